This is an optimization exercise on Yosys and OpenROAD, whose aim is small area, a short achievable clock period and few clock cycles, not a production implementation.
Where RTL was checked, it was by simulation tests only, not by an equivalence proof against the original.
The runs stand in the order in which they began. Some may have run side by side, so a run need not build on the results above it, and the first need not be the original design.
Not every run is shown, and edits may drop behaviour that the tests do not exercise.
Function not checked in runs 2 to 4: the RTL went through the layout flow alone.
Power and IR drop assume default switching activity.

$ cat flow/run.sh
#!/bin/bash
# synth_recipe.tcl (not shown) runs the flow's synth.tcl, then flattens the netlist and writes it again
# the make line also repeats each setting of config.mk as NAME=value (left out here)
make -C /OpenROAD-flow-scripts/flow DESIGN_CONFIG=/design/flow/config.mk WORK_HOME=/design/flow/orfs CLKGATE_MAP_FILE= SYNTH_SCRIPT=/design/flow/synth_recipe.tcl finish
$ cat flow/constraint.sdc
create_clock -name core_clock -period 11.0 [get_ports {clk}]
set_input_delay 2.2000 -clock core_clock [delete_from_list [all_inputs] [get_ports {clk}]]
set_output_delay 2.2000 -clock core_clock [all_outputs]
set_load 0.01 [all_outputs]
$ cat flow/config.mk
export PLATFORM = sky130hd
export DESIGN_NAME = Processor_Top
export DESIGN_NICKNAME = Processor_Top
export VERILOG_FILES = /design/flow/design.v
export SDC_FILE = /design/flow/constraint.sdc
export NUM_CORES = 4
export LEC_CHECK = 0
export CAP_MARGIN = 20
export CORE_MARGIN = 2
export CORE_UTILIZATION = 40
export SLEW_MARGIN = 20
$ cat flow/design.v
module Program_Counter
( 
    clk, 
    rst_n, 
    in_address, 
    out_address
);
input clk, rst_n;
input [31:0] in_address;
output reg [31:0] out_address;
always @ (posedge clk or negedge rst_n)
begin
  if(!rst_n)
  out_address <= 32'd0;
  else
  out_address <= in_address;
end
endmodule
module Sign_Extension
( 
    bits16_in, 
    bits32_out 
);
input [15:0] bits16_in;
output wire [31:0] bits32_out;
assign bits32_out = {{16{bits16_in[15]}} , bits16_in[15:0]};
endmodule
module Shifter
(
    indata, 
    shift_amt, 
    shift_left,
    outdata
);
input [31:0] indata;
input [1:0] shift_amt;
input shift_left;
output wire [31:0] outdata;
assign outdata = shift_left ? indata<<shift_amt : indata>>shift_amt;
endmodule
module Adder
( 
    in1, 
    in2, 
    out
);
input [31:0] in1;
input [31:0] in2;
output wire [31:0] out;
assign out = in1 + in2;
endmodule
module Alu_Control
(
	opcode,
	func_field,
	alu_control
);
input [5:0] opcode;
input [5:0] func_field;
output reg [2:0] alu_control;
reg [2:0] func_code;
always @ (*)
begin
	case (func_field)
	6'h20: func_code = 3'h0;
	6'h22: func_code = 3'h1;
	6'h24: func_code = 3'h2;
	6'h25: func_code = 3'h3;
	6'h27: func_code = 3'h4;
	6'h2A: func_code = 3'h5;
	default: func_code = 3'h0;
	endcase
	case (opcode)
	6'h00: alu_control = func_code;
	6'h04: alu_control = 3'h1;
	6'h23: alu_control = 3'h0;
	6'h2B: alu_control = 3'h0;
	default: alu_control = 3'h0;
	endcase
end
endmodule
module Alu_Core
(
	A,
	B,
	alu_control,
	result,
	zero
);
input [31:0] A;
input [31:0] B;
input [2:0] alu_control;
output reg [31:0] result;
output wire zero;
assign zero = !(|result);
always @ (*)
begin
	case(alu_control)
	3'h0: result = A + B;
	3'h1: result = A - B;
	3'h2: result = A & B;
	3'h3: result = A | B;
	3'h4: result = ~(A | B);
	3'h5: result = (A < B);
	default: result = A + B;
	endcase
end
endmodule
module Alu_Top
( 
    opcode, 
    func_field, 
    A, 
    B, 
    result, 
    zero
);
input  [5:0] opcode;
input  [5:0] func_field;
input  [31:0] A;
input  [31:0] B;
output [31:0] result;
output zero;
wire   [2:0] alu_control;
Alu_Control alu_ctrlr_inst 
(
    .opcode (opcode),
    .func_field (func_field),
    .alu_control (alu_control)
);
Alu_Core alu_core_inst 
(
    .A (A),
    .B (B),
    .alu_control (alu_control),
    .result (result),
    .zero (zero)
);
endmodule
module Register_File
(
    clk, 
    rst_n, 
    read_addr1, 
    read_addr2, 
    write_en, 
    write_addr, 
    write_data, 
    read_data1, 
    read_data2 
);
input clk;
input rst_n;
input [4:0] read_addr1;
input [4:0] read_addr2;
input write_en;
input [4:0] write_addr;
input [31:0] write_data;
output wire [31:0] read_data1;
output wire [31:0] read_data2;
reg [31:0] reg_mem [0:31];
assign read_data1 = reg_mem[read_addr1];
assign read_data2 = reg_mem[read_addr2];
always @ (posedge clk)
begin
  if (write_en)
    reg_mem[write_addr] <= write_data;
end
endmodule
module Control_Logic
(
    instrn,
	instrn_opcode,
	address_plus_4,
	branch_address,
	ctrl_in_address,
	alu_result,
	zero_out,
	ctrl_write_en,
	ctrl_write_addr,
	read_data2,
	sign_ext_out,
	ctrl_aluin2,
	ctrl_datamem_write_en,
	datamem_read_data,
	ctrl_regwrite_data
);
input [31:0] instrn;	 
input [5:0] instrn_opcode;
input [31:0] address_plus_4;
input [31:0] branch_address;
input [31:0] datamem_read_data;
input [31:0] alu_result;
input zero_out;
input [31:0] read_data2;
input [31:0] sign_ext_out;
output wire [31:0] ctrl_in_address;
output wire ctrl_write_en;
output wire [4:0] ctrl_write_addr;
output wire [31:0] ctrl_aluin2;
output wire ctrl_datamem_write_en;
output wire [31:0] ctrl_regwrite_data;
assign ctrl_in_address = (instrn_opcode==6'h04 && zero_out) ? branch_address : address_plus_4;
assign ctrl_write_en = (instrn_opcode==6'h00) || (instrn_opcode==6'h23);
assign ctrl_write_addr = (instrn_opcode==6'h00) ? instrn[15:11] : instrn[20:16];
assign ctrl_regwrite_data = (instrn_opcode==6'h23) ? datamem_read_data : alu_result;
assign ctrl_aluin2 = (instrn_opcode==6'h23 || instrn_opcode==6'h2B) ? sign_ext_out : read_data2;
assign ctrl_datamem_write_en = (instrn_opcode==6'h2B); 
endmodule
module Processor_Top
( 
    clk, rst_n,
    imem_addr, imem_rdata,
    dmem_addr, dmem_wdata, dmem_we, dmem_rdata
);
input clk;
input rst_n;
output [31:0] imem_addr;
input [31:0] imem_rdata;
output [31:0] dmem_addr;
output [31:0] dmem_wdata;
output dmem_we;
input [31:0] dmem_rdata;
wire [31:0] ctrl_in_address;
wire [31:0] out_address;
wire [31:0] addr_incr;
wire [31:0] address_plus_4;
wire [31:0] branch_addr_offset;
wire [31:0] branch_address;
wire [31:0] instrn;
wire ctrl_write_en;
wire final_write_en;
wire [4:0] ctrl_write_addr;
wire [31:0] ctrl_regwrite_data;
wire [31:0] read_data1;
wire [31:0] read_data2;
wire [31:0] sign_ext_out;
wire [31:0] ctrl_aluin2;
wire [31:0] alu_result;
wire zero_out;
wire [31:0] datamem_read_data;
wire ctrl_datamem_write_en;
assign addr_incr = (!rst_n) ? 32'd0 : 32'd4;
assign final_write_en = (!rst_n) ? 1'b0 : ctrl_write_en;
Program_Counter prg_cntr 
(
    .clk (clk),
    .rst_n (rst_n),
    .in_address (ctrl_in_address),
    .out_address (out_address)	
);
Adder adder_next_addr 
(
    .in1 (out_address),
    .in2 (addr_incr),
    .out (address_plus_4)
);
Adder adder_branch_addr 
(
    .in1 (address_plus_4),
    .in2 (branch_addr_offset),
    .out (branch_address)
);
assign imem_addr = out_address;
assign instrn = imem_rdata;
Register_File regfile 
(
    .clk (clk),
    .rst_n (rst_n),
    .read_addr1 (instrn[25:21]),
    .read_addr2 (instrn[20:16]), 
    .write_en   (final_write_en),
    .write_addr (ctrl_write_addr),
    .write_data (ctrl_regwrite_data),
    .read_data1 (read_data1),
    .read_data2 (read_data2)
);
Sign_Extension sign_ext 
(
    .bits16_in (instrn[15:0]),
    .bits32_out (sign_ext_out)
);
Shifter shifter 
(
    .indata (sign_ext_out),
    .shift_amt (2'd2),
    .shift_left (1'b1),
    .outdata (branch_addr_offset)
);
Alu_Top alu 
(
    .opcode (instrn[31:26]),
    .func_field (instrn[5:0]),
    .A (read_data1),
    .B (ctrl_aluin2),
    .result (alu_result),
    .zero (zero_out)
);
assign dmem_addr = alu_result;
assign dmem_wdata = read_data2;
assign dmem_we = ctrl_datamem_write_en;
assign datamem_read_data = dmem_rdata;
Control_Logic ctrl_logic 
(
    .instrn	(instrn),
    .instrn_opcode (instrn[31:26]),
    .address_plus_4 (address_plus_4),
    .branch_address (branch_address),
    .ctrl_in_address (ctrl_in_address),
    .alu_result (alu_result),
    .zero_out (zero_out),
    .ctrl_write_en (ctrl_write_en),
    .ctrl_write_addr (ctrl_write_addr),
    .read_data2 (read_data2),
    .sign_ext_out (sign_ext_out),
    .ctrl_aluin2 (ctrl_aluin2),
    .ctrl_datamem_write_en (ctrl_datamem_write_en),
    .datamem_read_data (datamem_read_data),
    .ctrl_regwrite_data (ctrl_regwrite_data)
);
endmodule
==> run notes, run 1 <==
- Run status: complete, no violations
- Reg-to-reg slack, setup: 4.15 ns
- Grt ovf: 0
- Synth warn: 4
- Post-synth top cells: edfxtp_1 (1024), mux4_2 (548), nor2_1 (197)
- CP Launch Type: primary input
- Nets: 4055
- Vias per inst: 6.415
- Max-cap violations: 0
- Hold path depth: 2
- Setup-failing EPs final: 0
- Per-cell routed wire length: approximately 33 um
- Hold_buf cts: 0
- Power Total: 11650 uW
- Rel. slew slack: a little over a fifth
- HP Class: reg2reg
- Initial antenna violation count: 6
- Reg clk slew, reported paths: 0.06 ns
- Max VDD drop: 0.1455 mV
- Global router's overall resource usage: 25.92%
- Seq/Total Area, Yosys: 54.98%
- Syn Area/Cell: 15.88 sq um
- DP Area: between 0.06 and 0.07 sq mm
- DR vias: around 37k
- 1st-pass router iterations: 5
- Drt drc: 0
- Row count: 138
- Reg2reg path depth: 18
- Tightest Pin Transition: 1.172 ns
- Largest area contributor in the netlist: edfxtp_1
- Pwr Density: approximately 180 mW/mm^2
- Unique masters post-synth: 99
- Fmax: 93.73 MHz
- Unrepaired setup endpoints after global routing: false
- CTS max path bufs: 3
- Vias in the first global route: between 30k and 40k
- Syn-to-layout area delta: 15.42%
- Final hold vios: 0
- DIE WIDTH: 382.5 um
- Starting Density: between 40% and 50%
- Critical path class: in2out
- RR Endpoint: prg_cntr.out_address[11]
- CP Capture Type: primary output
- Post-Syn Area: approximately 0.057 sq mm
- Full die area: 0.1463 sq mm
- Most frequent cell after synthesis: edfxtp_1
- Share of layout cells above drive strength 1: 27.62%
- Clk sinks: 1054
- Finished layout cell area: between 0.06 and 0.07 sq mm
- Final worst path period share: between 90% and 100%
- Post-CTS Setup Inserts: 0
- Hold path endpoint: prg_cntr.out_address[31]
- H-tree levels: 3
- CTS root buffer: clkbuf_16
- TritonCTS Buffers: 107
- Port-buffer cells: 160
- Critical Path AT: 8.47 ns
- Mapped Cells: 3608
- Min-delay src: prg_cntr.out_address[31]
- WL final: 191400 um
- First-pass GRT wire length: 270700 um
- Critical-path maximum fanout: between 40 and 50
- Die height: 382.5 um
- Pin count of the biggest net entering global routing: a little under 80
- Top_reg_cell synth: edfxtp_1
- Clock Latency Late Sink: 0.76 ns
- TNS Setup: 0 ns
- Final slew viol count: 0
- Area contributors post-synth: edfxtp_1 (54%), mux4_2 (22%), mux2i_1 (3.3%)
- Io pins: roughly 160
- Final Critical Period: 10.67 ns
- Core area: between 0.1 and 0.15 sq mm
- Final WS setup: about 0.33 ns
- TritonCTS clock tree: done
- Worst slack, placed: approximately 0.33 ns
- Filler Cell Count: 12.20k
- Number of synthesized flops with an enable pin: 1024
- Antenna-violating nets left: 0
- DR iter-0 viols: roughly 4.9k
- GP Congestion: 0.9661
- Critical path required time: 8.80 ns
- Post-synth top area share: 53.67%
- Async set-reset flop share out of synthesis: 2.846%
- Clock skew: 0.04658 ns
- Leakage: 0.02251 uW
- FF-to-FF Start: regfile.reg_mem[15][6]
- #FFs+latches synth: between 1k and 1.5k
- Dpl hpwl: ~120000 um
==> report_power, final <==
part | switching, uW | internal (uW)
combinational | 1770 | 975
clock | 1640 | 2270
sequential | 16.6 | 4970
total | 3430 | 8210
==> layout make-up <==
type                       count  area, sq um  share of cell area, %
sequential                  1054        31500                  47.63
multi-input combinational   2211        24670                  37.31
timing repair buffer         360         3395                  5.133
clock buffer                 125         2745                  4.151
tap                         1890         2365                  3.576
clock inverter                76         1008                  1.525
inverter                     117        440.4                 0.6660
antenna                        3        7.507                0.01135
==> how the worst max path moves through the flow <==
stage / from / end / slack [ns]
5_1_grt: imem_rdata[16] / dmem_addr[31] / 0.05
3_5_place_dp: imem_rdata[16] / dmem_addr[31] / 0.33
3_3_place_gp: imem_rdata[16] / dmem_addr[31] / 0.42
2_1_floorplan: imem_rdata[16] / dmem_addr[31] / 0.34
4_1_cts: imem_rdata[16] / dmem_addr[31] / 0.35
6_report: imem_rdata[16] / dmem_addr[31] / 0.33
==> cells by family after synthesis <==
family                     Yosys count  synth area share (%)
and+or+nand+nor                    636                 5.540
xor gates and xnor gates            73                 1.116
buffers and inverters              344                 2.586
adders and majority gates          138                 3.027
other                                1              0.006545
muxes                              804                 26.30
DFF                               1054                 54.98
AOI/OAI and AO/OA                  558                 6.451
==> through the flow <==
step	cells	hold slack [ns]	util, %
CTS	5832	0.6029	46.56
global route	5833	0.6220	46.59
detailed placement	5631	0.5891	43.92
finish	5836	0.5990	46.59
floorplan	3609	0.6307	-
global placement	5630	0.5885	43.89
==> critical path: stages <==
cell and delay [ns]:
buf_8 0.43, buf_12 0.33, buf_4 0.28, mux2i_1 0.11
a22oi_1 0.19, a21oi_1 0.10, nor4_2 0.56, buf_4 0.24
mux2i_1 0.12, ha_1 0.49, nand3_1 0.13, a21oi_1 0.16
a311oi_1 0.08, buf_4 0.18, a21o_1 0.20, and3_1 0.20
nor3_1 0.19, buf_4 0.15, o211ai_1 0.12, a31o_1 0.22
a221oi_1 0.35, nor4_1 0.13, nor3_1 0.41, or2_2 0.27
clkdlybuf4s50_1 0.56
==> layer usage <==
metal	vias to the layer above	GRT usage, %	wire (um)
met5	-	0	13
met4	2	9.347	7171
met3	381	4.220	17080
met2	2064	41.24	90100
met1	19709	36.06	77010
li1	15283	-	-
==> flip-flops by register name (all words and copies together), names as in the netlist <==
name                  count
prg_cntr.out_address     30
regfile.reg_mem        1024
==> layout by cell type (no fill, tap or decap), types with 51 or more instances in the layout <==
cell / synthesis / final
inv_1: 116 / 116
a22oi_1: 77 / 77
clkbuf_16: 0 / 107
edfxtp_1: 1024 / 1024
mux2_2: 54 / 54
nand3_1: 59 / 59
nor2_1: 197 / 152
clkdlybuf4s50_1: 0 / 149
mux4_2: 548 / 548
ha_1: 137 / 137
xnor2_1: 51 / 51
nand2_1: 139 / 137
buf_4: 9 / 181
mux2i_1: 188 / 188
a21oi_1: 148 / 144
o21ai_0: 103 / 99
==> timing repair <==
action | 4_1_cts | 5_1_grt
endpoints found under the hold margin | 0 | 0
endpoints found under the setup margin | 0 | 3
gates resized for setup | 0 | 1
Testbench counts, summed over its fixed seeds: cycles 28,212.
==> run 2: changes to the inputs <==
==> flow/design.v (replaced) <==
module Program_Counter
( 
    clk, 
    rst_n, 
    in_address, 
    out_address
);
input clk, rst_n;
input [31:0] in_address;
output reg [31:0] out_address;
always @ (posedge clk or negedge rst_n)
begin
  if(!rst_n)
  out_address <= 32'd0;
  else
  out_address <= in_address;
end
endmodule
module Sign_Extension
( 
    bits16_in, 
    bits32_out 
);
input [15:0] bits16_in;
output wire [31:0] bits32_out;
assign bits32_out = {{16{bits16_in[15]}} , bits16_in[15:0]};
endmodule
module Shifter
(
    indata, 
    shift_amt, 
    shift_left,
    outdata
);
input [31:0] indata;
input [1:0] shift_amt;
input shift_left;
output wire [31:0] outdata;
assign outdata = shift_left ? indata<<shift_amt : indata>>shift_amt;
endmodule
module Adder
( 
    in1, 
    in2, 
    out
);
input [31:0] in1;
input [31:0] in2;
output wire [31:0] out;
assign out = in1 + in2;
endmodule
module Alu_Control
(
	opcode,
	func_field,
	alu_control
);
input [5:0] opcode;
input [5:0] func_field;
output reg [2:0] alu_control;
reg [2:0] func_code;
always @ (*)
begin
	case (func_field)
	6'h20: func_code = 3'h0;
	6'h22: func_code = 3'h1;
	6'h24: func_code = 3'h2;
	6'h25: func_code = 3'h3;
	6'h27: func_code = 3'h4;
	6'h2A: func_code = 3'h5;
	default: func_code = 3'h0;
	endcase
	case (opcode)
	6'h00: alu_control = func_code;
	6'h04: alu_control = 3'h1;
	6'h23: alu_control = 3'h0;
	6'h2B: alu_control = 3'h0;
	default: alu_control = 3'h0;
	endcase
end
endmodule
module Alu_Core
(
	A,
	B,
	sub,
	op_and,
	op_or,
	op_nor,
	op_slt,
	result
);
input [31:0] A;
input [31:0] B;
input sub;
input op_and;
input op_or;
input op_nor;
input op_slt;
output reg [31:0] result;
wire [32:0] sum = {1'b0, A} + {1'b0, B ^ {32{sub}}} + {32'd0, sub};
wire ltu = ~sum[32];
always @ (*)
begin
	if (op_and)      result = A & B;
	else if (op_or)  result = A | B;
	else if (op_nor) result = ~(A | B);
	else if (op_slt) result = {31'd0, ltu};
	else             result = sum[31:0];
end
endmodule
module Alu_Top
(
    A,
    B,
    sub,
    op_and,
    op_or,
    op_nor,
    op_slt,
    result
);
input  [31:0] A;
input  [31:0] B;
input  sub;
input  op_and;
input  op_or;
input  op_nor;
input  op_slt;
output [31:0] result;
Alu_Core alu_core_inst
(
    .A (A),
    .B (B),
    .sub (sub),
    .op_and (op_and),
    .op_or (op_or),
    .op_nor (op_nor),
    .op_slt (op_slt),
    .result (result)
);
endmodule
module Register_File
(
    clk,
    read_addr1,
    read_addr2,
    write_en,
    write_addr,
    write_data,
    read_data1,
    read_data2
);
input clk;
input [4:0] read_addr1;
input [4:0] read_addr2;
input write_en;
input [4:0] write_addr;
input [31:0] write_data;
output wire [31:0] read_data1;
output wire [31:0] read_data2;
reg [31:0] reg_mem [0:31];
assign read_data1 = reg_mem[read_addr1];
assign read_data2 = reg_mem[read_addr2];
always @ (posedge clk)
begin
  if (write_en)
    reg_mem[write_addr] <= write_data;
end
endmodule
module Control_Logic
(
    instrn,
	instrn_opcode,
	address_plus_4,
	branch_address,
	ctrl_in_address,
	alu_result,
	zero_out,
	ctrl_write_en,
	ctrl_write_addr,
	read_data2,
	sign_ext_out,
	ctrl_aluin2,
	ctrl_datamem_write_en,
	datamem_read_data,
	ctrl_regwrite_data
);
input [31:0] instrn;	 
input [5:0] instrn_opcode;
input [31:0] address_plus_4;
input [31:0] branch_address;
input [31:0] datamem_read_data;
input [31:0] alu_result;
input zero_out;
input [31:0] read_data2;
input [31:0] sign_ext_out;
output wire [31:0] ctrl_in_address;
output wire ctrl_write_en;
output wire [4:0] ctrl_write_addr;
output wire [31:0] ctrl_aluin2;
output wire ctrl_datamem_write_en;
output wire [31:0] ctrl_regwrite_data;
assign ctrl_in_address = (instrn_opcode==6'h04 && zero_out) ? branch_address : address_plus_4;
assign ctrl_write_en = (instrn_opcode==6'h00) || (instrn_opcode==6'h23);
assign ctrl_write_addr = (instrn_opcode==6'h00) ? instrn[15:11] : instrn[20:16];
assign ctrl_regwrite_data = (instrn_opcode==6'h23) ? datamem_read_data : alu_result;
assign ctrl_aluin2 = (instrn_opcode==6'h23 || instrn_opcode==6'h2B) ? sign_ext_out : read_data2;
assign ctrl_datamem_write_en = (instrn_opcode==6'h2B); 
endmodule
module Processor_Top
(
    clk, rst_n,
    imem_addr, imem_rdata,
    dmem_addr, dmem_wdata, dmem_we, dmem_rdata
);
input clk;
input rst_n;
output [31:0] imem_addr;
input [31:0] imem_rdata;
output [31:0] dmem_addr;
output [31:0] dmem_wdata;
output dmem_we;
input [31:0] dmem_rdata;
reg  [9:0] pc;           
reg        id_valid;
reg [31:0] id_ir;
reg  [9:0] id_pc1;       
wire [5:0] id_op = id_ir[31:26];
wire [4:0] id_rs = id_ir[25:21];
wire [4:0] id_rt = id_ir[20:16];
wire [4:0] id_rdf = id_ir[15:11];
wire [5:0] id_fn = id_ir[5:0];
wire id_is_r  = (id_op == 6'h00);
wire id_is_lw = (id_op == 6'h23);
wire id_is_sw = (id_op == 6'h2B);
wire id_is_beq = (id_op == 6'h04);
wire id_same = (id_rs == id_rt);
wire id_uncond = id_is_beq & id_same;
wire id_cond = id_is_beq & ~id_same;
wire id_writes = id_is_r | id_is_lw;
wire [4:0] id_dest = id_is_r ? id_rdf : id_rt;
wire id_use_rs = id_is_r | id_is_lw | id_is_sw | id_cond;
wire id_use_rt = id_is_r | id_is_sw | id_cond;
wire id_f_sub = id_is_r & ((id_fn == 6'h22) | (id_fn == 6'h2A));
wire id_f_and = id_is_r & (id_fn == 6'h24);
wire id_f_or  = id_is_r & (id_fn == 6'h25);
wire id_f_nor = id_is_r & (id_fn == 6'h27);
wire id_f_slt = id_is_r & (id_fn == 6'h2A);
wire [9:0] id_target = id_pc1 + id_ir[9:0];
reg        ex_valid;
reg [31:0] ex_a, ex_b;
reg [15:0] ex_imm;
reg  [4:0] ex_dest;
reg        ex_writes, ex_lw, ex_sw, ex_cond, ex_useimm;
reg        ex_sub, ex_and, ex_or, ex_nor, ex_slt;
reg        ex_fa_mem, ex_fa_wb, ex_fb_mem, ex_fb_wb;
reg  [9:0] ex_target;
reg [31:0] mem_res;
reg [31:0] mem_sd;
reg        mem_sw, mem_lw, mem_writes;
reg  [4:0] mem_dest;
reg [31:0] wb_data;
reg        wb_we;
reg  [4:0] wb_dest;
wire [31:0] rf_a, rf_b;
Register_File regfile
(
    .clk (clk),
    .read_addr1 (id_rs),
    .read_addr2 (id_rt),
    .write_en (wb_we),
    .write_addr (wb_dest),
    .write_data (wb_data),
    .read_data1 (rf_a),
    .read_data2 (rf_b)
);
wire [31:0] id_a = (wb_we && wb_dest == id_rs) ? wb_data : rf_a;
wire [31:0] id_b = (wb_we && wb_dest == id_rt) ? wb_data : rf_b;
wire ex_live_w = ex_valid & ex_writes;
wire id_stall = id_valid & ex_valid & ex_lw &
                ((id_use_rs & (ex_dest == id_rs)) | (id_use_rt & (ex_dest == id_rt)));
wire [31:0] x_a = ex_fa_mem ? mem_res : ex_fa_wb ? wb_data : ex_a;
wire [31:0] x_b = ex_fb_mem ? mem_res : ex_fb_wb ? wb_data : ex_b;
wire [31:0] x_op2 = ex_useimm ? {{16{ex_imm[15]}}, ex_imm} : x_b;
wire [31:0] x_res;
Alu_Top alu
(
    .A (x_a),
    .B (x_op2),
    .sub (ex_sub),
    .op_and (ex_and),
    .op_or (ex_or),
    .op_nor (ex_nor),
    .op_slt (ex_slt),
    .result (x_res)
);
wire ex_taken = ex_valid & ex_cond & (x_a == x_b);
wire id_taken = id_valid & id_uncond & ~ex_taken;
always @ (posedge clk or negedge rst_n)
begin
  if (!rst_n) begin
    pc <= 10'd0;
    id_valid <= 1'b0;
    ex_valid <= 1'b0;
    mem_sw <= 1'b0;
    mem_writes <= 1'b0;
    wb_we <= 1'b0;
  end else begin
    if (ex_taken) begin
      pc <= ex_target;
      id_valid <= 1'b0;
    end else if (id_taken) begin
      pc <= id_target;
      id_valid <= 1'b0;
    end else if (!id_stall) begin
      pc <= pc + 10'd1;
      id_valid <= 1'b1;
    end
    ex_valid <= id_valid & ~id_stall & ~ex_taken & ~id_uncond;
    mem_sw <= ex_valid & ex_sw;
    mem_writes <= ex_valid & ex_writes;
    wb_we <= mem_writes;
  end
end
always @ (posedge clk)
begin
  if (!id_stall) begin
    id_ir <= imem_rdata;
    id_pc1 <= pc + 10'd1;
  end
  ex_a <= id_a;
  ex_b <= id_b;
  ex_imm <= id_ir[15:0];
  ex_dest <= id_dest;
  ex_writes <= id_writes;
  ex_lw <= id_is_lw;
  ex_sw <= id_is_sw;
  ex_cond <= id_cond;
  ex_useimm <= id_is_lw | id_is_sw;
  ex_sub <= id_f_sub | id_cond;
  ex_and <= id_f_and;
  ex_or <= id_f_or;
  ex_nor <= id_f_nor;
  ex_slt <= id_f_slt;
  ex_fa_mem <= ex_live_w & (ex_dest == id_rs);
  ex_fa_wb <= mem_writes & (mem_dest == id_rs);
  ex_fb_mem <= ex_live_w & (ex_dest == id_rt);
  ex_fb_wb <= mem_writes & (mem_dest == id_rt);
  ex_target <= id_target;
  mem_res <= x_res;
  mem_sd <= x_b;
  mem_lw <= ex_lw;
  mem_dest <= ex_dest;
  wb_data <= mem_lw ? dmem_rdata : mem_res;
  wb_dest <= mem_dest;
end
assign imem_addr = {20'd0, pc, 2'b00};
assign dmem_addr = mem_res;
assign dmem_wdata = mem_sd;
assign dmem_we = mem_sw;
endmodule
==> run 2 against run 1 <==
Via count increased by 3.3%; largest cell class unchanged; highest routed layer unchanged; sequential power up 28%; wire length is 13% higher; maximum frequency increased by 48%; register-to-register slack worse by 0.35 ns; critical endpoint is now mem_res[30]; global-route usage is 2.1 points higher; design area up 2.1%; still clean; non-clock buffer count is 80 lower.
==> run notes, run 2 <==
- Run status: complete, no violations (unchanged)
- Critical path required time: 11.65 ns (was 8.80 ns)
- Setup-failing EPs final: 0 (unchanged)
- Global router's overall resource usage: 28.05% (was 25.92%)
- Worst slack, placed: 3.943 ns (was 0.3349 ns)
- Number of synthesized flops with an enable pin: 1066 (was 1024)
- Most frequent cell after synthesis: edfxtp_1 (unchanged)
- Io pins: 163 (unchanged)
- Share of power burned in the clock network: 34.1% (was 33.6%)
- Die height: 389.8 um (was 382.5 um)
- Share of layout cells above drive strength 1: 24.03% (was 27.62%)
- Largest family of logic cells by synthesized area: multiplexers (unchanged)
- Tightest Pin Transition: 1.320 ns (was 1.172 ns)
- Synth Area in Compound Gates: 6.868% (was 6.451%)
- Final slew viol count: 0 (unchanged)
- Async set-reset flop share out of synthesis: 1.207% (was 2.846%)
- Sequential cell fraction of total power: 49.5% (was 42.8%)
- Switching share of power: 28.88% (was 29.47%)
- #FFs+latches synth: 1243 (was 1054)
- Final hold vios: 0 (unchanged)
- Pin count of the biggest net entering global routing: 123 (was 77)
- Syn-to-layout area delta: 13.45% (was 15.42%)
- Hold_buf cts: 0 (unchanged)
- CP Launch Type: flop (was primary input)
- WL final: 215400 um (was 191400 um)
- Grt ovf: 0 (unchanged)
- CTS max path bufs: 3 (unchanged)
- DR iter-0 viols: 5635 (was 4942)
- Leakage: 0.02250 uW (was 0.02251 uW)
- Post-synth top area share: 53.77% (was 53.67%)
- Met1 usage: 37.70% (was 36.06%)
- Critical Path AT: 7.85 ns (was 8.47 ns)
- CP Capture Type: flop (was primary output)
- Vias per inst: 6.575 (was 6.415)
- CTS root buffer: clkbuf_16 (unchanged)
- Switch Pwr: 3723 uW (was 3432 uW)
- Clk sinks: 1243 (was 1054)
- Post-synthesis simple-gate area fraction: 4.802% (was 5.540%)
- Max-cap violations: 0 (unchanged)
- Per-cell routed wire length: 36.62 um (was 32.79 um)
- H-tree levels: 4 (was 3)
- Antenna-violating nets left: 0 (unchanged)
- GP Congestion: 1.005 (was 0.9661)
- Combinational share of power: 16.4% (was 23.6%)
- Nets: 3959 (was 4055)
- Xor and xnor area share after synthesis: 2.060% (was 1.116%)
- Area contributors post-synth: edfxtp_1 (54%), mux4_2 (18%), dfxtp_1 (5.4%) (was edfxtp_1 (54%), mux4_2 (22%), mux2i_1 (3.3%))
- Pwr Density: 190.9 mW/mm^2 (was 176.1 mW/mm^2)
- Final WS setup: 3.801 ns (was 0.3311 ns)
- Core area: 0.1478 sq mm (was 0.1419 sq mm)
- Unrepaired setup endpoints after global routing: false (unchanged)
- TNS Setup: 0 ns (unchanged)
- Full die area: 0.1519 sq mm (was 0.1463 sq mm)
- TritonCTS clock tree: done (unchanged)
- FF/Latch Area: 0.03567 sq mm (was 0.03150 sq mm)
- CTS resizes: 0 (unchanged)
- Seq/Total Area, Yosys: 59.85% (was 54.98%)
- Fmax: 138.9 MHz (was 93.73 MHz)
- Synth warn: 3 (was 4)
- Grt peak-use layer: met2 (unchanged)
- DP Cell Count: 5637 (was 5631)
- Max VDD drop: 0.1644 mV (was 0.1455 mV)
- Most frequent cells in the layout: edfxtp_1 (1066), mux4_2 (476), mux2i_1 (200), nand2_1 (159), dfxtp_1 (142) (was edfxtp_1 (1024), mux4_2 (548), mux2i_1 (188), buf_4 (181), nor2_1 (152))
- Critical path class: reg2reg (was in2out)
- Critical-path maximum fanout: 47 (was 48)
- Multi-input logic area: 0.02256 sq mm (was 0.02467 sq mm)
- Drt drc: 0 (unchanged)
- Unique masters post-synth: 88 (was 99)
- Clock skew: 0.03242 ns (was 0.04658 ns)
- DIE WIDTH: 389.8 um (was 382.5 um)
- DR vias: 38.68k (was 37.44k)
- Met3 Use GR: 8.203% (was 4.220%)
- Top_reg_cell synth: edfxtp_1 (unchanged)
- Post-Syn Area: 0.05953 sq mm (was 0.05730 sq mm)
- P_int: 9170 uW (was 8215 uW)
- Adder-Cell Fraction of Synth Area: 1.097% (was 3.027%)
- Reg clk slew, reported paths: 0.06 ns (about the same)
- Initial antenna violation count: 12 (was 6)
- Mapped Cells: 3658 (was 3608)
- Row count: 141 (was 138)
- Starting Density: 40.27% (was 40.37%)
- 1st-pass router iterations: 6 (was 5)
- Post-CTS Setup Inserts: 0 (unchanged)
- Most common cell after layout, fill and taps aside: edfxtp_1 (unchanged)
- Filler Cell Count: 12.86k (was 12.20k)
- HP Class: reg2reg (unchanged)
- Largest area contributor in the netlist: edfxtp_1 (unchanged)
- Max FFs per register: 1024 (unchanged)
- Reg with most FFs: regfile.reg_mem (unchanged)
- Post-synthesis mux area share: 22.49% (was 26.30%)
- Syn Area/Cell: 16.28 sq um (was 15.88 sq um)
- Final worst path period share: 65.44% (was 96.99%)
- Clock Latency Late Sink: 0.79 ns (was 0.76 ns)
- First-pass GRT wire length: 296500 um (was 270700 um)
- Post-synth top cells: edfxtp_1 (1066), mux4_2 (476), mux2i_1 (200) (was edfxtp_1 (1024), mux4_2 (548), nor2_1 (197))
- Port-buffer cells: 140 (was 160)
- Final Critical Period: 7.199 ns (was 10.67 ns)
- Grt met2 use: 42.24% (was 41.24%)
- Vias in the first global route: 37.58k (was 36.67k)
- TritonCTS Buffers: 133 (was 107)
- Dpl hpwl: 139000 um (was 118300 um)
- Rel. slew slack: 12.01% (was 21.67%)
- Non-Filler Instances: 5882 (was 5836)
-- run 2: cell count changes after synthesis, sizes merged, moves of 25 or more --
| cell | before | now |
|---|---|---|
| clkbuf | 150 | 97 |
| o21ai | 116 | 80 |
| a221oi | 2 | 27 |
| buf | 77 | 155 |
| dfxtp | 0 | 162 |
| xnor2 | 51 | 94 |
| mux4 | 550 | 476 |
| nand2b | 39 | 14 |
| edfxtp | 1024 | 1066 |
| o22ai | 16 | 57 |
| nor2 | 200 | 152 |
| inv | 116 | 59 |
| ha | 137 | 49 |
-- run 2: per-stage QoR --
stage,hold WS (ns),utilization (%),total power [uW],instance area [sq um]
floorplan,0.3233,-,7420,59610
global placement,0.3305,42.85,8518,63350
detailed placement,0.3345,42.86,8531,63360
CTS,0.3484,45.68,12870,67530
global route,0.3538,45.68,13250,67540
finish,0.3493,45.69,12890,67540
-- run 2: final cells by class --
class	count	area share [%]
tap	1930	3.575
inverter	59	0.3279
timing repair buffer	280	3.705
clock inverter	67	0.8299
clock buffer	176	5.350
sequential	1243	52.81
multi-input combinational	2125	33.40
antenna	2	0.007410
-- run 2: path summary, 6_finish.rpt --
path	from	to	slack (ns)	cells after the start
setup / recovery	flop	mem_res[30]	3.80	20
hold / removal	id_ir[10]	ex_imm[10]	0.35	0
setup reg to reg	flop	mem_res[30]	3.80	20
hold reg to reg	id_ir[10]	ex_imm[10]	0.35	0
max in group asynchronous	rst_n	pc[0]	8.61	1
min in group asynchronous	rst_n	pc[5]	1.88	1
-- run 2: cells by family after synthesis --
kind of cell,after synthesis
adders and majority gates,51
DFF,1243
other,1
xor gates and xnor gates,140
buffers and inverters,311
and+or+nand+nor,589
AOI/OAI and AO/OA,589
muxes,734
-- run 2: layer usage --
metal  up-vias  routed length (um)
met1     20278               83160
li1      15323                   -
met4        11               10910
met5         -                  77
met3       564               24920
met2      2501               96320
-- run 2: power by group through the flow --
| stage | registers [uW] | logic (uW) | clock network, uW |
|---|---|---|---|
| after floorplan | 6390 | 1030 | 0 |
| after global placement | 6460 | 2060 | 0 |
| after detailed placement | 6460 | 2070 | 0 |
| after CTS | 6370 | 2080 | 4430 |
| after global routing | 6390 | 2240 | 4620 |
| final | 6380 | 2110 | 4390 |
-- run 2: critical path: stages, from the launching register on --
cell      delay, ns
dfxtp_4        0.83
buf_4          0.47
buf_4          0.59
nand2b_1       0.37
a21oi_1        0.07
nand3_1        0.12
and4_1         0.40
a21oi_1        0.21
mux2_2         0.34
xnor2_1        0.35
fa_1           0.31
nand3_1        0.12
a21oi_1        0.22
o211ai_1       0.17
a311oi_1       0.60
a21oi_1        0.34
o41a_1         0.52
o21a_1         0.25
o21ai_0        0.33
xnor2_1        0.16
o221ai_1       0.12
==> run 3: changes to the inputs <==
--- a/flow/design.v
+++ b/flow/design.v
@@ -157,11 +157,21 @@
 input write_en;
 input [4:0] write_addr;
 input [31:0] write_data;
-output wire [31:0] read_data1;
-output wire [31:0] read_data2;
+output reg [31:0] read_data1;
+output reg [31:0] read_data2;
 reg [31:0] reg_mem [0:31];
-assign read_data1 = reg_mem[read_addr1];
-assign read_data2 = reg_mem[read_addr2];
+wire [31:0] sel1 = 32'd1 << read_addr1;
+wire [31:0] sel2 = 32'd1 << read_addr2;
+integer i;
+always @ (*)
+begin
+  read_data1 = 32'd0;
+  read_data2 = 32'd0;
+  for (i = 0; i < 32; i = i + 1) begin
+    read_data1 = read_data1 | (reg_mem[i] & {32{sel1[i]}});
+    read_data2 = read_data2 | (reg_mem[i] & {32{sel2[i]}});
+  end
+end
 always @ (posedge clk)
 begin
   if (write_en)
@@ -254,34 +264,32 @@
 reg  [4:0] ex_dest;
 reg        ex_writes, ex_lw, ex_sw, ex_cond, ex_useimm;
 reg        ex_sub, ex_and, ex_or, ex_nor, ex_slt;
-reg        ex_fa_mem, ex_fa_wb, ex_fb_mem, ex_fb_wb;
+reg        ex_fa_mem, ex_fb_mem;
 reg  [9:0] ex_target;
 reg [31:0] mem_res;
 reg [31:0] mem_sd;
 reg        mem_sw, mem_lw, mem_writes;
 reg  [4:0] mem_dest;
-reg [31:0] wb_data;
-reg        wb_we;
-reg  [4:0] wb_dest;
+wire [31:0] wb_data = mem_lw ? dmem_rdata : mem_res;
 wire [31:0] rf_a, rf_b;
 Register_File regfile
 (
     .clk (clk),
     .read_addr1 (id_rs),
     .read_addr2 (id_rt),
-    .write_en (wb_we),
-    .write_addr (wb_dest),
+    .write_en (mem_writes),
+    .write_addr (mem_dest),
     .write_data (wb_data),
     .read_data1 (rf_a),
     .read_data2 (rf_b)
 );
-wire [31:0] id_a = (wb_we && wb_dest == id_rs) ? wb_data : rf_a;
-wire [31:0] id_b = (wb_we && wb_dest == id_rt) ? wb_data : rf_b;
+wire [31:0] id_a = (mem_writes && mem_dest == id_rs) ? wb_data : rf_a;
+wire [31:0] id_b = (mem_writes && mem_dest == id_rt) ? wb_data : rf_b;
 wire ex_live_w = ex_valid & ex_writes;
 wire id_stall = id_valid & ex_valid & ex_lw &
                 ((id_use_rs & (ex_dest == id_rs)) | (id_use_rt & (ex_dest == id_rt)));
-wire [31:0] x_a = ex_fa_mem ? mem_res : ex_fa_wb ? wb_data : ex_a;
-wire [31:0] x_b = ex_fb_mem ? mem_res : ex_fb_wb ? wb_data : ex_b;
+wire [31:0] x_a = ex_fa_mem ? mem_res : ex_a;
+wire [31:0] x_b = ex_fb_mem ? mem_res : ex_b;
 wire [31:0] x_op2 = ex_useimm ? {{16{ex_imm[15]}}, ex_imm} : x_b;
 wire [31:0] x_res;
 Alu_Top alu
@@ -305,7 +313,6 @@
     ex_valid <= 1'b0;
     mem_sw <= 1'b0;
     mem_writes <= 1'b0;
-    wb_we <= 1'b0;
   end else begin
     if (ex_taken) begin
       pc <= ex_target;
@@ -320,7 +327,6 @@
     ex_valid <= id_valid & ~id_stall & ~ex_taken & ~id_uncond;
     mem_sw <= ex_valid & ex_sw;
     mem_writes <= ex_valid & ex_writes;
-    wb_we <= mem_writes;
   end
 end
 always @ (posedge clk)
@@ -344,16 +350,12 @@
   ex_nor <= id_f_nor;
   ex_slt <= id_f_slt;
   ex_fa_mem <= ex_live_w & (ex_dest == id_rs);
-  ex_fa_wb <= mem_writes & (mem_dest == id_rs);
   ex_fb_mem <= ex_live_w & (ex_dest == id_rt);
-  ex_fb_wb <= mem_writes & (mem_dest == id_rt);
   ex_target <= id_target;
   mem_res <= x_res;
   mem_sd <= x_b;
   mem_lw <= ex_lw;
   mem_dest <= ex_dest;
-  wb_data <= mem_lw ? dmem_rdata : mem_res;
-  wb_dest <= mem_dest;
 end
 assign imem_addr = {20'd0, pc, 2'b00};
 assign dmem_addr = mem_res;
==> flow/flow/run.sh (new file) <==
#!/bin/bash
# Standard layout, with repair_timing aiming for extra setup margin so that
# the layout is optimised for a shorter achieved period than the fixed clock.
set -euo pipefail
bash standard.sh SETUP_SLACK_MARGIN=7.5 finish > standard_make.log 2>&1
==> flow/standard.sh (new file) <==
#!/bin/bash
# synth_recipe.tcl (not shown) runs the flow's synth.tcl, then flattens the netlist and writes it again
# the make line also repeats each setting of config.mk as NAME=value (left out here)
make -C /OpenROAD-flow-scripts/flow DESIGN_CONFIG=/design/flow/config.mk WORK_HOME=/design/flow/orfs CLKGATE_MAP_FILE= SYNTH_SCRIPT=/design/flow/synth_recipe.tcl "${@:-finish}"
removed: flow/run.sh
==> run 3 against run 2 <==
Clock skew down 0.0066 ns; critical endpoint is now ex_b[16]; critical path type unchanged; area after synthesis shrank 8.1%; sequential cell count increased by 14; worst setup slack gained 3.3 ns; die area is 8.1% lower; register-to-register slack better by 3.3 ns; critical path depth shrank 11; design area down 3.3%; global-route usage rose by 8.4 points.
==> run notes, run 3 <==
- Run status: complete, no violations (unchanged)
- Hold path depth: 0 (unchanged)
- Pin count of the biggest net entering global routing: 59 (was 123)
- Synth warn: 3 (unchanged)
- Switch Pwr: 3880 uW (was 3723 uW)
- Die height: 373.8 um (was 389.8 um)
- Number of synthesized flops with an enable pin: 1066 (unchanged)
- Critical-path maximum fanout: 19 (was 47)
- Port-buffer cells: 140 (unchanged)
- Setup-failing EPs final: 0 (unchanged)
- Mapped Cells: 3907 (was 3658)
- Clock Latency Late Sink: 0.79 ns (about the same)
- Fmax: 259.7 MHz (was 138.9 MHz)
- Final hold vios: 0 (unchanged)
- HP Class: reg2reg (unchanged)
- Power Total: 13390 uW (was 12890 uW)
- Grt ovf: 0 (unchanged)
- Unrepaired setup endpoints after global routing: true (was false)
- TritonCTS Buffers: 131 (was 133)
- Reg clk slew, reported paths: 0.07 ns (was 0.06 ns)
- Syn-to-layout area delta: 19.39% (was 13.45%)
- FF-to-FF Start: id_ir[18]
- Reg2reg path depth: 9 (was 20)
- Tightest Pin Transition: 1.240 ns (was 1.320 ns)
- Syn Area/Cell: 14.00 sq um (was 16.28 sq um)
- Async set-reset flop share out of synthesis: 1.114% (was 1.207%)
- Leakage: 0.02143 uW (was 0.02250 uW)
- Final slew viol count: 0 (unchanged)
- WL final: 264100 um (was 215400 um)
- Final worst path period share: 35.00% (was 65.44%)
- Row count: 135 (was 141)
- Drt drc: 0 (unchanged)
- Sequential cell fraction of total power: 46.0% (was 49.5%)
- Critical Path AT: 4.44 ns (was 7.85 ns)
- Unique masters post-synth: 83 (was 88)
- Post-synth top area share: 58.53% (was 53.77%)
- DR vias: 46.00k (was 38.68k)
- Max FFs per register: 1024 (unchanged)
- Pwr Density: 205.1 mW/mm^2 (was 190.9 mW/mm^2)
- Share of power burned in the clock network: 34.3% (was 34.1%)
- Per-cell routed wire length: 43.50 um (was 36.62 um)
- RR Endpoint: ex_b[16] (was mem_res[30])
- Min-delay src: id_ir[10] (unchanged)
- Clock skew: 0.02577 ns (was 0.03242 ns)
- CP Capture Type: flop (unchanged)
- Switching share of power: 28.98% (was 28.88%)
- Global router's overall resource usage: 36.47% (was 28.05%)
- Vias per inst: 7.576 (was 6.575)
- Nets: 4290 (was 3959)
- Clk sinks: 1257 (was 1243)
- CTS root buffer: clkbuf_16 (unchanged)
- Starting Density: 40.32% (was 40.27%)
- DR iter-0 viols: 11.23k (was 5635)
- TNS Setup: 0 ns (unchanged)
- Most frequent cells in the layout: edfxtp_1 (1066), a221oi_1 (420), a22o_1 (383), buf_4 (230), a22oi_1 (222) (was edfxtp_1 (1066), mux4_2 (476), mux2i_1 (200), nand2_1 (159), dfxtp_1 (142))
- Combinational share of power: 19.8% (was 16.4%)
- Max VDD drop: 0.1076 mV (was 0.1644 mV)
- Max-cap violations: 0 (unchanged)
- CP Launch Type: flop (unchanged)
- Seq/Total Area, Yosys: 65.65% (was 59.85%)
- Most frequent cell after synthesis: edfxtp_1 (unchanged)
- Io pins: 163 (unchanged)
- DP Area: 0.05884 sq mm (was 0.06336 sq mm)
- Area contributors post-synth: edfxtp_1 (59%), a221oi_1 (6.8%), dfxtp_1 (6.5%) (was edfxtp_1 (54%), mux4_2 (18%), dfxtp_1 (5.4%))
- First-pass GRT wire length: 353500 um (was 296500 um)
- Finished layout cell area: 0.06530 sq mm (was 0.06754 sq mm)
- GP Congestion: 0.9449 (was 1.005)
- Reg with most FFs: regfile.reg_mem (unchanged)
- 1st-pass router iterations: 10 (was 6)
- Most common cell after layout, fill and taps aside: edfxtp_1 (unchanged)
- Core area: 0.1356 sq mm (was 0.1478 sq mm)
- Final Critical Period: 3.850 ns (was 7.199 ns)
- Initial antenna violation count: 11 (was 12)
- Critical path class: reg2reg (unchanged)
- Vias in the first global route: 42.59k (was 37.58k)
- #FFs+latches synth: 1257 (was 1243)
- Antenna-violating nets left: 0 (unchanged)
- DIE WIDTH: 373.8 um (was 389.8 um)
- Post-Syn Area: 0.05469 sq mm (was 0.05953 sq mm)
- Rel. slew slack: 17.13% (was 12.01%)
- Top_reg_cell synth: edfxtp_1 (unchanged)
- Full die area: 0.1397 sq mm (was 0.1519 sq mm)
- Hold path endpoint: ex_imm[10] (unchanged)
- Reg-to-reg slack, setup: 7.15 ns (was 3.80 ns)
- Post-synth top cells: edfxtp_1 (1066), a221oi_1 (427), a22o_1 (384) (was edfxtp_1 (1066), mux4_2 (476), mux2i_1 (200))
- Critical path required time: 11.59 ns (was 11.65 ns)
- P_int: 9510 uW (was 9170 uW)
- CTS max path bufs: 3 (unchanged)
- Share of layout cells above drive strength 1: 21.33% (was 24.03%)
- TritonCTS clock tree: done (unchanged)
- Dpl hpwl: 142500 um (was 139000 um)
- H-tree levels: 4 (unchanged)
- Largest area contributor in the netlist: edfxtp_1 (unchanged)
## run 3: cell types whose count changed after synthesis, moves of 106 or more
| cell | delta |
|---|---|
| nand4_1 | +127 |
| mux2i_1 | -140 |
| a22oi_1 | +132 |
| clkbuf_1 | +106 |
| a22o_1 | +373 |
| a221oi_1 | +402 |
| mux4_2 | -476 |
## run 3: cell type report
cell class	count	area, sq um
diodes	5	12.51
clock buffers	172	3618
clock inverters	65	730.7
fillers	11635	70340
inverters	80	322.8
multi-input cells	2299	18820
flip-flops and latches	1257	36040
well taps	1781	2228
repair buffers	406	3480
repair inverters	6	42.54
## run 3: power by group through the flow
stage                     Sequential, uW  Combinational, uW  Clock [uW]
after floorplan                     6180               1190           0
after global placement              6290               2070           0
after detailed placement            6290               2100           0
after CTS                           6150               2370        4570
after global routing                6170               2760        4750
final                               6150               2650        4590
## run 3: critical path, cell delays in order, from the launching register on
cell	delay (ns)
edfxtp_1	0.61
or3b_2	0.69
nor2_4	0.11
buf_4	0.49
buf_6	0.44
a22o_1	0.22
a221oi_1	0.06
nand4_1	0.19
nor3_1	0.07
a21oi_1	0.69
## run 3: timing repair
item | 4_1_cts | 5_1_grt
buffers inserted | 92 | 45
hold buffers | 0 | 0
pin swaps | 44 | 66
cloned | 5 | 4
setup endpoints to repair | 230 | 218
gates resized for setup | 502 | 140
## run 3: worst max-delay path by stage
stage                    from                      end  slack [ns]  cells past startpoint
6_report            id_ir[18]                 ex_b[16]        7.15                      9
5_1_grt             ex_fb_mem              mem_res[26]        7.33                     16
4_1_cts            mem_res[8]             dmem_addr[8]        7.40                      1
3_5_place_dp   dmem_rdata[18]  regfile.reg_mem[13][18]        6.62                      3
3_3_place_gp   dmem_rdata[21]  regfile.reg_mem[15][21]        6.67                      3
2_1_floorplan       ex_fb_mem              mem_res[28]        7.52                     14
## run 3: stage by stage
step | worst slack, ns | hold WS, ns | instances | utilization (%)
floorplan | 7.524 | 0.3233 | 3928 | -
global placement | 6.672 | 0.3285 | 5683 | 43.38
detailed placement | 6.620 | 0.3269 | 5683 | 43.38
CTS | 7.397 | 0.3404 | 6017 | 47.41
global route | 7.331 | 0.3489 | 6066 | 48.13
finish | 7.150 | 0.3404 | 6071 | 48.14
## run 3: cell families after synthesis
| family | synth area share [%] |
|---|---|
| AOI/OAI and AO/OA | 19.76 |
| and+or+nand+nor | 5.806 |
| adders and majority gates | 1.011 |
| buffers and inverters | 2.864 |
| other | 0.006857 |
| xor gates and xnor gates | 2.178 |
| DFF | 65.65 |
| muxes | 2.722 |
## run 3: routing by layer
metal	track usage [%]	wire length, um
met5	0.4803	368
met4	23.27	22770
met3	18.40	47880
met2	51.68	107100
met1	43.65	85990
==> run 4: changes to the inputs <==
--- a/flow/design.v
+++ b/flow/design.v
@@ -233,63 +233,59 @@
 output dmem_we;
 input [31:0] dmem_rdata;
 reg  [9:0] pc;           
-reg        id_valid;
-reg [31:0] id_ir;
-reg  [9:0] id_pc1;       
-wire [5:0] id_op = id_ir[31:26];
-wire [4:0] id_rs = id_ir[25:21];
-wire [4:0] id_rt = id_ir[20:16];
-wire [4:0] id_rdf = id_ir[15:11];
-wire [5:0] id_fn = id_ir[5:0];
-wire id_is_r  = (id_op == 6'h00);
-wire id_is_lw = (id_op == 6'h23);
-wire id_is_sw = (id_op == 6'h2B);
-wire id_is_beq = (id_op == 6'h04);
-wire id_same = (id_rs == id_rt);
-wire id_uncond = id_is_beq & id_same;
-wire id_cond = id_is_beq & ~id_same;
-wire id_writes = id_is_r | id_is_lw;
-wire [4:0] id_dest = id_is_r ? id_rdf : id_rt;
-wire id_use_rs = id_is_r | id_is_lw | id_is_sw | id_cond;
-wire id_use_rt = id_is_r | id_is_sw | id_cond;
-wire id_f_sub = id_is_r & ((id_fn == 6'h22) | (id_fn == 6'h2A));
-wire id_f_and = id_is_r & (id_fn == 6'h24);
-wire id_f_or  = id_is_r & (id_fn == 6'h25);
-wire id_f_nor = id_is_r & (id_fn == 6'h27);
-wire id_f_slt = id_is_r & (id_fn == 6'h2A);
-wire [9:0] id_target = id_pc1 + id_ir[9:0];
 reg        ex_valid;
 reg [31:0] ex_a, ex_b;
 reg [15:0] ex_imm;
 reg  [4:0] ex_dest;
 reg        ex_writes, ex_lw, ex_sw, ex_cond, ex_useimm;
 reg        ex_sub, ex_and, ex_or, ex_nor, ex_slt;
-reg        ex_fa_mem, ex_fb_mem;
+reg        ex_fa, ex_fb;
 reg  [9:0] ex_target;
 reg [31:0] mem_res;
 reg [31:0] mem_sd;
 reg        mem_sw, mem_lw, mem_writes;
 reg  [4:0] mem_dest;
+wire [31:0] ins = imem_rdata;
+wire [5:0] f_op = ins[31:26];
+wire [4:0] f_rs = ins[25:21];
+wire [4:0] f_rt = ins[20:16];
+wire [4:0] f_rdf = ins[15:11];
+wire [5:0] f_fn = ins[5:0];
+wire f_is_r  = (f_op == 6'h00);
+wire f_is_lw = (f_op == 6'h23);
+wire f_is_sw = (f_op == 6'h2B);
+wire f_is_beq = (f_op == 6'h04);
+wire f_same = (f_rs == f_rt);
+wire f_uncond = f_is_beq & f_same;
+wire f_cond = f_is_beq & ~f_same;
+wire f_writes = f_is_r | f_is_lw;
+wire [4:0] f_dest = f_is_r ? f_rdf : f_rt;
+wire f_use_rs = f_is_r | f_is_lw | f_is_sw | f_cond;
+wire f_use_rt = f_is_r | f_is_sw | f_cond;
+wire f_sub = f_is_r & ((f_fn == 6'h22) | (f_fn == 6'h2A));
+wire f_and = f_is_r & (f_fn == 6'h24);
+wire f_or  = f_is_r & (f_fn == 6'h25);
+wire f_nor = f_is_r & (f_fn == 6'h27);
+wire f_slt = f_is_r & (f_fn == 6'h2A);
+wire [9:0] pc1 = pc + 10'd1;
+wire [9:0] f_target = pc1 + ins[9:0];
 wire [31:0] wb_data = mem_lw ? dmem_rdata : mem_res;
 wire [31:0] rf_a, rf_b;
 Register_File regfile
 (
     .clk (clk),
-    .read_addr1 (id_rs),
-    .read_addr2 (id_rt),
+    .read_addr1 (f_rs),
+    .read_addr2 (f_rt),
     .write_en (mem_writes),
     .write_addr (mem_dest),
     .write_data (wb_data),
     .read_data1 (rf_a),
     .read_data2 (rf_b)
 );
-wire [31:0] id_a = (mem_writes && mem_dest == id_rs) ? wb_data : rf_a;
-wire [31:0] id_b = (mem_writes && mem_dest == id_rt) ? wb_data : rf_b;
-wire ex_live_w = ex_valid & ex_writes;
-wire id_stall = id_valid & ex_valid & ex_lw &
-                ((id_use_rs & (ex_dest == id_rs)) | (id_use_rt & (ex_dest == id_rt)));
-wire [31:0] x_a = ex_fa_mem ? mem_res : ex_a;
-wire [31:0] x_b = ex_fb_mem ? mem_res : ex_b;
+wire [31:0] f_a = (mem_writes && mem_dest == f_rs) ? wb_data : rf_a;
+wire [31:0] f_b = (mem_writes && mem_dest == f_rt) ? wb_data : rf_b;
+wire [31:0] x_a = ex_fa ? mem_res : ex_a;
+wire [31:0] x_b = ex_fb ? mem_res : ex_b;
 wire [31:0] x_op2 = ex_useimm ? {{16{ex_imm[15]}}, ex_imm} : x_b;
 wire [31:0] x_res;
 Alu_Top alu
@@ -304,54 +300,49 @@
     .result (x_res)
 );
 wire ex_taken = ex_valid & ex_cond & (x_a == x_b);
-wire id_taken = id_valid & id_uncond & ~ex_taken;
+wire ex_live_w = ex_valid & ex_writes;
+wire f_stall = ex_valid & ex_lw &
+               ((f_use_rs & (ex_dest == f_rs)) | (f_use_rt & (ex_dest == f_rt)));
 always @ (posedge clk or negedge rst_n)
 begin
   if (!rst_n) begin
     pc <= 10'd0;
-    id_valid <= 1'b0;
     ex_valid <= 1'b0;
     mem_sw <= 1'b0;
     mem_writes <= 1'b0;
   end else begin
-    if (ex_taken) begin
+    if (ex_taken)
       pc <= ex_target;
-      id_valid <= 1'b0;
-    end else if (id_taken) begin
-      pc <= id_target;
-      id_valid <= 1'b0;
-    end else if (!id_stall) begin
-      pc <= pc + 10'd1;
-      id_valid <= 1'b1;
-    end
-    ex_valid <= id_valid & ~id_stall & ~ex_taken & ~id_uncond;
+    else if (f_stall)
+      pc <= pc;
+    else if (f_uncond)
+      pc <= f_target;
+    else
+      pc <= pc1;
+    ex_valid <= ~ex_taken & ~f_stall & ~f_uncond;
     mem_sw <= ex_valid & ex_sw;
-    mem_writes <= ex_valid & ex_writes;
+    mem_writes <= ex_live_w;
   end
 end
 always @ (posedge clk)
 begin
-  if (!id_stall) begin
-    id_ir <= imem_rdata;
-    id_pc1 <= pc + 10'd1;
-  end
-  ex_a <= id_a;
-  ex_b <= id_b;
-  ex_imm <= id_ir[15:0];
-  ex_dest <= id_dest;
-  ex_writes <= id_writes;
-  ex_lw <= id_is_lw;
-  ex_sw <= id_is_sw;
-  ex_cond <= id_cond;
-  ex_useimm <= id_is_lw | id_is_sw;
-  ex_sub <= id_f_sub | id_cond;
-  ex_and <= id_f_and;
-  ex_or <= id_f_or;
-  ex_nor <= id_f_nor;
-  ex_slt <= id_f_slt;
-  ex_fa_mem <= ex_live_w & (ex_dest == id_rs);
-  ex_fb_mem <= ex_live_w & (ex_dest == id_rt);
-  ex_target <= id_target;
+  ex_a <= f_a;
+  ex_b <= f_b;
+  ex_imm <= ins[15:0];
+  ex_dest <= f_dest;
+  ex_writes <= f_writes;
+  ex_lw <= f_is_lw;
+  ex_sw <= f_is_sw;
+  ex_cond <= f_cond;
+  ex_useimm <= f_is_lw | f_is_sw;
+  ex_sub <= f_sub;
+  ex_and <= f_and;
+  ex_or <= f_or;
+  ex_nor <= f_nor;
+  ex_slt <= f_slt;
+  ex_fa <= ex_live_w & (ex_dest == f_rs);
+  ex_fb <= ex_live_w & (ex_dest == f_rt);
+  ex_target <= f_target;
   mem_res <= x_res;
   mem_sd <= x_b;
   mem_lw <= ex_lw;
==> run 4 against run 3 <==
Critical path depth rose by 5; utilization rose by 4.4 points; register-to-register slack worse by 0.16 ns; global-route usage rose by 1.9 points; worst hold slack improved by 0.016 ns; sequential share of layout area shrank 4.9 points; synthesized cell count shrank 2.2%; power is 3.3% lower; sequential cell count decreased by 43; clock power shrank 6.5%; critical endpoint is now mem_res[0]; highest routed layer unchanged.
==> run notes, run 4 <==
- Area contributors post-synth: edfxtp_1 (58%), a221oi_1 (8.8%), a22o_1 (8.4%) (was edfxtp_1 (59%), a221oi_1 (6.8%), dfxtp_1 (6.5%))
- CP Launch Type: flop (unchanged)
- Pwr Density: 187.3 mW/mm^2 (was 205.1 mW/mm^2)
- Tightest Pin Transition: 1.215 ns (was 1.240 ns)
- Per-cell routed wire length: 45.30 um (was 43.50 um)
- Starting Density: 40.34% (was 40.32%)
- Slowest Stage Delay on Critical Path: 0.42 ns (was 0.69 ns)
- Clk sinks: 1214 (was 1257)
- Antenna-violating nets left: 0 (unchanged)
- CTS root buffer: clkbuf_16 (unchanged)
- Unrepaired setup endpoints after global routing: true (unchanged)
- Row count: 133 (was 135)
- Unique masters post-synth: 71 (was 83)
- DP Cell Count: 5573 (was 5683)
- Dpl hpwl: 137800 um (was 142500 um)
- Largest family of logic cells by synthesized area: compound AO/OA/AOI/OAI gates (unchanged)
- Clock Latency Late Sink: 0.79 ns (about the same)
- Core area: 0.1316 sq mm (was 0.1356 sq mm)
- Post-synth top area share: 57.91% (was 58.53%)
- Run status: complete, no violations (unchanged)
- Filler Cell Count: 10.64k (was 11.64k)
- First-pass GRT wire length: 358800 um (was 353500 um)
- Final worst path period share: 36.42% (was 35.00%)
- Io pins: 163 (unchanged)
- Largest area contributor in the netlist: edfxtp_1 (unchanged)
- Initial antenna violation count: 13 (was 11)
- Post-synth top cells: edfxtp_1 (1024), a221oi_1 (534), a22o_1 (512) (was edfxtp_1 (1066), a221oi_1 (427), a22o_1 (384))
- Xor and xnor area share after synthesis: 1.996% (was 2.178%)
- Critical path class: reg2reg (unchanged)
- Post-synthesis mux area share: 2.481% (was 2.722%)
- Synth warn: 3 (unchanged)
- Fmax: 249.6 MHz (was 259.7 MHz)
- Post-synthesis simple-gate area fraction: 5.754% (was 5.806%)
- Synth Area in Compound Gates: 20.70% (was 19.76%)
- Critical-path maximum fanout: 6 (was 19)
- Hold path depth: 0 (unchanged)
- Critical Path AT: 4.67 ns (was 4.44 ns)
- Most frequent cells in the layout: edfxtp_1 (1024), a22o_1 (510), buf_4 (294), a221oi_2 (281), a221oi_1 (250) (was edfxtp_1 (1066), a221oi_1 (420), a22o_1 (383), buf_4 (230), a22oi_1 (222))
- CTS max path bufs: 3 (unchanged)
- Reg-to-reg slack, setup: 6.99 ns (was 7.15 ns)
- Most frequent cell after synthesis: edfxtp_1 (unchanged)
- Crit path max-delay cell type: dfxtp_4 (was or3b_2)
- 1st-pass router iterations: 10 (unchanged)
- Vias in the first global route: 43.01k (was 42.59k)
- Final hold vios: 0 (unchanged)
- Adder-Cell Fraction of Synth Area: 1.042% (was 1.011%)
- Setup-failing EPs final: 0 (unchanged)
- Hold path endpoint: mem_lw (was ex_imm[10])
- TritonCTS Buffers: 120 (was 131)
- Number of synthesized flops with an enable pin: 1024 (was 1066)
- Max-cap violations: 0 (unchanged)
- Max VDD drop: 0.1537 mV (was 0.1076 mV)
- Seq/Total Area, Yosys: 65.20% (was 65.65%)
- Rel. slew slack: 19.02% (was 17.13%)
- Async set-reset flop share out of synthesis: 1.071% (was 1.114%)
- TNS Setup: 0 ns (unchanged)
- DR iter-0 viols: 10.46k (was 11.23k)
- Die height: 368.3 um (was 373.8 um)
- Post-Syn Area: 0.05310 sq mm (was 0.05469 sq mm)
- CP Capture Type: flop (unchanged)
- DIE WIDTH: 368.3 um (was 373.8 um)
- TritonCTS clock tree: done (unchanged)
- Reg with most FFs: regfile.reg_mem (unchanged)
- Nets: 4386 (was 4290)
- Drt drc: 0 (unchanged)
- Clock skew: 0.03873 ns (was 0.02577 ns)
- Final Critical Period: 4.006 ns (was 3.850 ns)
- Top_reg_cell synth: edfxtp_1 (unchanged)
- GP Congestion: 0.9517 (was 0.9449)
- DR vias: 46.98k (was 46.00k)
- #FFs+latches synth: 1214 (was 1257)
- RR Endpoint: mem_res[0] (was ex_b[16])
- Share of layout cells above drive strength 1: 33.34% (was 21.33%)
- Min-delay src: ex_lw (was id_ir[10])
- WL final: 278200 um (was 264100 um)
- Syn Area/Cell: 13.90 sq um (was 14.00 sq um)
- Pin count of the biggest net entering global routing: 58 (was 59)
- Leakage: 0.02322 uW (was 0.02143 uW)
- Final slew viol count: 0 (unchanged)
- Full die area: 0.1357 sq mm (was 0.1397 sq mm)
- Reg clk slew, reported paths: 0.06 ns (was 0.07 ns)
- Non-Filler Instances: 6141 (was 6071)
- Critical path required time: 11.66 ns (was 11.59 ns)
- Mapped Cells: 3821 (was 3907)
- Global router's overall resource usage: 38.33% (was 36.47%)
- Worst-path cell chain: buf_6 > mux2_4 > mux2i_4 > xnor2_1 > ha_1 > a21o_1 > a211o_1 > a32o_2 > a21oi_4 > o211ai_2 > a311o_1 > or3b_4 > nand4_1 > a222oi_1 (was or3b_2 > nor2_4 > buf_4 > buf_6 > a22o_1 > a221oi_1 > nand4_1 > nor3_1 > a21oi_1)
- FF-to-FF Start: ex_fb (was id_ir[18])
- HP Class: reg2reg (unchanged)
- Max FFs per register: 1024 (unchanged)
- H-tree levels: 3 (was 4)
- Port-buffer cells: 140 (unchanged)
- Syn-to-layout area delta: 30.15% (was 19.39%)
- Most common cell after layout, fill and taps aside: edfxtp_1 (unchanged)
- Vias per inst: 7.649 (was 7.576)
- Grt ovf: 0 (unchanged)
- Reg2reg path depth: 14 (was 9)
[run 4: cell types whose count changed in the layout (fill, tap and decap cells not counted), moves of 64 or more]
cell      previous run  this run
a221oi_1           420       250
a221oi_2             7       281
a22oi_1            222         2
a22o_1             383       510
buf_4              230       294
buf_12               8        80
[run 4: timing repair]
action	CTS	global route
pin swaps	99	137
gates cloned	12	26
resized for setup	800	338
hold buffers	0	0
setup buffers	171	128
endpoints found under the setup margin	441	443
[run 4: worst max path at each step]
stage | from | endpoint | slack (ns)
floorplan | imem_rdata[0] | pc[8] | 6.90
global placement | imem_rdata[18] | ex_b[16] | 5.27
detailed placement | imem_rdata[18] | ex_b[20] | 5.27
CTS | ex_fb | mem_res[0] | 7.08
global route | ex_fb | mem_res[0] | 6.96
finish | ex_fb | mem_res[0] | 6.99
[run 4: cell families (layout without fill, tap and decap cells)]
group / count (synthesis) / count (layout)
AOI/OAI and AO/OA: 1345 / 1346
DFF: 1214 / 1214
and+or+nand+nor: 606 / 607
buffers and inverters: 368 / 906
muxes: 123 / 123
xor gates and xnor gates: 121 / 121
adders and majority gates: 43 / 43
other: 1 / 26
[run 4: cell type report]
type / instances / area, sq um / area share [%]
clock inverters: 61 / 638.1 / 0.9234
diodes: 4 / 10.01 / 0.01448
inverters: 68 / 330.3 / 0.4780
flip-flops and latches: 1214 / 34730 / 50.25
repair buffers: 599 / 6650 / 9.623
multi-input cells: 2262 / 21070 / 30.49
repair inverters: 12 / 87.58 / 0.1267
clock buffers: 166 / 3396 / 4.914
well taps: 1755 / 2196 / 3.178
[run 4: per-stage QoR]
step	area (sq um)	util, %	hold slack, ns	power (uW)	worst slack, ns
3_5_place_dp	58860	44.71	0.3508	8115	5.271
2_1_floorplan	56480	-	0.3311	7161	6.895
4_1_cts	65980	50.13	0.3580	12540	7.075
3_3_place_gp	58840	44.70	0.3445	8092	5.275
5_1_grt	69100	52.49	0.3613	13220	6.955
6_report	69110	52.50	0.3565	12940	6.994
[run 4: per-layer routing]
metal | vias up | wire length [um] | track usage (%)
met2 | 5593 | 109000 | 53.58
met3 | 1923 | 51590 | 19.31
met1 | 22468 | 89600 | 45.50
met4 | 34 | 27430 | 26.49
met5 | - | 585 | 2.600
li1 | 16957 | - | -
[run 4: critical path, delay by kind of cell (launching register included)]
kind,cells,cell delay [ns]
mux,2,0.54
simple gates,2,0.55
flops,1,0.42
buf+inv,1,0.16
xor+xnor,1,0.15
compound gates,7,1.83
fa+ha+maj,1,0.27
[run 4: power by group]
part | leakage [uW] | switching [uW] | total, uW | internal [uW]
registers | 0.0108 | 187 | 5950 | 5770
logic | 0.0104 | 1750 | 2700 | 948
clock network | 0.00199 | 1890 | 4290 | 2400
total | 0.0232 | 3830 | 12900 | 9110
==> run 5: changes to the inputs <==
--- a/flow/design.v
+++ b/flow/design.v
@@ -82,100 +82,126 @@
 module Alu_Core
 (
 	A,
-	B,
-	sub,
+	BX,
+	cin,
 	op_and,
 	op_or,
 	op_nor,
 	op_slt,
-	result
+	result,
+	all_p
 );
 input [31:0] A;
-input [31:0] B;
-input sub;
+input [31:0] BX;
+input cin;
 input op_and;
 input op_or;
 input op_nor;
 input op_slt;
 output reg [31:0] result;
-wire [32:0] sum = {1'b0, A} + {1'b0, B ^ {32{sub}}} + {32'd0, sub};
-wire ltu = ~sum[32];
+output wire all_p;
+wire [31:0] p0 = A ^ BX;
+wire [31:0] g0 = A & BX;
+wire [31:0] g0c = g0 | {31'd0, p0[0] & cin};
+wire [31:0] gl [0:5];
+wire [31:0] pl [0:5];
+assign gl[0] = g0c;
+assign pl[0] = p0;
+genvar l, i;
+generate
+  for (l = 0; l < 5; l = l + 1) begin : lvl
+    for (i = 0; i < 32; i = i + 1) begin : bt
+      if ((i >> l) & 1) begin : comb
+        localparam integer J = ((i >> l) << l) - 1;
+        assign gl[l+1][i] = gl[l][i] | (pl[l][i] & gl[l][J]);
+        assign pl[l+1][i] = pl[l][i] & pl[l][J];
+      end else begin : pass
+        assign gl[l+1][i] = gl[l][i];
+        assign pl[l+1][i] = pl[l][i];
+      end
+    end
+  end
+endgenerate
+wire [31:0] carry = {gl[5][30:0], cin};
+wire [31:0] sum = p0 ^ carry;
+wire ltu = ~gl[5][31];
+assign all_p = &p0;
 always @ (*)
 begin
-	if (op_and)      result = A & B;
-	else if (op_or)  result = A | B;
-	else if (op_nor) result = ~(A | B);
+	if (op_and)      result = g0;
+	else if (op_or)  result = g0 | p0;
+	else if (op_nor) result = ~(g0 | p0);
 	else if (op_slt) result = {31'd0, ltu};
-	else             result = sum[31:0];
+	else             result = sum;
 end
 endmodule
 module Alu_Top
 (
     A,
-    B,
-    sub,
+    BX,
+    cin,
     op_and,
     op_or,
     op_nor,
     op_slt,
-    result
+    result,
+    all_p
 );
 input  [31:0] A;
-input  [31:0] B;
-input  sub;
+input  [31:0] BX;
+input  cin;
 input  op_and;
 input  op_or;
 input  op_nor;
 input  op_slt;
 output [31:0] result;
+output all_p;
 Alu_Core alu_core_inst
 (
     .A (A),
-    .B (B),
-    .sub (sub),
+    .BX (BX),
+    .cin (cin),
     .op_and (op_and),
     .op_or (op_or),
     .op_nor (op_nor),
     .op_slt (op_slt),
-    .result (result)
+    .result (result),
+    .all_p (all_p)
 );
 endmodule
 module Register_File
 (
     clk,
-    read_addr1,
-    read_addr2,
-    write_en,
-    write_addr,
+    read_sel1,
+    read_sel2,
+    write_sel,
     write_data,
     read_data1,
     read_data2
 );
 input clk;
-input [4:0] read_addr1;
-input [4:0] read_addr2;
-input write_en;
-input [4:0] write_addr;
+input [31:0] read_sel1;
+input [31:0] read_sel2;
+input [31:0] write_sel;
 input [31:0] write_data;
 output reg [31:0] read_data1;
 output reg [31:0] read_data2;
 reg [31:0] reg_mem [0:31];
-wire [31:0] sel1 = 32'd1 << read_addr1;
-wire [31:0] sel2 = 32'd1 << read_addr2;
 integer i;
 always @ (*)
 begin
   read_data1 = 32'd0;
   read_data2 = 32'd0;
   for (i = 0; i < 32; i = i + 1) begin
-    read_data1 = read_data1 | (reg_mem[i] & {32{sel1[i]}});
-    read_data2 = read_data2 | (reg_mem[i] & {32{sel2[i]}});
+    read_data1 = read_data1 | (reg_mem[i] & {32{read_sel1[i]}});
+    read_data2 = read_data2 | (reg_mem[i] & {32{read_sel2[i]}});
   end
 end
 always @ (posedge clk)
 begin
-  if (write_en)
-    reg_mem[write_addr] <= write_data;
+  for (i = 0; i < 32; i = i + 1)
+    if (write_sel[i])
+      reg_mem[i] <= write_data;
 end
 endmodule
 module Control_Logic
@@ -234,7 +260,8 @@
 input [31:0] dmem_rdata;
 reg  [9:0] pc;           
 reg        ex_valid;
-reg [31:0] ex_a, ex_b;
+reg [31:0] ex_a;         
+reg [31:0] ex_bx;        
 reg [15:0] ex_imm;
 reg  [4:0] ex_dest;
 reg        ex_writes, ex_lw, ex_sw, ex_cond, ex_useimm;
@@ -262,7 +289,7 @@
 wire [4:0] f_dest = f_is_r ? f_rdf : f_rt;
 wire f_use_rs = f_is_r | f_is_lw | f_is_sw | f_cond;
 wire f_use_rt = f_is_r | f_is_sw | f_cond;
-wire f_sub = f_is_r & ((f_fn == 6'h22) | (f_fn == 6'h2A));
+wire f_sub = (f_is_r & ((f_fn == 6'h22) | (f_fn == 6'h2A))) | f_cond;
 wire f_and = f_is_r & (f_fn == 6'h24);
 wire f_or  = f_is_r & (f_fn == 6'h25);
 wire f_nor = f_is_r & (f_fn == 6'h27);
@@ -270,36 +297,43 @@
 wire [9:0] pc1 = pc + 10'd1;
 wire [9:0] f_target = pc1 + ins[9:0];
 wire [31:0] wb_data = mem_lw ? dmem_rdata : mem_res;
+wire [31:0] wsel = {31'd0, mem_writes} << mem_dest;
+wire [31:0] dec_a = 32'd1 << f_rs;
+wire [31:0] dec_b = 32'd1 << f_rt;
+wire byp_a = mem_writes & (mem_dest == f_rs);
+wire byp_b = mem_writes & (mem_dest == f_rt);
 wire [31:0] rf_a, rf_b;
 Register_File regfile
 (
     .clk (clk),
-    .read_addr1 (f_rs),
-    .read_addr2 (f_rt),
-    .write_en (mem_writes),
-    .write_addr (mem_dest),
+    .read_sel1 (dec_a & ~wsel),
+    .read_sel2 (dec_b & ~wsel),
+    .write_sel (wsel),
     .write_data (wb_data),
     .read_data1 (rf_a),
     .read_data2 (rf_b)
 );
-wire [31:0] f_a = (mem_writes && mem_dest == f_rs) ? wb_data : rf_a;
-wire [31:0] f_b = (mem_writes && mem_dest == f_rt) ? wb_data : rf_b;
+wire [31:0] f_a = rf_a | (wb_data & {32{byp_a}});
+wire [31:0] f_b = rf_b | (wb_data & {32{byp_b}});
 wire [31:0] x_a = ex_fa ? mem_res : ex_a;
-wire [31:0] x_b = ex_fb ? mem_res : ex_b;
-wire [31:0] x_op2 = ex_useimm ? {{16{ex_imm[15]}}, ex_imm} : x_b;
+wire [31:0] x_op2 = ex_useimm ? {{16{ex_imm[15]}}, ex_imm} :
+                    ex_fb ? (mem_res ^ {32{ex_sub}}) : ex_bx;
+wire [31:0] x_sd = ex_fb ? mem_res : ex_bx;
 wire [31:0] x_res;
+wire x_eq;
 Alu_Top alu
 (
     .A (x_a),
-    .B (x_op2),
-    .sub (ex_sub),
+    .BX (x_op2),
+    .cin (ex_sub),
     .op_and (ex_and),
     .op_or (ex_or),
     .op_nor (ex_nor),
     .op_slt (ex_slt),
-    .result (x_res)
+    .result (x_res),
+    .all_p (x_eq)
 );
-wire ex_taken = ex_valid & ex_cond & (x_a == x_b);
+wire ex_taken = ex_valid & ex_cond & x_eq;
 wire ex_live_w = ex_valid & ex_writes;
 wire f_stall = ex_valid & ex_lw &
                ((f_use_rs & (ex_dest == f_rs)) | (f_use_rt & (ex_dest == f_rt)));
@@ -327,7 +361,7 @@
 always @ (posedge clk)
 begin
   ex_a <= f_a;
-  ex_b <= f_b;
+  ex_bx <= f_b ^ {32{f_sub}};
   ex_imm <= ins[15:0];
   ex_dest <= f_dest;
   ex_writes <= f_writes;
@@ -344,7 +378,7 @@
   ex_fb <= ex_live_w & (ex_dest == f_rt);
   ex_target <= f_target;
   mem_res <= x_res;
-  mem_sd <= x_b;
+  mem_sd <= x_sd;
   mem_lw <= ex_lw;
   mem_dest <= ex_dest;
 end
==> flow/flow/run.sh (replaced) <==
#!/bin/bash
# Standard layout, with repair_timing aiming for extra setup margin so that
# the layout is optimised for a shorter achieved period than the fixed clock.
set -euo pipefail
bash standard.sh SETUP_SLACK_MARGIN=7.0 finish > standard_make.log 2>&1
==> run 5 against run 4 <==
Non-clock buffer count down 240; first-iteration DRC count up 7.4%; largest cell class unchanged; register-to-register slack worse by 0.03 ns; clock power down 4%; sequential share of layout area up 4.1 points; cell count up 1.8%; worst hold slack about the same; utilization down 5.3 points.
==> run notes, run 5 <==
- DIE WIDTH: 372.7 um (was 368.3 um)
- TNS Setup: 0 ns (unchanged)
- TritonCTS clock tree: done (unchanged)
- Per-cell routed wire length: 43.34 um (was 45.30 um)
- Async set-reset flop share out of synthesis: 1.071% (unchanged)
- Share of layout cells above drive strength 1: 15.90% (was 33.34%)
- WL final: 270900 um (was 278200 um)
- DR iter-0 viols: 11.23k (was 10.46k)
- Post-synth top area share: 56.54% (was 57.91%)
- Antenna-violating nets left: 0 (unchanged)
- Max VDD drop: 0.1477 mV (was 0.1537 mV)
- Final slew viol count: 0 (unchanged)
- #FFs+latches synth: 1214 (unchanged)
- Tightest Pin Transition: 1.172 ns (was 1.215 ns)
- Top Family by Delay on Critical Path: simple AND/OR/NAND/NOR gates (was compound AO/OA/AOI/OAI gates)
- Grt ovf: 0 (unchanged)
- Reg with most FFs: regfile.reg_mem (unchanged)
- Critical Path AT: 4.67 ns (about the same)
- Setup-failing EPs final: 0 (unchanged)
- GP Congestion: 0.9634 (was 0.9517)
- CP bufs+invs: 3 (was 1)
- Vias per inst: 7.409 (was 7.649)
- Pwr Density: 191.8 mW/mm^2 (was 187.3 mW/mm^2)
- Clk sinks: 1214 (unchanged)
- CP Launch Type: primary input (was flop)
- Crit path max-delay cell type: or4_1 (was dfxtp_4)
- Clock skew: 0.02914 ns (was 0.03873 ns)
- Mapped Cells: 4167 (was 3821)
- HP Class: reg2reg (unchanged)
- Nets: 4507 (was 4386)
- Fmax: 246.3 MHz (was 249.6 MHz)
- Final hold vios: 0 (unchanged)
- Clock Latency Late Sink: 0.73 ns (was 0.79 ns)
- CP Capture Type: flop (unchanged)
- Global router's overall resource usage: 37.31% (was 38.33%)
- Finished layout cell area: 0.06383 sq mm (was 0.06911 sq mm)
- Vias in the first global route: 42.31k (was 43.01k)
- H-tree levels: 3 (unchanged)
- Post-synth top cells: edfxtp_1 (1024), a22oi_1 (782), nand2_1 (387) (was edfxtp_1 (1024), a221oi_1 (534), a22o_1 (512))
- First-pass GRT wire length: 358200 um (was 358800 um)
- Worst path depth: 10 (was 14)
- Largest area contributor in the netlist: edfxtp_1 (unchanged)
- Reg2reg path depth: 9 (was 14)
- Max-cap violations: 0 (unchanged)
- Die height: 372.7 um (was 368.3 um)
- Worst-path cell chain: clkbuf_4 > or3b_4 > buf_4 > a211oi_4 > buf_6 > a22oi_1 > nand2_1 > or4_1 > a2111oi_4 > xnor2_1 (was buf_6 > mux2_4 > mux2i_4 > xnor2_1 > ha_1 > a21o_1 > a211o_1 > a32o_2 > a21oi_4 > o211ai_2 > a311o_1 > or3b_4 > nand4_1 > a222oi_1)
- Filler Cell Count: 11.83k (was 10.64k)
- DR vias: 46.31k (was 46.98k)
- Number of synthesized flops with an enable pin: 1024 (unchanged)
- Run status: complete, no violations (unchanged)
- Most common cell after layout, fill and taps aside: edfxtp_1 (unchanged)
- Leakage: 0.02135 uW (was 0.02322 uW)
- 1st-pass router iterations: 11 (was 10)
- Full die area: 0.1389 sq mm (was 0.1357 sq mm)
- Multi-input logic area: 0.01917 sq mm (was 0.02107 sq mm)
- Critical path class: in2reg (was reg2reg)
- Critical-path maximum fanout: 29 (was 6)
- Seq/Total Area, Yosys: 63.65% (was 65.20%)
- TritonCTS Buffers: 118 (was 120)
- Most frequent cells in the layout: edfxtp_1 (1024), a22oi_1 (778), nand2_1 (379), buf_4 (151), dfxtp_1 (147) (was edfxtp_1 (1024), a22o_1 (510), buf_4 (294), a221oi_2 (281), a221oi_1 (250))
- FF/Latch Area: 0.03467 sq mm (was 0.03473 sq mm)
- Dpl hpwl: 145400 um (was 137800 um)
- Initial antenna violation count: 17 (was 13)
- CTS max path bufs: 3 (unchanged)
- Max FFs per register: 1024 (unchanged)
- Syn-to-layout area delta: 17.37% (was 30.15%)
- Rel. slew slack: 21.83% (was 19.02%)
- Post-Syn Area: 0.05439 sq mm (was 0.05310 sq mm)
- Drt drc: 0 (unchanged)
- Final Critical Period: 4.060 ns (was 4.006 ns)
- Pin count of the biggest net entering global routing: 71 (was 58)
- Io pins: 163 (unchanged)
- CTS root buffer: clkbuf_16 (unchanged)
- Unrepaired setup endpoints after global routing: true (unchanged)
- Starting Density: 40.25% (was 40.34%)
- Hold path depth: 0 (unchanged)
- Reg clk slew, reported paths: 0.06 ns (about the same)
- Top_reg_cell synth: edfxtp_1 (unchanged)
- Most frequent cell after synthesis: edfxtp_1 (unchanged)
- Syn Area/Cell: 13.05 sq um (was 13.90 sq um)
- Unique masters post-synth: 84 (was 71)
- DP Area: 0.05854 sq mm (was 0.05886 sq mm)
- Core area: 0.1351 sq mm (was 0.1316 sq mm)
- Synth warn: 4 (was 3)
- Critical path required time: 11.61 ns (was 11.66 ns)
- Row count: 135 (was 133)
- Port-buffer cells: 140 (unchanged)
- Slowest Stage Delay on Critical Path: 0.46 ns (was 0.42 ns)
- Area contributors post-synth: edfxtp_1 (57%), a22oi_1 (11%), dfxtp_1 (6.5%) (was edfxtp_1 (58%), a221oi_1 (8.8%), a22o_1 (8.4%))
- Final worst path period share: 36.91% (was 36.42%)
==> run 5: report_power, final <==
| part | total, uW | switching [uW] | internal, uW |
|---|---|---|---|
| registers | 6060 | 317 | 5750 |
| logic | 2070 | 1400 | 668 |
| clock network | 4110 | 1840 | 2280 |
==> run 5: layer usage <==
| layer | GRT usage (%) | up-vias | part of all wire, % |
|---|---|---|---|
| li1 | - | 17097 | - |
| met1 | 45.00 | 22365 | 33 |
| met2 | 53.19 | 5263 | 40 |
| met3 | 16.84 | 1560 | 18 |
| met4 | 25.61 | 24 | 9.1 |
| met5 | 0.03494 | - | 0.084 |
==> run 5: metrics by stage <==
stage	setup slack, ns	instances	power, uW	util (%)	hold slack [ns]
finish	6.940	6250	12240	47.24	0.3569
global route	6.946	6242	12510	47.22	0.3577
CTS	6.903	6212	12090	46.84	0.3562
detailed placement	5.067	5940	8062	43.32	0.3570
global placement	5.119	5940	8032	43.32	0.3412
floorplan	6.907	4188	7087	-	0.3311
==> run 5: worst paths after layout <==
kind	start	end	slack (ns)
max reg2reg	mem_writes	ex_a[18]	6.96
max in group asynchronous	rst_n	pc[3]	8.57
min reg2reg	ex_lw	mem_lw	0.36
max	imem_rdata[20]	ex_bx[2]	6.94
min in group asynchronous	rst_n	pc[8]	1.93
min	ex_lw	mem_lw	0.36
==> run 5: cell families (layout without fill, tap and decap cells) <==
logic type	after synthesis	after routing	share of synthesized area (%)
buffers and inverters	409	680	3.354
AND/OR/NAND/NOR	877	877	7.932
flip-flops	1214	1214	63.65
adder cells (fa/ha/maj)	81	81	1.960
multiplexers	112	112	2.218
XOR/XNOR	115	115	1.852
AO/OA/AOI/OAI	1358	1358	19.02
other	1	32	0.006895
==> run 5: cell type report <==
type,instances,share of cell area [%]
diodes,10,0.03920
clock buffers,141,4.871
clock inverters,78,1.164
inverters,102,0.6037
multi-input cells,2565,30.03
flip-flops and latches,1214,54.31
well taps,1781,3.491
repair buffers,359,5.490
==> run 5: repair_timing <==
action | CTS | global route
pin swaps | 20 | 12
cloned | 4 | 2
setup buffers | 49 | 26
hold buffers | 0 | 0
setup endpoints to repair | 128 | 88
resized for setup | 178 | 83
Testbench counts for the RTL of run 5, summed over its fixed seeds: cycles 29,352.
==> run 6: changes to the inputs <==
--- a/flow/design.v
+++ b/flow/design.v
@@ -259,6 +259,9 @@
 output dmem_we;
 input [31:0] dmem_rdata;
 reg  [9:0] pc;           
+reg        id_valid;
+reg [31:0] id_ir;
+reg  [9:0] id_pc1;       
 reg        ex_valid;
 reg [31:0] ex_a;         
 reg [31:0] ex_bx;        
@@ -272,49 +275,53 @@
 reg [31:0] mem_sd;
 reg        mem_sw, mem_lw, mem_writes;
 reg  [4:0] mem_dest;
+reg [31:0] w_data;
+reg        w_we;
+reg  [4:0] w_dest;
 wire [31:0] ins = imem_rdata;
-wire [5:0] f_op = ins[31:26];
-wire [4:0] f_rs = ins[25:21];
-wire [4:0] f_rt = ins[20:16];
-wire [4:0] f_rdf = ins[15:11];
-wire [5:0] f_fn = ins[5:0];
-wire f_is_r  = (f_op == 6'h00);
-wire f_is_lw = (f_op == 6'h23);
-wire f_is_sw = (f_op == 6'h2B);
-wire f_is_beq = (f_op == 6'h04);
-wire f_same = (f_rs == f_rt);
-wire f_uncond = f_is_beq & f_same;
-wire f_cond = f_is_beq & ~f_same;
-wire f_writes = f_is_r | f_is_lw;
-wire [4:0] f_dest = f_is_r ? f_rdf : f_rt;
-wire f_use_rs = f_is_r | f_is_lw | f_is_sw | f_cond;
-wire f_use_rt = f_is_r | f_is_sw | f_cond;
-wire f_sub = (f_is_r & ((f_fn == 6'h22) | (f_fn == 6'h2A))) | f_cond;
-wire f_and = f_is_r & (f_fn == 6'h24);
-wire f_or  = f_is_r & (f_fn == 6'h25);
-wire f_nor = f_is_r & (f_fn == 6'h27);
-wire f_slt = f_is_r & (f_fn == 6'h2A);
+wire f_uncond = (ins[31:26] == 6'h04) & (ins[25:21] == ins[20:16]);
 wire [9:0] pc1 = pc + 10'd1;
 wire [9:0] f_target = pc1 + ins[9:0];
-wire [31:0] wb_data = mem_lw ? dmem_rdata : mem_res;
-wire [31:0] wsel = {31'd0, mem_writes} << mem_dest;
-wire [31:0] dec_a = 32'd1 << f_rs;
-wire [31:0] dec_b = 32'd1 << f_rt;
-wire byp_a = mem_writes & (mem_dest == f_rs);
-wire byp_b = mem_writes & (mem_dest == f_rt);
+wire [5:0] d_op = id_ir[31:26];
+wire [4:0] d_rs = id_ir[25:21];
+wire [4:0] d_rt = id_ir[20:16];
+wire [4:0] d_rdf = id_ir[15:11];
+wire [5:0] d_fn = id_ir[5:0];
+wire d_is_r  = (d_op == 6'h00);
+wire d_is_lw = (d_op == 6'h23);
+wire d_is_sw = (d_op == 6'h2B);
+wire d_cond = (d_op == 6'h04) & (d_rs != d_rt);
+wire d_writes = d_is_r | d_is_lw;
+wire [4:0] d_dest = d_is_r ? d_rdf : d_rt;
+wire d_use_rs = d_is_r | d_is_lw | d_is_sw | d_cond;
+wire d_use_rt = d_is_r | d_is_sw | d_cond;
+wire d_sub = (d_is_r & ((d_fn == 6'h22) | (d_fn == 6'h2A))) | d_cond;
+wire d_and = d_is_r & (d_fn == 6'h24);
+wire d_or  = d_is_r & (d_fn == 6'h25);
+wire d_nor = d_is_r & (d_fn == 6'h27);
+wire d_slt = d_is_r & (d_fn == 6'h2A);
+wire [31:0] m_data = mem_lw ? dmem_rdata : mem_res;
+wire [31:0] msel = {31'd0, mem_writes} << mem_dest;
+wire [31:0] wsel = {31'd0, w_we} << w_dest;
+wire [31:0] dec_a = 32'd1 << d_rs;
+wire [31:0] dec_b = 32'd1 << d_rt;
+wire bm_a = mem_writes & (mem_dest == d_rs);
+wire bm_b = mem_writes & (mem_dest == d_rt);
+wire bw_a = w_we & (w_dest == d_rs) & ~bm_a;
+wire bw_b = w_we & (w_dest == d_rt) & ~bm_b;
 wire [31:0] rf_a, rf_b;
 Register_File regfile
 (
     .clk (clk),
-    .read_sel1 (dec_a & ~wsel),
-    .read_sel2 (dec_b & ~wsel),
+    .read_sel1 (dec_a & ~msel & ~wsel),
+    .read_sel2 (dec_b & ~msel & ~wsel),
     .write_sel (wsel),
-    .write_data (wb_data),
+    .write_data (w_data),
     .read_data1 (rf_a),
     .read_data2 (rf_b)
 );
-wire [31:0] f_a = rf_a | (wb_data & {32{byp_a}});
-wire [31:0] f_b = rf_b | (wb_data & {32{byp_b}});
+wire [31:0] d_a = rf_a | (m_data & {32{bm_a}}) | (w_data & {32{bw_a}});
+wire [31:0] d_b = rf_b | (m_data & {32{bm_b}}) | (w_data & {32{bw_b}});
 wire [31:0] x_a = ex_fa ? mem_res : ex_a;
 wire [31:0] x_op2 = ex_useimm ? {{16{ex_imm[15]}}, ex_imm} :
                     ex_fb ? (mem_res ^ {32{ex_sub}}) : ex_bx;
@@ -335,52 +342,60 @@
 );
 wire ex_taken = ex_valid & ex_cond & x_eq;
 wire ex_live_w = ex_valid & ex_writes;
-wire f_stall = ex_valid & ex_lw &
-               ((f_use_rs & (ex_dest == f_rs)) | (f_use_rt & (ex_dest == f_rt)));
+wire d_stall = id_valid & ex_valid & ex_lw &
+               ((d_use_rs & (ex_dest == d_rs)) | (d_use_rt & (ex_dest == d_rt)));
 always @ (posedge clk or negedge rst_n)
 begin
   if (!rst_n) begin
     pc <= 10'd0;
+    id_valid <= 1'b0;
     ex_valid <= 1'b0;
     mem_sw <= 1'b0;
     mem_writes <= 1'b0;
+    w_we <= 1'b0;
   end else begin
-    if (ex_taken)
+    if (ex_taken) begin
       pc <= ex_target;
-    else if (f_stall)
-      pc <= pc;
-    else if (f_uncond)
-      pc <= f_target;
-    else
-      pc <= pc1;
-    ex_valid <= ~ex_taken & ~f_stall & ~f_uncond;
+      id_valid <= 1'b0;
+    end else if (!d_stall) begin
+      pc <= f_uncond ? f_target : pc1;
+      id_valid <= ~f_uncond;
+    end
+    ex_valid <= id_valid & ~d_stall & ~ex_taken;
     mem_sw <= ex_valid & ex_sw;
     mem_writes <= ex_live_w;
+    w_we <= mem_writes;
   end
 end
 always @ (posedge clk)
 begin
-  ex_a <= f_a;
-  ex_bx <= f_b ^ {32{f_sub}};
-  ex_imm <= ins[15:0];
-  ex_dest <= f_dest;
-  ex_writes <= f_writes;
-  ex_lw <= f_is_lw;
-  ex_sw <= f_is_sw;
-  ex_cond <= f_cond;
-  ex_useimm <= f_is_lw | f_is_sw;
-  ex_sub <= f_sub;
-  ex_and <= f_and;
-  ex_or <= f_or;
-  ex_nor <= f_nor;
-  ex_slt <= f_slt;
-  ex_fa <= ex_live_w & (ex_dest == f_rs);
-  ex_fb <= ex_live_w & (ex_dest == f_rt);
-  ex_target <= f_target;
+  if (!d_stall) begin
+    id_ir <= ins;
+    id_pc1 <= pc1;
+  end
+  ex_a <= d_a;
+  ex_bx <= d_b ^ {32{d_sub}};
+  ex_imm <= id_ir[15:0];
+  ex_dest <= d_dest;
+  ex_writes <= d_writes;
+  ex_lw <= d_is_lw;
+  ex_sw <= d_is_sw;
+  ex_cond <= d_cond;
+  ex_useimm <= d_is_lw | d_is_sw;
+  ex_sub <= d_sub;
+  ex_and <= d_and;
+  ex_or <= d_or;
+  ex_nor <= d_nor;
+  ex_slt <= d_slt;
+  ex_fa <= ex_live_w & (ex_dest == d_rs);
+  ex_fb <= ex_live_w & (ex_dest == d_rt);
+  ex_target <= id_pc1 + id_ir[9:0];
   mem_res <= x_res;
   mem_sd <= x_sd;
   mem_lw <= ex_lw;
   mem_dest <= ex_dest;
+  w_data <= m_data;
+  w_dest <= mem_dest;
 end
 assign imem_addr = {20'd0, pc, 2'b00};
 assign dmem_addr = mem_res;
==> flow/flow/run.sh (replaced) <==
#!/bin/bash
# Standard layout (standard synthesis unchanged), with three changes to how
# the layout is made:
#  - repair_timing aims for 7.6 ns of extra setup margin, so the layout is
#    optimised for a shorter achieved period than the fixed clock;
#  - the port buffers are buf_2 cells instead of the default delay buffers;
#  - sizing may swap cells of different footprints.
set -euo pipefail
bash standard.sh SETUP_SLACK_MARGIN=7.6 \
  "BUFFER_PORTS_ARGS=-buffer_cell sky130_fd_sc_hd__buf_2" \
  MATCH_CELL_FOOTPRINT=0 finish > standard_make.log 2>&1
==> run 6 against run 5 <==
Still clean on timing, DRC and antenna; die area increased by 5.5%; sequential cell count increased by 81; utilization decreased by 0.38 points; clock power increased by 15%; sequential power increased by 13%; largest power group unchanged; highest routed layer unchanged.
==> run notes, run 6 <==
- Clock skew: 0.03237 ns (was 0.02914 ns)
- Met3 WL post-DR: 48740 um (was 48110 um)
- Async set-reset flop share out of synthesis: 1.158% (was 1.071%)
- Drt drc: 0 (unchanged)
- Vias per inst: 7.438 (was 7.409)
- Hold path depth: 0 (unchanged)
- Row count: 139 (was 135)
- Unrepaired setup endpoints after global routing: true (unchanged)
- Reg clk slew, reported paths: 0.06 ns (about the same)
- #FFs+latches synth: 1295 (was 1214)
- Metal-1 WL: 87870 um (was 88440 um)
- Clk sinks: 1295 (was 1214)
- Global router's overall resource usage: 36.29% (was 37.31%)
- Tightest Pin Transition: 1.192 ns (was 1.172 ns)
- Post-synth top area share: 55.75% (was 56.54%)
- Max FFs per register: 1024 (unchanged)
- Number of synthesized flops with an enable pin: 1066 (was 1024)
- Fmax: 277.6 MHz (was 246.3 MHz)
- DP Area: 0.06027 sq mm (was 0.05854 sq mm)
- Largest area contributor in the netlist: edfxtp_1 (unchanged)
- TritonCTS Buffers: 132 (was 118)
- HP Class: reg2reg (unchanged)
- Core area: 0.1431 sq mm (was 0.1351 sq mm)
- Reg2reg path depth: 10 (was 9)
- RR Endpoint: ex_bx[31] (was ex_a[18])
- Per-cell routed wire length: 42.98 um (was 43.34 um)
- Most common cell after layout, fill and taps aside: edfxtp_1 (unchanged)
- FF/Latch Area: 0.03686 sq mm (was 0.03467 sq mm)
- Rel. slew slack: 20.53% (was 21.83%)
- Antenna-violating nets left: 0 (unchanged)
- Grt ovf: 0 (unchanged)
- Clock Latency Late Sink: 0.80 ns (was 0.73 ns)
- H-tree levels: 4 (was 3)
- Worst slack, placed: 6.354 ns (was 5.067 ns)
- Met2 wire len: 112900 um (was 109400 um)
- GP Congestion: 0.9478 (was 0.9634)
- Dpl hpwl: 141500 um (was 145400 um)
- First-pass GRT wire length: 366100 um (was 358200 um)
- Hold path endpoint: mem_lw (unchanged)
- DR vias: 47.74k (was 46.31k)
- CP Capture Type: flop (unchanged)
- Setup-failing EPs final: 0 (unchanged)
- Final worst path period share: 32.75% (was 36.91%)
- WL final: 275900 um (was 270900 um)
- FF-to-FF Start: w_we (was mem_writes)
- Post-Syn Area: 0.05742 sq mm (was 0.05439 sq mm)
- Seq/Total Area, Yosys: 63.86% (was 63.65%)
- Run status: complete, no violations (unchanged)
- Full die area: 0.1466 sq mm (was 0.1389 sq mm)
- Initial antenna violation count: 16 (was 17)
- Syn Area/Cell: 13.70 sq um (was 13.05 sq um)
- Filler Cell Count: 12.39k (was 11.83k)
- Critical path class: reg2reg (was in2reg)
- Power Total: 13640 uW (was 12240 uW)
- CTS max path bufs: 3 (unchanged)
- 1st-pass router iterations: 12 (was 11)
- Multi-input logic area: 0.01967 sq mm (was 0.01917 sq mm)
- Reg-to-reg slack, setup: 7.40 ns (was 6.96 ns)
- CTS root buffer: clkbuf_16 (unchanged)
- Io pins: 163 (unchanged)
- Min-delay src: ex_lw (unchanged)
- Synth warn: 4 (unchanged)
- CP Launch Type: flop (was primary input)
- Pin count of the biggest net entering global routing: 49 (was 71)
- Max VDD drop: 0.1892 mV (was 0.1477 mV)
- Critical Path AT: 4.23 ns (was 4.67 ns)
- Finished Core Util: 46.86% (was 47.24%)
- Syn-to-layout area delta: 16.80% (was 17.37%)
- DIE WIDTH: 382.9 um (was 372.7 um)
- Top_reg_cell synth: edfxtp_1 (unchanged)
- Unique masters post-synth: 86 (was 84)
- Reg with most FFs: regfile.reg_mem (unchanged)
- Critical-path maximum fanout: 23 (was 29)
- Most frequent cell after synthesis: edfxtp_1 (unchanged)
- Final slew viol count: 0 (unchanged)
- Max-cap violations: 0 (unchanged)
- DR iter-0 viols: 11.94k (was 11.23k)
- Starting Density: 40.12% (was 40.25%)
- Final WS setup: 7.397 ns (was 6.940 ns)
- Hold_buf cts: 0 (unchanged)
- Nets: 4544 (was 4507)
- Port-buffer cells: 140 (unchanged)
- Post-synth top cells: edfxtp_1 (1066), a22oi_1 (501), dfxtp_1 (214) (was edfxtp_1 (1024), a22oi_1 (782), nand2_1 (387))
- Critical path required time: 11.62 ns (was 11.61 ns)
- Die height: 382.9 um (was 372.7 um)
- Uppermost routed layer: met5 (unchanged)
- Vias in the first global route: 44.21k (was 42.31k)
- Pwr Density: 203.3 mW/mm^2 (was 191.8 mW/mm^2)
- TNS Setup: 0 ns (unchanged)
- Final Critical Period: 3.603 ns (was 4.060 ns)
- Mapped Cells: 4192 (was 4167)
- Final hold vios: 0 (unchanged)
- Share of layout cells above drive strength 1: 21.20% (was 15.90%)
- Leakage: 0.02253 uW (was 0.02135 uW)
- Most frequent cells in the layout: edfxtp_1 (1066), a22oi_1 (501), a22o_1 (213), buf_4 (206), a221oi_1 (183) (was edfxtp_1 (1024), a22oi_1 (778), nand2_1 (379), buf_4 (151), dfxtp_1 (147))
- Finished layout cell area: 0.06707 sq mm (was 0.06383 sq mm)
- Area contributors post-synth: edfxtp_1 (56%), dfxtp_1 (7.5%), a22oi_1 (6.5%) (was edfxtp_1 (57%), a22oi_1 (11%), dfxtp_1 (6.5%))
- TritonCTS clock tree: done (unchanged)
run 6: changes by cell type after synthesis, sizes merged, moves of 28 or more:
cell / delta
a22o: +98
nand3: +35
a211oi: -33
edfxtp: +42
nand4: +32
a221oi: +104
nand2: -228
clkbuf: +28
a22oi: -281
dfxtp: +37
a222oi: +116
run 6: final cells by class:
cell class	count	share of cell area [%]
Multi-Input combinational cell	2467	29.33
Sequential cell	1295	54.96
Inverter	101	0.5653
Tap cell	1903	3.550
Clock buffer	173	5.448
Clock inverter	73	1.302
Antenna cell	17	0.06343
Timing Repair Buffer	390	4.789
run 6: power by group:
group | switching [uW] | internal (uW) | total [uW]
registers | 674 | 6180 | 6860
logic | 1200 | 836 | 2040
clock network | 2050 | 2690 | 4740
total | 3930 | 9710 | 13600
run 6: timing repair:
action                                  CTS  global route
pin swaps                                15            31
resized for setup                       232            82
gates cloned                              1             1
endpoints found under the setup margin  182           121
buffers inserted                         84            39
run 6: worst max-delay path, cell delays in order, from the launching register on:
cell      delay, ns
dfrtp_4        0.55
buf_2          0.20
and4bb_1       0.24
a22oi_1        0.26
nor3b_4        0.67
buf_6          0.53
a22oi_1        0.16
and4_1         0.24
nand4_1        0.11
nor3_2         0.07
xnor2_1        0.39
run 6: worst max path at each step:
stage                             start           end  slack [ns]  depth (start not counted)
final                              w_we     ex_bx[31]        7.40                         10
after floorplan           imem_rdata[0]         pc[8]        6.87                         10
after CTS                         pc[5]  imem_addr[7]        7.41                          1
after detailed placement      ex_useimm   mem_res[17]        6.35                         12
after global routing             ex_sub   mem_res[17]        7.38                         17
after global placement        ex_useimm   mem_res[26]        6.38                         11
run 6: stage by stage:
stage,std cells,hold slack [ns]
floorplan,4213,0.3233
global placement,6030,0.3442
detailed placement,6031,0.3552
CTS,6362,0.3436
global route,6404,0.3382
finish,6419,0.3466
run 6: cell families after synthesis:
group                    after synthesis  synth area share [%]
other                                  1              0.006531
AND/OR/NAND/NOR                      771                 7.729
multiplexers                         117                 2.168
adder cells (fa/ha/maj)               91                 2.087
XOR/XNOR                             149                 2.273
AO/OA/AOI/OAI                       1316                 18.15
buffers and inverters                452                 3.726
flip-flops                          1295                 63.86
run 6: routing by layer:
| layer | track usage [%] | up-vias |
|---|---|---|
| li1 | - | 17526 |
| met1 | 42.18 | 22941 |
| met2 | 52.01 | 5538 |
| met3 | 17.29 | 1708 |
| met4 | 26.36 | 30 |
| met5 | 1.687 | - |
Testbench counts for the RTL of run 6, summed over its fixed seeds: cycles 30,108.
==> run 7: changes to the inputs <==
--- a/flow/config.mk
+++ b/flow/config.mk
@@ -8,4 +8,6 @@
 export CAP_MARGIN = 20
 export CORE_MARGIN = 2
 export CORE_UTILIZATION = 40
+export CTS_CLUSTER_DIAMETER = 60
+export CTS_CLUSTER_SIZE = 20
 export SLEW_MARGIN = 20
==> run 7 against run 6 <==
Non-clock buffer count rose by 3; critical path type unchanged; global-route usage fell by 0.18 points; sequential share of layout area rose by 1.1 points; largest power group unchanged; sequential cell count did not move; highest routed layer unchanged; area after synthesis did not move; clock-buffer cell count fell by 60; still clean on timing, DRC and antenna; combinational power barely moved.
==> run notes, run 7 <==
- Area contributors post-synth: edfxtp_1 (56%), dfxtp_1 (7.5%), a22oi_1 (6.5%) (unchanged)
- Pwr Density: 192.6 mW/mm^2 (was 203.3 mW/mm^2)
- Pin count of the biggest net entering global routing: 49 (unchanged)
- DIE WIDTH: 382.9 um (unchanged)
- Reg with most FFs: regfile.reg_mem (unchanged)
- Port-buffer cells: 140 (unchanged)
- Mapped Cells: 4192 (unchanged)
- Per-cell routed wire length: 43.36 um (was 42.98 um)
- Clock skew: 0.06763 ns (was 0.03237 ns)
- Critical Path AT: 4.14 ns (was 4.23 ns)
- CP Launch Type: flop (unchanged)
- Clock Latency Late Sink: 0.79 ns (was 0.80 ns)
- Critical-path maximum fanout: 33 (was 23)
- 1st-pass router iterations: 13 (was 12)
- Reg2reg path depth: 9 (was 10)
- Most frequent cell after synthesis: edfxtp_1 (unchanged)
- Max-cap violations: 0 (unchanged)
- Clk sinks: 1295 (unchanged)
- Antenna-violating nets left: 0 (unchanged)
- Vias in the first global route: 43.81k (was 44.21k)
- Rel. slew slack: 19.83% (was 20.53%)
- TritonCTS clock tree: done (unchanged)
- Power Total: 12680 uW (was 13640 uW)
- Max VDD drop: 0.1912 mV (was 0.1892 mV)
- Critical path required time: 11.61 ns (was 11.62 ns)
- Final hold vios: 0 (unchanged)
- Syn-to-layout area delta: 14.61% (was 16.80%)
- Setup-failing EPs final: 0 (unchanged)
- Leakage: 0.02193 uW (was 0.02253 uW)
- Critical path class: reg2reg (unchanged)
- Hold_buf cts: 0 (unchanged)
- Largest area contributor in the netlist: edfxtp_1 (unchanged)
- CTS max path bufs: 3 (unchanged)
- Io pins: 163 (unchanged)
- Vias per inst: 7.452 (was 7.438)
- Syn Area/Cell: 13.70 sq um (unchanged)
- Run status: complete, no violations (unchanged)
- #FFs+latches synth: 1295 (unchanged)
- DR iter-0 viols: 12.33k (was 11.94k)
- Top_reg_cell synth: edfxtp_1 (unchanged)
- Starting Density: 40.12% (unchanged)
- GP Congestion: 0.9478 (unchanged)
- Nets: 4511 (was 4544)
- Fmax: 283.5 MHz (was 277.6 MHz)
- Synth warn: 4 (unchanged)
- TNS Setup: 0 ns (unchanged)
- WL final: 275400 um (was 275900 um)
- Min-delay src: ex_lw (unchanged)
- Core area: 0.1431 sq mm (unchanged)
- Row count: 139 (unchanged)
- Number of synthesized flops with an enable pin: 1066 (unchanged)
- TritonCTS Buffers: 96 (was 132)
- CTS root buffer: clkbuf_16 (unchanged)
- DR vias: 47.32k (was 47.74k)
- Most frequent cells in the layout: edfxtp_1 (1066), a22oi_1 (499), a22o_1 (213), buf_4 (212), a221oi_1 (184) (was edfxtp_1 (1066), a22oi_1 (501), a22o_1 (213), buf_4 (206), a221oi_1 (183))
- Drt drc: 0 (unchanged)
- CP Capture Type: flop (unchanged)
- Seq/Total Area, Yosys: 63.86% (unchanged)
- Final worst path period share: 32.07% (was 32.75%)
- RR Endpoint: ex_bx[31] (unchanged)
- Post-synth top area share: 55.75% (unchanged)
- Initial antenna violation count: 16 (unchanged)
- Reg clk slew, reported paths: 0.08 ns (was 0.06 ns)
- Hold path depth: 0 (unchanged)
- Async set-reset flop share out of synthesis: 1.158% (unchanged)
- Share of layout cells above drive strength 1: 20.87% (was 21.20%)
- Reg-to-reg slack, setup: 7.47 ns (was 7.40 ns)
- Dpl hpwl: 141500 um (unchanged)
- FF-to-FF Start: id_ir[17] (was w_we)
- HP Class: reg2reg (unchanged)
- Full die area: 0.1466 sq mm (unchanged)
- H-tree levels: 3 (was 4)
- Global router's overall resource usage: 36.11% (was 36.29%)
- Most common cell after layout, fill and taps aside: edfxtp_1 (unchanged)
- DP Cell Count: 6031 (unchanged)
- Die height: 382.9 um (unchanged)
- Final Critical Period: 3.528 ns (was 3.603 ns)
- Tightest Pin Transition: 1.202 ns (was 1.192 ns)
- Unrepaired setup endpoints after global routing: true (unchanged)
- Non-Filler Instances: 6350 (was 6419)
- WHS: 0.3638 ns (was 0.3466 ns)
- Setup crit start: id_ir[17] (was w_we)
- Max FFs per register: 1024 (unchanged)
- Grt ovf: 0 (unchanged)
- Finished Core Util: 45.98% (was 46.86%)
- First-pass GRT wire length: 364600 um (was 366100 um)
- Hold path endpoint: mem_lw (unchanged)
- Post-synth top cells: edfxtp_1 (1066), a22oi_1 (501), dfxtp_1 (214) (unchanged)
- Post-Syn Area: 0.05742 sq mm (unchanged)
- Final slew viol count: 0 (unchanged)
- Unique masters post-synth: 86 (unchanged)
-- run 7: changes by cell type in the layout (fill, tap and decap cells not counted), moves of 5 or more --
cell	change
clkbuf_16	-39
bufinv_16	-10
buf_4	+6
inv_6	+9
clkbuf_1	-13
inv_8	+11
clkbuf_8	-7
clkinv_1	-14
clkinv_2	-10
diode_2	-7
o21ai_1	+5
-- run 7: where the power goes --
group / total, uW / switching [uW] / internal [uW]
Clock: 3790 / 1990 / 1800
Sequential: 6850 / 677 / 6180
Combinational: 2040 / 1200 / 837
-- run 7: worst max path at each step --
stage / endpoint / slack [ns] / cells past startpoint
finish: ex_bx[31] / 7.47 / 9
global route: pc[8] / 7.42 / 11
CTS: imem_addr[7] / 7.45 / 1
detailed placement: mem_res[17] / 6.35 / 12
global placement: mem_res[26] / 6.38 / 11
floorplan: pc[8] / 6.87 / 10
-- run 7: critical path: stages (launching register included) --
cell      delay (ns)
edfxtp_1        0.57
buf_4           0.23
or3b_2          0.57
nor3b_4         0.20
buf_4           0.76
a22oi_1         0.15
and4_1          0.26
nand4_1         0.11
nor3_2          0.07
xnor2_1         0.38
-- run 7: routing by layer --
metal	GRT usage, %	vias to the layer above	routed length (um)
met5	1.488	-	596
met4	26.04	27	26230
met3	17.23	1635	48880
met2	52.18	5459	112700
met1	41.68	22762	86970
li1	-	17440	-
-- run 7: layout make-up --
class	count	area, sq um
clock inverters	68	767.0
multi-input cells	2467	19670
well taps	1903	2381
repair buffers	393	3221
flip-flops and latches	1295	36860
inverters	101	379.1
fillers	12528	77320
diodes	10	25.02
clock buffers	113	2507
-- run 7: kinds of logic after synthesis --
| logic type | share of synthesized area [%] |
|---|---|
| mux | 2.168 |
| xor+xnor | 2.273 |
| flops | 63.86 |
| other cells | 0.006531 |
| compound gates | 18.15 |
| simple gates | 7.729 |
| buf+inv | 3.726 |
| fa+ha+maj | 2.087 |
-- run 7: per-stage QoR --
stage	setup WS (ns)	instance area, sq um
after floorplan	6.872	57590
after detailed placement	6.354	60270
after global placement	6.383	60260
final	7.472	65810
after global routing	7.416	65800
after CTS	7.452	65060
-- run 7: what timing repair did --
| item | CTS | global route |
|---|---|---|
| endpoints found under the setup margin | 168 | 120 |
| pin swaps | 19 | 44 |
| gates resized for setup | 225 | 100 |
| cloned | 2 | 1 |
| setup buffers | 82 | 43 |
==> run 8: changes to the inputs <==
--- a/flow/config.mk
+++ b/flow/config.mk
@@ -8,6 +8,6 @@
 export CAP_MARGIN = 20
 export CORE_MARGIN = 2
 export CORE_UTILIZATION = 40
-export CTS_CLUSTER_DIAMETER = 60
-export CTS_CLUSTER_SIZE = 20
+export CTS_CLUSTER_DIAMETER = 70
+export CTS_CLUSTER_SIZE = 24
 export SLEW_MARGIN = 20
==> run 8 against run 7 <==
Sequential power hardly changed; worst hold slack gained 0.0014 ns; power shrank 5.1%; register-to-register slack got worse by 0.02 ns; clock-buffer cell count shrank 5; clock skew shrank 0.016 ns; critical path depth rose by 1; via count decreased by 0.68%; highest routed layer unchanged; area after synthesis did not move; clock power shrank 16%.
==> run notes, run 8 <==
- Tightest Pin Transition: 1.207 ns (was 1.202 ns)
- Synth warn: 4 (unchanged)
- Reg clk slew, reported paths: 0.10 ns (was 0.08 ns)
- Row count: 139 (unchanged)
- Max VDD drop: 0.1617 mV (was 0.1912 mV)
- WL final: 275000 um (was 275400 um)
- CTS max path bufs: 3 (unchanged)
- Final worst path period share: 32.28% (was 32.07%)
- Reg with most FFs: regfile.reg_mem (unchanged)
- Critical-path maximum fanout: 28 (was 33)
- Top_reg_cell synth: edfxtp_1 (unchanged)
- TritonCTS Buffers: 74 (was 96)
- Die height: 382.9 um (unchanged)
- Full die area: 0.1466 sq mm (unchanged)
- Post-synth top cells: edfxtp_1 (1066), a22oi_1 (501), dfxtp_1 (214) (unchanged)
- Number of synthesized flops with an enable pin: 1066 (unchanged)
- Clock Latency Late Sink: 0.75 ns (was 0.79 ns)
- Clock skew: 0.05198 ns (was 0.06763 ns)
- Largest area contributor in the netlist: edfxtp_1 (unchanged)
- Most common cell after layout, fill and taps aside: edfxtp_1 (unchanged)
- TNS Setup: 0 ns (unchanged)
- H-tree levels: 3 (unchanged)
- Dpl hpwl: 141500 um (unchanged)
- Per-cell routed wire length: 43.64 um (was 43.36 um)
- Max-cap violations: 0 (unchanged)
- DP Area: 0.06027 sq mm (unchanged)
- Finished layout cell area: 0.06492 sq mm (was 0.06581 sq mm)
- Drt drc: 0 (unchanged)
- Nets: 4488 (was 4511)
- Final Critical Period: 3.550 ns (was 3.528 ns)
- Most frequent cells in the layout: edfxtp_1 (1066), a22oi_1 (500), a22o_1 (213), buf_4 (207), a221oi_1 (183) (was edfxtp_1 (1066), a22oi_1 (499), a22o_1 (213), buf_4 (212), a221oi_1 (184))
- Syn-to-layout area delta: 13.05% (was 14.61%)
- Critical path class: reg2reg (unchanged)
- Port-buffer cells: 140 (unchanged)
- Starting Density: 40.12% (unchanged)
- HP Class: reg2reg (unchanged)
- Async set-reset flop share out of synthesis: 1.158% (unchanged)
- Most frequent cell after synthesis: edfxtp_1 (unchanged)
- Vias per inst: 7.458 (was 7.452)
- Core area: 0.1431 sq mm (unchanged)
- Leakage: 0.02151 uW (was 0.02193 uW)
- Pwr Density: 185.4 mW/mm^2 (was 192.6 mW/mm^2)
- Syn Area/Cell: 13.70 sq um (unchanged)
- Mapped Cells: 4192 (unchanged)
- Fmax: 281.7 MHz (was 283.5 MHz)
- DR iter-0 viols: 12.55k (was 12.33k)
- TritonCTS clock tree: done (unchanged)
- Hold_buf cts: 0 (unchanged)
- DR vias: 47.00k (was 47.32k)
- Critical Path AT: 4.15 ns (was 4.14 ns)
- CTS root buffer: clkbuf_16 (unchanged)
- CP Launch Type: flop (unchanged)
- CP Capture Type: flop (unchanged)
- Share of layout cells above drive strength 1: 19.40% (was 20.87%)
- First-pass GRT wire length: 364600 um (about the same)
- Pin count of the biggest net entering global routing: 49 (unchanged)
- Final hold vios: 0 (unchanged)
- GP Congestion: 0.9478 (unchanged)
- Post-Syn Area: 0.05742 sq mm (unchanged)
- Vias in the first global route: 43.64k (was 43.81k)
- Run status: complete, no violations (unchanged)
- #FFs+latches synth: 1295 (unchanged)
- Critical path required time: 11.60 ns (was 11.61 ns)
- Initial antenna violation count: 12 (was 16)
- Grt ovf: 0 (unchanged)
- Clk sinks: 1295 (unchanged)
- Max FFs per register: 1024 (unchanged)
- Rel. slew slack: 19.51% (was 19.83%)
- Post-synth top area share: 55.75% (unchanged)
- Area contributors post-synth: edfxtp_1 (56%), dfxtp_1 (7.5%), a22oi_1 (6.5%) (unchanged)
- DIE WIDTH: 382.9 um (unchanged)
- Io pins: 163 (unchanged)
- 1st-pass router iterations: 13 (unchanged)
- Unique masters post-synth: 86 (unchanged)
- Final slew viol count: 0 (unchanged)
- Antenna-violating nets left: 0 (unchanged)
- Seq/Total Area, Yosys: 63.86% (unchanged)
- Global router's overall resource usage: 36.12% (was 36.11%)
- Unrepaired setup endpoints after global routing: true (unchanged)
- Setup-failing EPs final: 0 (unchanged)
==> run 8: what timing repair did <==
item | CTS | global route
gates cloned | 2 | 1
pin swaps | 22 | 30
setup buffers | 81 | 43
gates resized for setup | 216 | 97
setup endpoints to repair | 158 | 95
==> run 8: routing by layer <==
layer  track usage, %  share of wire, %  vias up
met5            1.124              0.11        -
met4            25.83               9.6       21
met3            17.04                18     1684
met2            52.21                41     5473
met1            41.92                31    22465
li1                 -                 -    17359
==> run 8: area by class of cell <==
cell class	instances	area, sq um
well taps	1903	2381
inverters	101	379.1
flip-flops and latches	1295	36850
clock inverters	29	392.9
multi-input cells	2467	19660
fillers	12614	78220
diodes	7	17.52
clock buffers	108	2022
repair buffers	392	3214
==> run 8: final timing paths <==
kind / slack [ns] / depth (start not counted) / to / startpoint
setup reg to reg: 7.45 / 10 / ex_bx[31] / w_we
setup / recovery: 7.45 / 10 / ex_bx[31] / w_we
hold reg to reg: 0.37 / 0 / mem_lw / ex_lw
min in group asynchronous: 1.43 / 1 / ex_valid / rst_n
hold / removal: 0.37 / 0 / mem_lw / ex_lw
max in group asynchronous: 9.20 / 1 / w_we / rst_n
==> run 8: power by group <==
| part | internal, uW | switching [uW] |
|---|---|---|
| Sequential | 6170 | 671 |
| Combinational | 820 | 1200 |
| Clock | 1360 | 1810 |
| Total | 8360 | 3680 |
==> run 8: kinds of logic (layout without fill, tap and decap cells) <==
logic type	count (synthesis)	after routing	share of synthesized area, %
other cells	1	29	0.006531
flops	1295	1295	63.86
mux	117	117	2.168
compound gates	1316	1316	18.15
fa+ha+maj	91	91	2.087
buf+inv	452	630	3.726
xor+xnor	149	149	2.273
simple gates	771	772	7.729
==> run 8: metrics by stage <==
| step | setup slack [ns] | hold WS, ns | power (uW) | utilization [%] | cells |
|---|---|---|---|---|---|
| after floorplan | 6.872 | 0.3233 | 7576 | - | 4213 |
| after global placement | 6.383 | 0.3442 | 8416 | 42.10 | 6030 |
| after detailed placement | 6.354 | 0.3552 | 8444 | 42.11 | 6031 |
| after CTS | 7.480 | 0.3669 | 11810 | 44.85 | 6251 |
| after global routing | 7.363 | 0.3659 | 12330 | 45.34 | 6296 |
| final | 7.450 | 0.3652 | 12030 | 45.35 | 6302 |
==> run 8: critical path, cell delays in order, from the launching register on <==
cell      delay, ns
dfrtp_4        0.56
clkbuf_4       0.21
and4bb_1       0.24
a22oi_1        0.30
nor3b_4        0.69
buf_8          0.49
a22o_1         0.20
a221oi_1       0.05
nand4_1        0.18
nor3_2         0.07
xnor2_1        0.37
==> run 9: changes to the inputs <==
--- a/flow/config.mk
+++ b/flow/config.mk
@@ -8,6 +8,6 @@
 export CAP_MARGIN = 20
 export CORE_MARGIN = 2
 export CORE_UTILIZATION = 40
-export CTS_CLUSTER_DIAMETER = 70
-export CTS_CLUSTER_SIZE = 24
+export CTS_CLUSTER_DIAMETER = 75
+export CTS_CLUSTER_SIZE = 27
 export SLEW_MARGIN = 20
==> run 9 against run 8 <==
Clock power is 14% lower; still clean; clock-buffer cell count decreased by 12; critical path depth shrank 2; register-to-register slack gained 0.02 ns; combinational power about the same; worst hold slack gained 0.0026 ns; clock skew up 0.0010 ns.
==> run notes, run 9 <==
- Final worst path period share: 32.07% (was 32.28%)
- Hold_buf cts: 0 (unchanged)
- Critical path class: reg2reg (unchanged)
- Syn Area/Cell: 13.70 sq um (unchanged)
- Critical Path AT: 4.06 ns (was 4.15 ns)
- CP Capture Type: flop (unchanged)
- First-pass GRT wire length: 363000 um (was 364600 um)
- Synth warn: 4 (unchanged)
- Async set-reset flop share out of synthesis: 1.158% (unchanged)
- Unrepaired setup endpoints after global routing: true (unchanged)
- Multi-input logic area: 0.01963 sq mm (was 0.01966 sq mm)
- 1st-pass router iterations: 14 (was 13)
- Worst-path cell chain: nor2b_1 > a22oi_1 > and3_2 > buf_4 > a222oi_1 > nand3_1 > nor4_1 > nand2_1 (was clkbuf_4 > and4bb_1 > a22oi_1 > nor3b_4 > buf_8 > a22o_1 > a221oi_1 > nand4_1 > nor3_2 > xnor2_1)
- Global router's overall resource usage: 35.91% (was 36.12%)
- GP Congestion: 0.9478 (unchanged)
- Pwr Density: 180.4 mW/mm^2 (was 185.4 mW/mm^2)
- Crit path max-delay cell type: dfxtp_2 (was nor3b_4)
- Pin count of the biggest net entering global routing: 49 (unchanged)
- CTS root buffer: clkbuf_16 (unchanged)
- Nets: 4476 (was 4488)
- DR iter-0 viols: 11.92k (was 12.55k)
- Clock Latency Late Sink: 0.77 ns (was 0.75 ns)
- DR vias: 46.51k (was 47.00k)
- Max VDD drop: 0.2291 mV (was 0.1617 mV)
- Critical path required time: 11.54 ns (was 11.60 ns)
- Seq/Total Area, Yosys: 63.86% (unchanged)
- Post-synth top cells: edfxtp_1 (1066), a22oi_1 (501), dfxtp_1 (214) (unchanged)
- Syn-to-layout area delta: 12.09% (was 13.05%)
- Most frequent cell after synthesis: edfxtp_1 (unchanged)
- Full die area: 0.1466 sq mm (unchanged)
- H-tree levels: 2 (was 3)
- Antenna-violating nets left: 0 (unchanged)
- WL final: 274000 um (was 275000 um)
- Clock skew: 0.05298 ns (was 0.05198 ns)
- Reg clk slew, reported paths: 0.10 ns (about the same)
- Post-Syn Area: 0.05742 sq mm (unchanged)
- Core area: 0.1431 sq mm (unchanged)
- Leakage: 0.02127 uW (was 0.02151 uW)
- Setup-failing EPs final: 0 (unchanged)
- CP bufs+invs: 1 (was 2)
- Most common cell after layout, fill and taps aside: edfxtp_1 (unchanged)
- RR Endpoint: ex_a[2] (was ex_bx[31])
- CTS max path bufs: 3 (unchanged)
- FF-to-FF Start: mem_dest[4] (was w_we)
- Per-cell routed wire length: 43.67 um (was 43.64 um)
- DP Area: 0.06027 sq mm (unchanged)
- Row count: 139 (unchanged)
- Setup crit start: mem_dest[4] (was w_we)
- Reg-to-reg slack, setup: 7.47 ns (was 7.45 ns)
- Port-buffer cells: 140 (unchanged)
- CP Launch Type: flop (unchanged)
- Worst path depth: 8 (was 10)
- Fmax: 283.5 MHz (was 281.7 MHz)
- Most frequent cells in the layout: edfxtp_1 (1066), a22oi_1 (500), a22o_1 (213), buf_4 (209), a221oi_1 (184) (was edfxtp_1 (1066), a22oi_1 (500), a22o_1 (213), buf_4 (207), a221oi_1 (183))
- Filler Cell Count: 12.65k (was 12.61k)
- Starting Density: 40.12% (unchanged)
- Tightest Pin Transition: 1.211 ns (was 1.207 ns)
- Io pins: 163 (unchanged)
- Mapped Cells: 4192 (unchanged)
- TNS Setup: 0 ns (unchanged)
- Final hold vios: 0 (unchanged)
- Grt ovf: 0 (unchanged)
- Top_reg_cell synth: edfxtp_1 (unchanged)
- DIE WIDTH: 382.9 um (unchanged)
- Reg with most FFs: regfile.reg_mem (unchanged)
- Post-synth top area share: 55.75% (unchanged)
- Clk sinks: 1295 (unchanged)
- FF/Latch Area: 0.03685 sq mm (about the same)
- Dpl hpwl: 141500 um (unchanged)
- Number of synthesized flops with an enable pin: 1066 (unchanged)
- Finished Core Util: 44.97% (was 45.35%)
- Max-cap violations: 0 (unchanged)
- Share of layout cells above drive strength 1: 19.02% (was 19.40%)
- Finished layout cell area: 0.06437 sq mm (was 0.06492 sq mm)
- Unique masters post-synth: 86 (unchanged)
- WHS: 0.3677 ns (was 0.3652 ns)
- TritonCTS Buffers: 58 (was 74)
- Drt drc: 0 (unchanged)
- Vias in the first global route: 43.36k (was 43.64k)
- TritonCTS clock tree: done (unchanged)
- Max FFs per register: 1024 (unchanged)
- Reg2reg path depth: 8 (was 10)
- Die height: 382.9 um (unchanged)
- Initial antenna violation count: 15 (was 12)
- #FFs+latches synth: 1295 (unchanged)
- Run status: complete, no violations (unchanged)
- Largest area contributor in the netlist: edfxtp_1 (unchanged)
- HP Class: reg2reg (unchanged)
- Slowest Stage Delay on Critical Path: 0.56 ns (was 0.69 ns)
- Area contributors post-synth: edfxtp_1 (56%), dfxtp_1 (7.5%), a22oi_1 (6.5%) (unchanged)
- Final Critical Period: 3.528 ns (was 3.550 ns)
- Vias per inst: 7.413 (was 7.458)
- Critical-path maximum fanout: 25 (was 28)
- Rel. slew slack: 19.23% (was 19.51%)
- Power Total: 11610 uW (was 12030 uW)
- Critical Path End: ex_a[2] (was ex_bx[31])
- Final slew viol count: 0 (unchanged)
- Top Family by Delay on Critical Path: simple AND/OR/NAND/NOR gates (unchanged)
-- run 9: cell counts after synthesis --
No cell type changed its count.
-- run 9: how the worst min path moves through the flow --
stage          startpoint  depth (start not counted)  slack [ns]         end
5_1_grt             ex_lw                          0        0.37      mem_lw
6_report            ex_lw                          0        0.37      mem_lw
3_3_place_gp        ex_lw                          0        0.34      mem_lw
2_1_floorplan   id_ir[10]                          0        0.32  ex_imm[10]
4_1_cts             ex_lw                          0        0.37      mem_lw
3_5_place_dp        ex_lw                          0        0.36      mem_lw
-- run 9: kinds of logic (layout without fill, tap and decap cells) --
kind of cell / after synthesis / in the layout / share of synthesized area, %
xor+xnor: 149 / 149 / 2.273
mux: 117 / 117 / 2.168
flops: 1295 / 1295 / 63.86
other cells: 1 / 25 / 0.006531
fa+ha+maj: 91 / 91 / 2.087
compound gates: 1316 / 1316 / 18.15
simple gates: 771 / 772 / 7.729
buf+inv: 452 / 606 / 3.726
-- run 9: what timing repair did --
action | in CTS | in global routing
pin swaps | 20 | 33
cloned | 2 | 1
gates resized for setup | 228 | 93
endpoints found under the setup margin | 169 | 111
buffers inserted | 83 | 45
-- run 9: area by class of cell --
type / count / share of cell area, %
Antenna cell: 3 / 0.01166
Inverter: 101 / 0.5890
Sequential cell: 1295 / 57.26
Tap cell: 1903 / 3.699
Timing Repair Buffer: 396 / 5.077
Clock buffer: 96 / 2.593
Multi-Input combinational cell: 2467 / 30.49
Clock inverter: 13 / 0.2819
-- run 9: metrics by stage --
stage,cells,setup WS (ns)
final,6274,7.472
after global routing,6272,7.405
after CTS,6225,7.455
after detailed placement,6031,6.354
after global placement,6030,6.383
after floorplan,4213,6.872
-- run 9: report_power, final --
part	leakage, uW	internal, uW	switching (uW)
clock	0.000892	1090	1640
combinational	0.00876	827	1200
sequential	0.0116	6170	674
total	0.0213	8090	3520
-- run 9: per-layer routing --
layer	share of wire, %	wire, um	track usage (%)	vias up
met3	18	49060	17.34	1595
li1	-	-	-	17299
met1	31	85890	41.43	22420
met5	0.20	554	1.190	-
met2	41	112400	52.06	5158
met4	9.5	26130	25.26	38
==> run 10: changes to the inputs <==
==> flow/flow/run.sh (replaced) <==
#!/bin/bash
# Standard layout (standard synthesis unchanged), with three changes to how
# the layout is made:
#  - repair_timing aims for 7.4 ns of extra setup margin, so the layout is
#    optimised for a shorter achieved period than the fixed clock;
#  - the port buffers are buf_2 cells instead of the default delay buffers;
#  - sizing may swap cells of different footprints.
set -euo pipefail
bash standard.sh SETUP_SLACK_MARGIN=7.4 \
  "BUFFER_PORTS_ARGS=-buffer_cell sky130_fd_sc_hd__buf_2" \
  MATCH_CELL_FOOTPRINT=0 finish > standard_make.log 2>&1
--- a/flow/config.mk
+++ b/flow/config.mk
@@ -8,6 +8,6 @@
 export CAP_MARGIN = 20
 export CORE_MARGIN = 2
 export CORE_UTILIZATION = 40
-export CTS_CLUSTER_DIAMETER = 75
-export CTS_CLUSTER_SIZE = 27
+export CTS_CLUSTER_DIAMETER = 70
+export CTS_CLUSTER_SIZE = 24
 export SLEW_MARGIN = 20
==> run 10 against run 9 <==
Combinational power down 15%; via count up 1.2%; clock-buffer cell count up 6; still clean on timing, DRC and antenna; largest power group unchanged; die area unchanged; non-clock buffer count down 69.
==> run notes, run 10 <==
- Max VDD drop: 0.1741 mV (was 0.2291 mV)
- Most frequent cells in the layout: edfxtp_1 (1066), a22oi_1 (500), a22o_1 (213), a221oi_1 (185), dfxtp_1 (177) (was edfxtp_1 (1066), a22oi_1 (500), a22o_1 (213), buf_4 (209), a221oi_1 (184))
- Max FFs per register: 1024 (unchanged)
- Clk sinks: 1295 (unchanged)
- Synth warn: 4 (unchanged)
- Clock Latency Late Sink: 0.74 ns (was 0.77 ns)
- Critical Path AT: 4.29 ns (was 4.06 ns)
- Leakage: 0.02094 uW (was 0.02127 uW)
- FF-to-FF Start: w_we (was mem_dest[4])
- Top_reg_cell synth: edfxtp_1 (unchanged)
- Pin count of the biggest net entering global routing: 48 (was 49)
- CP bufs+invs: 2 (was 1)
- Worst-path cell chain: clkbuf_4 > nor4b_4 > a22oi_1 > nor3b_4 > buf_4 > a22o_1 > a221oi_2 > nand4_1 > nor3_2 > xnor2_1 (was nor2b_1 > a22oi_1 > and3_2 > buf_4 > a222oi_1 > nand3_1 > nor4_1 > nand2_1)
- CP Launch Type: flop (unchanged)
- Area contributors post-synth: edfxtp_1 (56%), dfxtp_1 (7.5%), a22oi_1 (6.5%) (unchanged)
- GP Congestion: 0.9584 (was 0.9478)
- Final worst path period share: 34.04% (was 32.07%)
- CTS max path bufs: 3 (unchanged)
- Starting Density: 40.12% (unchanged)
- Hold_buf cts: 0 (unchanged)
- Reg with most FFs: regfile.reg_mem (unchanged)
- Async set-reset flop share out of synthesis: 1.158% (unchanged)
- Run status: complete, no violations (unchanged)
- Top Family by Delay on Critical Path: buffers and inverters (was simple AND/OR/NAND/NOR gates)
- Fmax: 267.1 MHz (was 283.5 MHz)
- Syn-to-layout area delta: 10.72% (was 12.09%)
- Unrepaired setup endpoints after global routing: true (unchanged)
- Vias in the first global route: 43.40k (was 43.36k)
- Antenna-violating nets left: 0 (unchanged)
- Mapped Cells: 4192 (unchanged)
- TritonCTS clock tree: done (unchanged)
- Most common cell after layout, fill and taps aside: edfxtp_1 (unchanged)
- Post-Syn Area: 0.05742 sq mm (unchanged)
- Core area: 0.1431 sq mm (unchanged)
- TNS Setup: 0 ns (unchanged)
- Setup-failing EPs final: 0 (unchanged)
- Setup crit start: w_we (was mem_dest[4])
- Drt drc: 0 (unchanged)
- First-pass GRT wire length: 360000 um (was 363000 um)
- Dpl hpwl: 138200 um (was 141500 um)
- Final WS setup: 7.256 ns (was 7.472 ns)
- Die height: 382.9 um (unchanged)
- Final Critical Period: 3.744 ns (was 3.528 ns)
- #FFs+latches synth: 1295 (unchanged)
- Critical path class: reg2reg (unchanged)
- Grt ovf: 0 (unchanged)
- Filler Cell Count: 12.80k (was 12.65k)
- Power Total: 11650 uW (was 11610 uW)
- Most frequent cell after synthesis: edfxtp_1 (unchanged)
- Critical-path maximum fanout: 31 (was 25)
- Final slew viol count: 0 (unchanged)
- Nets: 4423 (was 4476)
- Syn Area/Cell: 13.70 sq um (unchanged)
- Largest area contributor in the netlist: edfxtp_1 (unchanged)
- Share of layout cells above drive strength 1: 17.10% (was 19.02%)
- Per-cell routed wire length: 43.75 um (was 43.67 um)
- H-tree levels: 3 (was 2)
- Slowest Stage Delay on Critical Path: 0.84 ns (was 0.56 ns)
- Post-synth top area share: 55.75% (unchanged)
- Port-buffer cells: 140 (unchanged)
- DIE WIDTH: 382.9 um (unchanged)
- 1st-pass router iterations: 14 (unchanged)
- Io pins: 163 (unchanged)
- Initial antenna violation count: 11 (was 15)
- WL final: 272800 um (was 274000 um)
- Min-delay src: ex_lw (unchanged)
- Post-synth top cells: edfxtp_1 (1066), a22oi_1 (501), dfxtp_1 (214) (unchanged)
- Finished Core Util: 44.42% (was 44.97%)
- Pwr Density: 183.3 mW/mm^2 (was 180.4 mW/mm^2)
- Global router's overall resource usage: 35.52% (was 35.91%)
- Max-cap violations: 0 (unchanged)
- Clock skew: 0.04634 ns (was 0.05298 ns)
- Reg clk slew, reported paths: 0.10 ns (about the same)
- HP Class: reg2reg (unchanged)
- Number of synthesized flops with an enable pin: 1066 (unchanged)
- DR iter-0 viols: 12.34k (was 11.92k)
- CTS root buffer: clkbuf_16 (unchanged)
- Unique masters post-synth: 86 (unchanged)
- CP Capture Type: flop (unchanged)
- Crit path max-delay cell type: buf_4 (was dfxtp_2)
- Seq/Total Area, Yosys: 63.86% (unchanged)
- Critical path required time: 11.55 ns (was 11.54 ns)
- Full die area: 0.1466 sq mm (unchanged)
- Tightest Pin Transition: 1.335 ns (was 1.211 ns)
- Worst slack, placed: 6.222 ns (was 6.354 ns)
- Row count: 139 (unchanged)
- Rel. slew slack: 10.97% (was 19.23%)
- Final hold vios: 0 (unchanged)
- TritonCTS Buffers: 73 (was 58)
- DR vias: 47.06k (was 46.51k)
- Vias per inst: 7.546 (was 7.413)
## run 10: cell counts after synthesis
Identical to the previous run, type by type.
## run 10: worst reg2reg max path, stage by stage (launching register included)
cell	delay [ns]
dfrtp_4	0.57
clkbuf_4	0.21
nor4b_4	0.15
a22oi_1	0.33
nor3b_4	0.28
buf_4	0.84
a22o_1	0.34
a221oi_2	0.04
nand4_1	0.19
nor3_2	0.08
xnor2_1	0.53
## run 10: cell type report
class	count	area [sq um]	share of cell area (%)
clock inverters	28	351.6	0.5530
flip-flops and latches	1295	36740	57.78
clock buffers	102	1998	3.143
multi-input cells	2468	19400	30.52
repair buffers	327	2298	3.615
diodes	12	30.03	0.04723
inverters	101	379.1	0.5963
well taps	1903	2381	3.745
## run 10: timing repair
item | CTS | global route
cloned | 2 | 3
setup buffers | 6 | 56
pin swaps | 4 | 20
resized for setup | 83 | 64
endpoints found under the setup margin | 110 | 52
## run 10: cell families after synthesis
logic type,Yosys count,share of synthesized area [%]
XOR/XNOR,149,2.273
multiplexers,117,2.168
flip-flops,1295,63.86
buffers and inverters,452,3.726
other,1,0.006531
adder cells (fa/ha/maj),91,2.087
AO/OA/AOI/OAI,1316,18.15
AND/OR/NAND/NOR,771,7.729
## run 10: per-stage QoR
step	area [sq um]	hold WS [ns]	std cells
global route	63550	0.3622	6224
finish	63580	0.3476	6236
detailed placement	60190	0.3335	6027
CTS	62890	0.3505	6165
global placement	60190	0.3360	6027
floorplan	57540	0.3233	4213
## run 10: power by group
part	switching [uW]	internal, uW	leakage (uW)
clock network	1770	1360	0.00112
logic	1090	621	0.00821
registers	667	6140	0.0116
## run 10: layer usage
metal	global-route usage, %	part of all wire [%]
met1	41.12	31
met2	51.39	41
met5	0.5952	0.067
met4	26.07	10
met3	16.51	18
## run 10: path summary, 6_finish.rpt
check	depth (start not counted)	slack (ns)	endpoint
max in group asynchronous	1	9.22	pc[0]
worst max register to register	10	7.26	ex_bx[3]
worst min-delay path	0	0.35	mem_lw
worst min register to register	0	0.35	mem_lw
min in group asynchronous	1	1.42	w_we
worst max-delay path	10	7.26	ex_bx[3]

[static timing again, ports no longer ideal]
The flow's constraints put no driver on any port. The routed layouts listed below were extracted and timed again, unchanged, in two steps.
Step 1, drivers: a clkbuf_16 drives clk and a buf_2 each remaining input, both assumed.
Step 2 adds t to the input delays and takes it off the output delays; t is the mean of the earliest and latest rising clock arrival at the registers after step 1. Input paths then give back, and output paths get back, about the clock's delay inside the block.
Slacks: ideal ports / drivers / drivers and shift; pairs: ideal ports / drivers.
| run | t, ns | setup WS [ns] | latest minus earliest clock arrival (ns) | slew at the worst register clock pin (ns) | worst data-port slew with drivers (ns) |
|---|---|---|---|---|---|
| run 1 | 0.821 | 0.331 / 0.284 / 0.284 | 0.046 / 0.047 | 0.07 / 0.07 | 0.07 |
| run 2 | 0.859 | 3.801 / 3.801 / 3.801 | 0.038 / 0.038 | 0.07 / 0.07 | 0.08 |
| run 3 | 0.857 | 7.150 / 7.150 / 6.531 | 0.027 / 0.026 | 0.07 / 0.07 | 0.07 |
| run 4 | 0.848 | 6.994 / 6.994 / 6.448 | 0.045 / 0.044 | 0.08 / 0.08 | 0.24 |
| run 5 | 0.789 | 6.940 / 6.916 / 6.127 | 0.032 / 0.032 | 0.07 / 0.07 | 0.14 |
| run 6 | 0.861 | 7.397 / 7.368 / 6.739 | 0.036 / 0.035 | 0.07 / 0.07 | 0.05 |
| run 7 | 0.828 | 7.472 / 7.414 / 6.751 | 0.069 / 0.068 | 0.09 / 0.09 | 0.05 |
| run 8 | 0.807 | 7.450 / 7.431 / 6.710 | 0.054 / 0.054 | 0.11 / 0.11 | 0.05 |
| run 9 | 0.825 | 7.472 / 7.392 / 6.755 | 0.054 / 0.054 | 0.11 / 0.11 | 0.05 |
| run 10 | 0.787 | 7.256 / 7.256 / 6.671 | 0.053 / 0.053 | 0.11 / 0.11 | 0.05 |
After both steps every run listed still meets setup and hold. The setup slack of run 5, which loses most, moves by -0.024 ns with the drivers and by -0.813 ns with both steps.
